Context: an optimization exercise on an open-source flow, tuned for small area, a short achievable clock period and few clock cycles per item. The choices shown serve that exercise and are no tape-out recipe. Where RTL was checked, it was by simulation tests only, not by an equivalence proof against the original. The runs stand in the order in which they began. Some may have run side by side, so a run need not build on the results above it, and the first need not be the original design. The series may have gaps, and a smaller design here may also do less where the tests do not look. For run 7, only the layout was checked, not whether the RTL still works. Power is estimated from default activity; no workload was simulated.

$ cat flow/config.mk
export PLATFORM = sky130hd
export DESIGN_NAME = alu
export DESIGN_NICKNAME = alu
export VERILOG_FILES = /design/flow/design.v
export SDC_FILE = /design/flow/constraint.sdc
export NUM_CORES = 4
export LEC_CHECK = 0
export CAP_MARGIN = 20
export CORE_MARGIN = 2
export CORE_UTILIZATION = 40
export PLACE_DENSITY = 0.6
export SLEW_MARGIN = 20
$ cat flow/constraint.sdc
create_clock -name core_clock -period 6.5 [get_ports {clk_i}]
set_input_delay 1.3000 -clock core_clock [delete_from_list [all_inputs] [get_ports {clk_i}]]
set_output_delay 1.3000 -clock core_clock [all_outputs]
set_load 0.01 [all_outputs]
$ cat flow/design.v
module add
  #(
    parameter IN_WL = 15,   
    parameter OUT_WL = 16  
    )
  (
    input wire rstb,  
    input wire clk,
    input wire [IN_WL-1:0] a,      
    input wire [IN_WL-1:0] b,      
    output logic [OUT_WL-1:0] r    
  );
  always_ff@(posedge clk) begin: main_ff
    if(rstb == 1'b0)
      r <= '0;
    else begin
      r <= {a[IN_WL-1], a} + {b[IN_WL-1], b};
    end
  end: main_ff
endmodule: add
module sub
  #(
    parameter IN_WL = 15,   
    parameter OUT_WL = 16  
    )
  (
    input wire rstb,  
    input wire clk,
    input wire [IN_WL-1:0] a,      
    input wire [IN_WL-1:0] b,      
    output logic [OUT_WL-1:0] r    
  );
  always_ff@(posedge clk) begin: main_ff
    if(rstb == 1'b0)
      r <= '0;
    else begin
      r <= {a[IN_WL-1], a} - {b[IN_WL-1], b};
    end
  end: main_ff
endmodule: sub
module mult
  #(
    parameter IN_WL = 15,   
    parameter OUT_WL = 16  
    )
  (
    input wire rstb,  
    input wire clk,
    input wire [IN_WL-1:0] a,      
    input wire [IN_WL-1:0] b,      
    output logic [OUT_WL-1:0] r    
  );
  logic [2*IN_WL-1:0] mult_r;
  assign r = mult_r[OUT_WL-1:0];
  always_ff@(posedge clk) begin: main_ff
    if(rstb == 1'b0)
      mult_r <= '0;
    else begin
      mult_r <= a*b;
    end
  end: main_ff
endmodule: mult
module div
  #(
    parameter IN_WL = 15,   
    parameter OUT_WL = 16  
    )
  (
    input wire rstb,  
    input wire clk,
    input wire [IN_WL-1:0] a,      
    input wire [IN_WL-1:0] b,      
    output logic [OUT_WL-1:0] r    
  );
  always_ff@(posedge clk) begin: main_ff
    if(rstb == 1'b0)
      r <= '0;
    else begin
      r <= a >> b;
    end
  end: main_ff
endmodule: div
module add_nsub
  #(
    parameter IN_WL = 15,   
    parameter OUT_WL = 16  
    )
  (
    input wire rstb,  
    input wire clk,
    input wire [IN_WL-1:0] a,      
    input wire [IN_WL-1:0] b,      
    input add_nsub_i,               
    output logic [OUT_WL-1:0] r    
  );
  logic [OUT_WL-1:0] add_r, sub_r;
  add #(.IN_WL(IN_WL), .OUT_WL(OUT_WL)) add_inst(rstb, clk, a, b, add_r);
  sub #(.IN_WL(IN_WL), .OUT_WL(OUT_WL)) sub_inst(rstb, clk, a, b, sub_r);
  always_ff@(posedge clk) begin: main_ff
    if(rstb == 1'b0)
      r <= '0;
    else begin
      if(add_nsub_i == 1'b1)
        r <= add_r;
      else
        r <= sub_r;
    end
  end: main_ff
endmodule: add_nsub
module alu
  #(
    parameter IN_WL = 15,   
    parameter OUT_WL = 16  
    )
  (
    input wire rstb,
    input wire clk_i,
    input wire in_valid,                  
    output wire in_ready,                 
    input wire [1:0] cmd,                 
    input wire [IN_WL-1:0] a,             
    input wire [IN_WL-1:0] b,             
    output logic out_valid,               
    output logic [OUT_WL-1:0] r           
  );
  logic add_or_sub;
  logic [OUT_WL-1:0] add_nsub_r, mult_r, div_r;
  logic [OUT_WL-1:0] mult_q, div_q;
  logic [1:0] cmd_q1, cmd_q2;
  logic valid_q1, valid_q2;
  assign in_ready = 1'b1;
  assign add_or_sub = ~cmd_q1[0];    
  always_ff@(posedge clk_i) begin
    if(!rstb) begin
      cmd_q1 <= '0;
      cmd_q2 <= '0;
      valid_q1 <= 1'b0;
      valid_q2 <= 1'b0;
      out_valid <= 1'b0;
      mult_q <= '0;
      div_q <= '0;
      r <= '0;
    end else begin
      cmd_q1 <= cmd;
      cmd_q2 <= cmd_q1;
      valid_q1 <= in_valid;
      valid_q2 <= valid_q1;
      out_valid <= valid_q2;
      mult_q <= mult_r;
      div_q <= div_r;
      case(cmd_q2)
        2'b00: r <= add_nsub_r;
        2'b01: r <= add_nsub_r;
        2'b10: r <= mult_q;
        2'b11: r <= div_q;
      endcase
    end
  end
  add_nsub #(.IN_WL(IN_WL), .OUT_WL(OUT_WL)) add_nsub_inst(rstb, clk_i, a, b, add_or_sub, add_nsub_r);
  mult
  #(
    IN_WL,
    OUT_WL
  )
  mult_inst
  (
    .rstb(rstb),
    .clk(clk_i),
    .a(a),
    .b(b),
    .r(mult_r)
  );
  div #(.IN_WL(IN_WL), .OUT_WL(OUT_WL)) div_inst(.clk(clk_i), .rstb(rstb), .a(a), .b(b), .r(div_r));
endmodule
$ cat flow/run.sh
#!/bin/bash
# synth_recipe.tcl (not shown) runs the flow's synth.tcl, then flattens the netlist and writes it again
# the make line also repeats each setting of config.mk as NAME=value (left out here)
make -C /OpenROAD-flow-scripts/flow DESIGN_CONFIG=/design/flow/config.mk WORK_HOME=/design/flow/orfs CLKGATE_MAP_FILE= SYNTH_SCRIPT=/design/flow/synth_recipe.tcl finish
==> metrics.yaml, run 1 <==
status: "finished clean"
dr.pass1.iters: 5
cp_max_fo: 6
die_x_um: 157
worstReg2RegStart: "cmd_q2[0]"
worstHoldStart: "div_inst.r[8]"
synth_cells: 1037
netlist_area_um2: 9330
ys.flop_type: "dfxtp_1"
power_w: 0.00408
drcViolationCount: 0
relSlewSlack_pct: 32.9
ioPinCount: 53
critPathLaunchType: "input pin"
ctsResizeCount: 0
period_share_pct: 95.1
arrival_ns: 6.47
slowest_delay_ns: 0.53
hp-class: "flop to flop"
syn_nets: 1229
grt_pass1_wl_um: 38600
synth_area_leader_cell: "dfxtp_1"
clkTransAtPathRegs_ns: 0.05
layout-drive-gt1-share_pct: 11.5
synthArstFlopShare_pct: 0
antenna_found_initial: 1
die-area_um2: 24600
wl_um: 24500
ys_ff_latch: 132
critPathKind: "input pin to flop"
grt_use_total_pct: 20.8
postCtsSetupRepairBufs: 0
reg2regPathDepth: 2
place.gp.congestion: 0.945
ant_nets: 0
timing.critical_path.cells: "clkdlybuf4s50_1, buf_4, and2_1, fa_1, inv_1, fa_1, inv_1, fa_1, inv_1, fa_1, inv_1, fa_1, inv_1, fa_1, inv_1, ha_1, a21oi_1, inv_1, a21oi_1, o21ai_1, buf_4, xnor2_1, nor2_1"
seq_area_um2: 2640
cellLeakagePower_nw: 5.11
whs_endpoint: "div_q[8]"
p_per_area_nw_per_um2: 362
drv_cap: 0
cts_sinks: 132
clk_latency_ns: 0.41
nFillCells: 2202
rsz0062_at_grt: "no"
worstSetupEndpointType: "flop"
r2r_slack_ns: 4.81
slowest_stage: "fa_1"
dp_hpwl_um: 19900
place_inst: 1445
ys.warnings.count: 6
r2r-end: "r[11]"
drv_slew: 0
port_buffers: 51
ctsHoldBuffers: 0
synthTopCellsByCount: "dfxtp_1, inv_1, nor2_1"
final_nets: 1343
htree_levels: 4
n_antenna_cell: 0
yosys.area.top_type_share_pct: 28.3
crit_top_cell: "inv_1"
skew_ns: 0.00740
final.min_clock_period_ns: 6.18
vias: 7143
grt_pass1_vias: 7030
cts_tree: "done"
numCtsBuffers: 17
synth.avg_cell_area_um2: 9.00
synth.most_common_cell: "dfxtp_1"
area_growth_pct: 20.7
via_per_inst: 4.85
fin_cells: 1474
start_util_pct: 41.0
grt_overflow: 0
synthDistinctLibCells: 66
utilization_pct: 49.4
worst_pin_slew_ns: 1.01
grt_start_max_net_pins: 59
yosys-top-cells-area: "dfxtp_1, fa_1, ha_1"
avgRoutedWirePerCell_um: 16.6
crit_required_ns: 6.79
finalSetupViolCount: 0
hold_viol_final: 0
cts_buffer_depth: 2
die_h_um: 157
whs_ns: 0.427
multiInputGateArea_um2: 6020
core_um2: 22800
drt_iter0_drc: 552
clock.fmax_mhz: 162
placementRows: 55
seq_area_frac_synth_pct: 28.3
synth_edf_count: 0
cts.root.buffer_cell: "clkbuf_16"
ir_drop_uv: 320
min_delay_path_depth: 1
cells in the final DEF, fill, tap and decap left out, types with 8 or more instances in the layout:
cell type        count
a211oi_1            17
a21oi_1             38
a31oi_1              8
and2_1              98
buf_4               90
clkbuf_16           17
clkdlybuf4s50_1     49
dfxtp_1            132
fa_1                82
ha_1                75
inv_1              124
mux2i_1             37
nand2_1             92
nor2_1             106
nor3_1              11
o21a_1               9
o21ai_0             21
o22ai_1              8
xnor2_1             38
xor2_1              10
worst max-delay path by stage:
stage	startpoint	endpoint	slack (ns)
final	b[1]	mult_inst.mult_r[13]	0.32
after global routing	b[4]	mult_inst.mult_r[14]	0.1
after CTS	a[6]	mult_inst.mult_r[15]	0.18
after detailed placement	a[6]	mult_inst.mult_r[15]	-0.25
after global placement	a[6]	mult_inst.mult_r[15]	-0.21
after floorplan	b[1]	mult_inst.mult_r[15]	0.03
flip-flops by register name (all words and copies together), names as in the netlist:
signal	cells
div_inst.r	15
r	16
cmd_q2	2
add_nsub_inst.add_inst.r	15
cmd_q1	2
div_q	15
add_nsub_inst.sub_inst.r	16
valid_q1	1
valid_q2	1
mult_inst.mult_r	16
mult_q	16
add_nsub_inst.r	16
out_valid	1
final cells by class:
class                   instances  area share [%]
multi-input cells             731            53.5
flip-flops and latches        132            23.5
repair buffers                142            10.8
clock buffers                  24            4.37
inverters                     127            4.23
well taps                     313            3.48
clock inverters                 5           0.244
per-stage QoR:
step           cell area [um2]  setup TNS [ns]  worst slack, ns
6_report                 11300               0            0.317
3_5_place_dp             10700          -0.453           -0.254
3_3_place_gp             10700          -0.319           -0.207
5_1_grt                  11300               0            0.100
2_1_floorplan             9350               0           0.0347
4_1_cts                  11300               0            0.184
worst max-delay path: cells and delay by family:
| kind | cells | cell delay, ns |
|---|---|---|
| buffers and inverters | 10 | 1.14 |
| XOR/XNOR | 1 | 0.23 |
| AND/OR/NAND/NOR | 2 | 0.24 |
| adder cells (fa/ha/maj) | 7 | 3.22 |
| AO/OA/AOI/OAI | 3 | 0.36 |
power by group:
| group | switching, W | internal (W) | total (W) |
|---|---|---|---|
| clock | 0.000312 | 0.000517 | 0.000829 |
| sequential | 0.0000359 | 0.000913 | 0.000949 |
| combinational | 0.00118 | 0.00112 | 0.00230 |
| total | 0.00153 | 0.00255 | 0.00408 |
metal layers:
| metal | wire length [um] | vias up | global-route usage, % | share of wire, % |
|---|---|---|---|---|
| met1 | 11400 | 3394 | 28.6 | 47 |
| met3 | 1190 | 23 | 3.21 | 4.9 |
| met5 | 0 | - | 0 | 0 |
| met4 | 344 | 0 | 5.24 | 1.4 |
| met2 | 11500 | 192 | 34.2 | 47 |
| li1 | - | 3534 | - | - |
cells by family (layout without fill, tap and decap cells):
| family | after synthesis | in the layout | synth area share [%] |
|---|---|---|---|
| fa+ha+maj | 157 | 157 | 27.6 |
| xor+xnor | 49 | 49 | 4.75 |
| buf+inv | 174 | 298 | 7.17 |
| compound gates | 139 | 139 | 9.80 |
| mux | 38 | 38 | 4.09 |
| simple gates | 347 | 347 | 18.2 |
| flops | 132 | 132 | 28.3 |
| other cells | 1 | 1 | 0.0402 |
Testbench counts, summed over its fixed seeds: cycles 16,016, items 16,000.
==> run 2, diff against run 1 <==
==> flow/design.v (replaced) <==
module add
  #(
    parameter IN_WL = 15,
    parameter OUT_WL = 16
    )
  (
    input wire [IN_WL-1:0] a,
    input wire [IN_WL-1:0] b,
    output logic [OUT_WL-1:0] r
  );
  assign r = {a[IN_WL-1], a} + {b[IN_WL-1], b};
endmodule
module sub
  #(
    parameter IN_WL = 15,
    parameter OUT_WL = 16
    )
  (
    input wire [IN_WL-1:0] a,
    input wire [IN_WL-1:0] b,
    output logic [OUT_WL-1:0] r
  );
  assign r = {a[IN_WL-1], a} - {b[IN_WL-1], b};
endmodule
module mult
  #(
    parameter IN_WL = 15,
    parameter OUT_WL = 16
    )
  (
    input wire [IN_WL-1:0] a,
    input wire [IN_WL-1:0] b,
    output logic [OUT_WL-1:0] r
  );
  logic [2*IN_WL-1:0] p;
  assign p = a * b;
  assign r = p[OUT_WL-1:0];
endmodule
module div
  #(
    parameter IN_WL = 15,
    parameter OUT_WL = 16
    )
  (
    input wire [IN_WL-1:0] a,
    input wire [IN_WL-1:0] b,
    output logic [OUT_WL-1:0] r
  );
  assign r = {1'b0, a} >> b;
endmodule
module add_nsub
  #(
    parameter IN_WL = 15,
    parameter OUT_WL = 16
    )
  (
    input wire [IN_WL-1:0] a,
    input wire [IN_WL-1:0] b,
    input wire add_nsub_i,               
    output logic [OUT_WL-1:0] r
  );
  logic [OUT_WL-1:0] add_r, sub_r;
  add #(.IN_WL(IN_WL), .OUT_WL(OUT_WL)) add_inst(.a(a), .b(b), .r(add_r));
  sub #(.IN_WL(IN_WL), .OUT_WL(OUT_WL)) sub_inst(.a(a), .b(b), .r(sub_r));
  assign r = add_nsub_i ? add_r : sub_r;
endmodule
module alu
  #(
    parameter IN_WL = 15,
    parameter OUT_WL = 16
    )
  (
    input wire rstb,
    input wire clk_i,
    input wire in_valid,
    output wire in_ready,
    input wire [1:0] cmd,                 
    input wire [IN_WL-1:0] a,
    input wire [IN_WL-1:0] b,
    output logic out_valid,
    output logic [OUT_WL-1:0] r
  );
  logic [OUT_WL-1:0] add_nsub_r, mult_r, div_r, res;
  assign in_ready = 1'b1;
  add_nsub #(.IN_WL(IN_WL), .OUT_WL(OUT_WL)) add_nsub_inst(.a(a), .b(b), .add_nsub_i(~cmd[0]), .r(add_nsub_r));
  mult #(.IN_WL(IN_WL), .OUT_WL(OUT_WL)) mult_inst(.a(a), .b(b), .r(mult_r));
  div #(.IN_WL(IN_WL), .OUT_WL(OUT_WL)) div_inst(.a(a), .b(b), .r(div_r));
  always_comb begin
    case(cmd)
      2'b10: res = mult_r;
      2'b11: res = div_r;
      default: res = add_nsub_r;
    endcase
  end
  always_ff@(posedge clk_i) begin
    if(!rstb)
      out_valid <= 1'b0;
    else
      out_valid <= in_valid;
    r <= res;
  end
endmodule
==> metrics.yaml, run 2 <==
status: "finished clean"  # unchanged
place_ws_ns: -0.425  # was -0.254 ns
cts_buffer_depth: 2  # unchanged
core_um2: 15100  # was 22,800 um2
timing.critical_path.cells: "clkdlybuf4s50_1, and2_1, fa_1, inv_1, fa_1, inv_1, fa_1, inv_1, fa_1, fa_1, fa_2, xnor2_2, xnor2_1, xnor2_1, xnor2_1, xnor3_1, xnor2_1, o31ai_1"  # was clkdlybuf4s50_1, buf_4, and2_1, fa_1, inv_1, fa_1, inv_1, fa_1, inv_1, fa_1, inv_1, fa_1, inv_1, fa_1, inv_1, ha_1, a21oi_1, inv_1, a21oi_1, o21ai_1, buf_4, xnor2_1, nor2_1
synth_cells: 763  # was 1,037
synthArstFlopShare_pct: 0  # unchanged
final_cell_mix: "inv_1, buf_4, and2_1"  # was dfxtp_1, inv_1, nor2_1
reg_top3: "r: 16 flops, out_valid: 1 flops"
dr.pass1.iters: 5  # unchanged
grt_pass1_wl_um: 30000  # was 38,600 um
ir_drop_uv: 252  # was 320 uV
layout-drive-gt1-share_pct: 17.2  # was 11.5%
area_growth_pct: 24.1  # was 20.7%
final.min_clock_period_ns: 6.30  # was 6.18 ns
power.share.sequential_pct: 5.5  # was 23.3%
crit_required_ns: 6.63  # was 6.79 ns
ioPinCount: 53  # unchanged
whs_ns: 1.60  # was 0.427 ns
syn_nets: 940  # was 1,229
arrival_ns: 6.43  # was 6.47 ns
numCtsBuffers: 3  # was 17
period_share_pct: 97.0  # was 95.1%
p_per_area_nw_per_um2: 381  # was 362 nW/um2
dr_wl_met2_um: 8490  # was 11,500 um
vias: 5442  # was 7,143
ys.flop_type: "dfxtp_1"  # unchanged
synthDistinctLibCells: 66  # unchanged
cp_max_fo: 4  # was 6
synth_edf_count: 0  # unchanged
p_sw_w: 0.00137  # was 0.00153 W
synth.most_common_cell: "inv_1"  # was dfxtp_1
synth.avg_cell_area_um2: 8.10  # was 9.00 um2
grt_use_total_pct: 23.0  # was 20.8%
avgRoutedWirePerCell_um: 16.9  # was 16.6 um
cts_tree: "done"  # unchanged
stdcell_area_um2: 7670  # was 11,300 um2
met3_wirelength_um: 782  # was 1190 um
final_nets: 1065  # was 1,343
whs_endpoint: "r[2]"  # was div_q[8]
ys_ff_latch: 17  # was 132
worstSetupEndpointType: "flop"  # unchanged
timing.final.ws_setup_ns: 0.197  # was 0.317 ns
slowest_stage: "fa_1"  # unchanged
synth_area_leader_cell: "fa_1"  # was dfxtp_1
drv_slew: 0  # unchanged
drcViolationCount: 0  # unchanged
grt_start_max_net_pins: 20  # was 59
critPathBufInv: 4  # was 10
yosys-top-cells-area: "fa_1, ha_1, and2_1"  # was dfxtp_1, fa_1, ha_1
yosys.area.top_type_share_pct: 26.6  # was 28.3%
seq_area_frac_synth_pct: 5.50  # was 28.3%
sw_frac_of_total_pct: 46.9  # was 37.4%
slowest_delay_ns: 0.54  # was 0.53 ns
synthTopCellsByCount: "inv_1, and2_1, fa_1"  # was dfxtp_1, inv_1, nor2_1
wl_um: 18200  # was 24,500 um
worstHoldStart: "b[2]"  # was div_inst.r[8]
worst_pin_slew_ns: 0.810  # was 1.01 ns
min_delay_path_depth: 5  # was 1
ant_nets: 0  # unchanged
cts.root.buffer_cell: "clkbuf_16"  # unchanged
grt_overflow: 0  # unchanged
htree_levels: 1  # was 4
cpLargestDelayFamily: "adder cells"  # unchanged
dp_hpwl_um: 15500  # was 19,900 um
start_util_pct: 40.8  # was 41.0%
hold_viol_final: 0  # unchanged
largest_reg_flops: 16
cellLeakagePower_nw: 3.71  # was 5.11 nW
die_x_um: 128  # was 157 um
cts_sinks: 17  # was 132
rsz0062_at_grt: "no"  # unchanged
clkPwrFrac_pct: 4.5  # was 20.3%
m1WireLength_um: 8490  # was 11,400 um
critPathLaunchType: "input pin"  # unchanged
routed.top_layer: "met4"  # unchanged
ys.warnings.count: 1  # was 6
place.gp.congestion: 0.915  # was 0.945
top_register: "r"
netlist_area_um2: 6180  # was 9330 um2
nFillCells: 1467  # was 2,202
crit_top_cell: "fa_1"  # was inv_1
die_h_um: 128  # was 157 um
power_frac_comb_pct: 90.1  # was 56.4%
port_buffers: 51  # unchanged
relSlewSlack_pct: 45.8  # was 32.9%
drv_cap: 0  # unchanged
p_int_w: 0.00155  # was 0.00255 W
clock.fmax_mhz: 159  # was 162 MHz
critPathKind: "input pin to flop"  # unchanged
power_w: 0.00292  # was 0.00408 W
placementRows: 45  # was 55
placed_area_um2: 7560  # was 10,700 um2
die-area_um2: 16500  # was 24,600 um2
finalSetupTns_ns: 0  # unchanged
clkTransAtPathRegs_ns: 0.05  # about the same
antenna_found_initial: 0  # was 1
finalSetupViolCount: 0  # unchanged
layout_commonest_cell: "inv_1"  # was dfxtp_1
hp-class: "input pin to flop"  # was flop to flop
grt_pass1_vias: 5847  # was 7,030
n_antenna_cell: 0  # unchanged
drt_iter0_drc: 326  # was 552
via_per_inst: 5.06  # was 4.85
==> run 2: worst max-delay path by stage <==
stage          slack, ns  cells past startpoint  from     to
5_1_grt            0.003                     19  b[8]  r[14]
3_3_place_gp       -0.40                     21  b[1]  r[14]
6_report            0.20                     18  b[8]  r[15]
4_1_cts            -0.03                     22  a[5]  r[14]
2_1_floorplan       0.03                     23  b[1]  r[14]
3_5_place_dp       -0.43                     21  b[1]  r[14]
==> run 2: cell families (layout without fill, tap and decap cells) <==
kind of cell	Yosys count	count (layout)	share of synthesized area, %
multiplexers	13	13	2.55
AND/OR/NAND/NOR	264	264	22.2
XOR/XNOR	55	55	8.01
flip-flops	17	17	5.51
AO/OA/AOI/OAI	113	113	12.4
buffers and inverters	158	282	10.6
other	1	1	0.0607
adder cells (fa/ha/maj)	142	142	38.7
==> run 2: worst min-delay path, stage by stage <==
cell and delay, ns:
clkbuf_2 0.16, nand2_1 0.07, o21ai_0 0.10, a222oi_1 0.09
o21ai_0 0.09
==> run 2: layout make-up <==
cell class	instances	area, um2	share of cell area (%)
Clock buffer	3	75.1	0.979
Clock inverter	1	7.51	0.0979
Inverter	123	462	6.02
Multi-Input combinational cell	588	5230	68.2
Sequential cell	17	340	4.44
Tap cell	188	235	3.07
Timing Repair Buffer	155	1320	17.2
==> run 2: layer usage <==
layer,vias to the layer above,global-route usage [%]
met5,-,0
met4,0,5.56
met3,23,1.17
met2,128,39.4
met1,2589,32.0
li1,2702,-
==> run 2: timing repair <==
action	in CTS	in global routing
gates cloned	0	1
setup buffers	0	2
hold buffers	0	0
resized for setup	18	38
pin swaps	4	12
endpoints found under the setup margin	4	4
==> run 2: per-stage QoR <==
stage / instances / util (%)
after global placement: 1068 / 49.9
after global routing: 1075 / 50.6
final: 1075 / 50.6
after floorplan: 763 / -
after detailed placement: 1068 / 49.9
after CTS: 1072 / 50.5
==> run 2: power by group through the flow <==
stage | clock network, W | logic (W) | registers, W
CTS | 0.000132 | 0.00261 | 0.000161
global placement | 0 | 0.00255 | 0.000162
finish | 0.000131 | 0.00263 | 0.000160
detailed placement | 0 | 0.00254 | 0.000161
global route | 0.000136 | 0.00295 | 0.000163
floorplan | 0 | 0.00160 | 0.000177
Testbench counts for the RTL of run 2, summed over its fixed seeds: cycles 16,000, items 16,000.
==> run 3, diff against run 2 <==
==> flow/design.v (replaced) <==
module alu
  #(
    parameter IN_WL = 15,
    parameter OUT_WL = 16
    )
  (
    input wire rstb,
    input wire clk_i,
    input wire in_valid,                  
    output wire in_ready,                 
    input wire [1:0] cmd,                 
    input wire [IN_WL-1:0] a,             
    input wire [IN_WL-1:0] b,             
    output logic out_valid,               
    output logic [OUT_WL-1:0] r           
  );
  assign in_ready = 1'b1;
  logic mul1;
  logic as2;
  logic sub3;
  logic dv4;
  logic e1_5;
  logic e2_6;
  logic ng_7;
  logic pp8;
  logic pp9;
  logic pp10;
  logic pp11;
  logic pp12;
  logic pp13;
  logic pp14;
  logic pp15;
  logic pp16;
  logic pp17;
  logic pp18;
  logic pp19;
  logic pp20;
  logic pp21;
  logic pp22;
  logic pp23;
  logic e1_24;
  logic e2_25;
  logic ng_26;
  logic pp27;
  logic pp28;
  logic pp29;
  logic pp30;
  logic pp31;
  logic pp32;
  logic pp33;
  logic pp34;
  logic pp35;
  logic pp36;
  logic pp37;
  logic pp38;
  logic pp39;
  logic pp40;
  logic e1_41;
  logic e2_42;
  logic ng_43;
  logic pp44;
  logic pp45;
  logic pp46;
  logic pp47;
  logic pp48;
  logic pp49;
  logic pp50;
  logic pp51;
  logic pp52;
  logic pp53;
  logic pp54;
  logic pp55;
  logic e1_56;
  logic e2_57;
  logic ng_58;
  logic pp59;
  logic pp60;
  logic pp61;
  logic pp62;
  logic pp63;
  logic pp64;
  logic pp65;
  logic pp66;
  logic pp67;
  logic pp68;
  logic e1_69;
  logic e2_70;
  logic ng_71;
  logic pp72;
  logic pp73;
  logic pp74;
  logic pp75;
  logic pp76;
  logic pp77;
  logic pp78;
  logic pp79;
  logic e1_80;
  logic e2_81;
  logic ng_82;
  logic pp83;
  logic pp84;
  logic pp85;
  logic pp86;
  logic pp87;
  logic pp88;
  logic e1_89;
  logic e2_90;
  logic ng_91;
  logic pp92;
  logic pp93;
  logic pp94;
  logic pp95;
  logic e1_96;
  logic e2_97;
  logic pp98;
  logic pp99;
  logic bz100;
  logic sh101;
  logic sh102;
  logic sh103;
  logic sh104;
  logic sh105;
  logic sh106;
  logic sh107;
  logic sh108;
  logic sh109;
  logic sh110;
  logic sh111;
  logic sh112;
  logic sh113;
  logic sh114;
  logic sh115;
  logic sh116;
  logic sh117;
  logic sh118;
  logic sh119;
  logic sh120;
  logic sh121;
  logic sh122;
  logic sh123;
  logic sh124;
  logic sh125;
  logic sh126;
  logic sh127;
  logic sh128;
  logic sh129;
  logic sh130;
  logic sh131;
  logic sh132;
  logic sh133;
  logic sh134;
  logic sh135;
  logic sh136;
  logic sh137;
  logic sh138;
  logic sh139;
  logic sh140;
  logic sh141;
  logic sh142;
  logic sh143;
  logic sh144;
  logic sh145;
  logic sh146;
  logic sh147;
  logic sh148;
  logic sh149;
  logic sh150;
  logic sh151;
  logic sh152;
  logic sh153;
  logic sh154;
  logic sh155;
  logic sh156;
  logic sh157;
  logic sh158;
  logic sh159;
  logic sh160;
  logic y161;
  logic y162;
  logic y163;
  logic y164;
  logic y165;
  logic y166;
  logic y167;
  logic y168;
  logic y169;
  logic y170;
  logic y171;
  logic y172;
  logic y173;
  logic y174;
  logic y175;
  logic y176;
  logic s177;
  logic c178;
  logic s179;
  logic c180;
  logic s181;
  logic c182;
  logic s183;
  logic c184;
  logic s185;
  logic c186;
  logic s187;
  logic c188;
  logic s189;
  logic c190;
  logic s191;
  logic c192;
  logic s193;
  logic c194;
  logic s195;
  logic c196;
  logic s197;
  logic c198;
  logic s199;
  logic c200;
  logic s201;
  logic c202;
  logic s203;
  logic c204;
  logic s205;
  logic c206;
  logic s207;
  logic s208;
  logic s209;
  logic s210;
  logic c211;
  logic s212;
  logic c213;
  logic s214;
  logic c215;
  logic s216;
  logic c217;
  logic s218;
  logic c219;
  logic s220;
  logic c221;
  logic s222;
  logic c223;
  logic s224;
  logic c225;
  logic s226;
  logic c227;
  logic s228;
  logic c229;
  logic s230;
  logic c231;
  logic s232;
  logic c233;
  logic s234;
  logic c235;
  logic s236;
  logic c237;
  logic s238;
  logic c239;
  logic s240;
  logic c241;
  logic s242;
  logic c243;
  logic s244;
  logic c245;
  logic s246;
  logic c247;
  logic s248;
  logic c249;
  logic s250;
  logic s251;
  logic s252;
  logic c253;
  logic s254;
  logic c255;
  logic s256;
  logic c257;
  logic s258;
  logic c259;
  logic s260;
  logic c261;
  logic s262;
  logic c263;
  logic s264;
  logic c265;
  logic s266;
  logic c267;
  logic s268;
  logic c269;
  logic s270;
  logic c271;
  logic s272;
  logic c273;
  logic s274;
  logic c275;
  logic s276;
  logic c277;
  logic s278;
  logic c279;
  logic s280;
  logic s281;
  logic c282;
  logic s283;
  logic c284;
  logic s285;
  logic c286;
  logic s287;
  logic c288;
  logic s289;
  logic c290;
  logic s291;
  logic c292;
  logic s293;
  logic c294;
  logic s295;
  logic c296;
  logic s297;
  logic c298;
  logic s299;
  logic c300;
  logic s301;
  logic c302;
  logic s303;
  logic c304;
  logic s305;
  logic c306;
  logic s307;
  logic c308;
  logic s309;
  logic c310;
  logic s311;
  logic e1_5_q1;
  logic a_0_q1;
  logic ng_7_q1;
  logic a_1_q1;
  logic e2_6_q1;
  logic a_2_q1;
  logic a_3_q1;
  logic a_4_q1;
  logic a_5_q1;
  logic a_6_q1;
  logic a_7_q1;
  logic a_8_q1;
  logic a_9_q1;
  logic a_10_q1;
  logic a_11_q1;
  logic a_12_q1;
  logic a_13_q1;
  logic a_14_q1;
  logic as2_q1;
  logic e1_24_q1;
  logic ng_26_q1;
  logic e2_25_q1;
  logic e1_41_q1;
  logic ng_43_q1;
  logic e2_42_q1;
  logic e1_56_q1;
  logic ng_58_q1;
  logic e2_57_q1;
  logic e1_69_q1;
  logic ng_71_q1;
  logic e2_70_q1;
  logic e1_80_q1;
  logic ng_82_q1;
  logic e2_81_q1;
  logic e1_89_q1;
  logic ng_91_q1;
  logic e2_90_q1;
  logic e1_96_q1;
  logic e2_97_q1;
  logic y169_q1;
  logic y170_q1;
  logic y171_q1;
  logic y172_q1;
  logic y173_q1;
  logic y174_q1;
  logic y175_q1;
  logic y176_q1;
  logic y165_q1;
  logic y166_q1;
  logic y167_q1;
  logic y168_q1;
  logic y163_q1;
  logic y164_q1;
  logic s252_q1;
  logic y161_q1;
  logic c253_q1;
  logic y162_q1;
  logic s224_q2;
  logic c265_q2;
  logic s266_q2;
  logic s228_q2;
  logic c267_q2;
  logic s268_q2;
  logic c269_q2;
  logic s232_q2;
  logic s270_q2;
  logic s236_q2;
  logic c271_q2;
  logic s272_q2;
  logic s240_q2;
  logic c273_q2;
  logic s274_q2;
  logic s244_q2;
  logic c275_q2;
  logic s276_q2;
  logic s248_q2;
  logic c277_q2;
  logic s278_q2;
  logic s251_q2;
  logic c279_q2;
  logic s280_q2;
  logic s281_q2;
  logic c282_q2;
  logic c284_q2;
  logic c286_q2;
  logic c288_q2;
  logic c290_q2;
  logic c292_q2;
  logic c294_q2;
  logic c296_q2;
  logic c298_q2;
  logic pp8_q2;
  logic s283_q2;
  logic s285_q2;
  logic s287_q2;
  logic s289_q2;
  logic s291_q2;
  logic s293_q2;
  logic s295_q2;
  assign mul1 = cmd[1] & ~cmd[0];
  assign as2 = ~cmd[1];
  assign sub3 = ~cmd[1] & cmd[0];
  assign dv4 = cmd[1] & cmd[0];
  assign e1_5 = ((mul1 & (b[0] ^ 1'b0)) | as2);
  assign e2_6 = (mul1 & ((b[1] & ~b[0] & ~1'b0) | (~b[1] & b[0] & 1'b0)));
  assign ng_7 = (mul1 & b[1]);
  assign pp8 = ((e1_5_q1 & a_0_q1) ^ ng_7_q1);
  assign pp9 = (((e1_5_q1 & a_1_q1) | (e2_6_q1 & a_0_q1)) ^ ng_7_q1);
  assign pp10 = (((e1_5_q1 & a_2_q1) | (e2_6_q1 & a_1_q1)) ^ ng_7_q1);
  assign pp11 = (((e1_5_q1 & a_3_q1) | (e2_6_q1 & a_2_q1)) ^ ng_7_q1);
  assign pp12 = (((e1_5_q1 & a_4_q1) | (e2_6_q1 & a_3_q1)) ^ ng_7_q1);
  assign pp13 = (((e1_5_q1 & a_5_q1) | (e2_6_q1 & a_4_q1)) ^ ng_7_q1);
  assign pp14 = (((e1_5_q1 & a_6_q1) | (e2_6_q1 & a_5_q1)) ^ ng_7_q1);
  assign pp15 = (((e1_5_q1 & a_7_q1) | (e2_6_q1 & a_6_q1)) ^ ng_7_q1);
  assign pp16 = (((e1_5_q1 & a_8_q1) | (e2_6_q1 & a_7_q1)) ^ ng_7_q1);
  assign pp17 = (((e1_5_q1 & a_9_q1) | (e2_6_q1 & a_8_q1)) ^ ng_7_q1);
  assign pp18 = (((e1_5_q1 & a_10_q1) | (e2_6_q1 & a_9_q1)) ^ ng_7_q1);
  assign pp19 = (((e1_5_q1 & a_11_q1) | (e2_6_q1 & a_10_q1)) ^ ng_7_q1);
  assign pp20 = (((e1_5_q1 & a_12_q1) | (e2_6_q1 & a_11_q1)) ^ ng_7_q1);
  assign pp21 = (((e1_5_q1 & a_13_q1) | (e2_6_q1 & a_12_q1)) ^ ng_7_q1);
  assign pp22 = (((e1_5_q1 & a_14_q1) | (e2_6_q1 & a_13_q1)) ^ ng_7_q1);
  assign pp23 = (((e2_6_q1 | as2_q1) & a_14_q1) ^ ng_7_q1);
  assign e1_24 = (mul1 & (b[2] ^ b[1]));
  assign e2_25 = (mul1 & ((b[3] & ~b[2] & ~b[1]) | (~b[3] & b[2] & b[1])));
  assign ng_26 = (mul1 & b[3]);
  assign pp27 = ((e1_24_q1 & a_0_q1) ^ ng_26_q1);
  assign pp28 = (((e1_24_q1 & a_1_q1) | (e2_25_q1 & a_0_q1)) ^ ng_26_q1);
  assign pp29 = (((e1_24_q1 & a_2_q1) | (e2_25_q1 & a_1_q1)) ^ ng_26_q1);
  assign pp30 = (((e1_24_q1 & a_3_q1) | (e2_25_q1 & a_2_q1)) ^ ng_26_q1);
  assign pp31 = (((e1_24_q1 & a_4_q1) | (e2_25_q1 & a_3_q1)) ^ ng_26_q1);
  assign pp32 = (((e1_24_q1 & a_5_q1) | (e2_25_q1 & a_4_q1)) ^ ng_26_q1);
  assign pp33 = (((e1_24_q1 & a_6_q1) | (e2_25_q1 & a_5_q1)) ^ ng_26_q1);
  assign pp34 = (((e1_24_q1 & a_7_q1) | (e2_25_q1 & a_6_q1)) ^ ng_26_q1);
  assign pp35 = (((e1_24_q1 & a_8_q1) | (e2_25_q1 & a_7_q1)) ^ ng_26_q1);
  assign pp36 = (((e1_24_q1 & a_9_q1) | (e2_25_q1 & a_8_q1)) ^ ng_26_q1);
  assign pp37 = (((e1_24_q1 & a_10_q1) | (e2_25_q1 & a_9_q1)) ^ ng_26_q1);
  assign pp38 = (((e1_24_q1 & a_11_q1) | (e2_25_q1 & a_10_q1)) ^ ng_26_q1);
  assign pp39 = (((e1_24_q1 & a_12_q1) | (e2_25_q1 & a_11_q1)) ^ ng_26_q1);
  assign pp40 = (((e1_24_q1 & a_13_q1) | (e2_25_q1 & a_12_q1)) ^ ng_26_q1);
  assign e1_41 = (mul1 & (b[4] ^ b[3]));
  assign e2_42 = (mul1 & ((b[5] & ~b[4] & ~b[3]) | (~b[5] & b[4] & b[3])));
  assign ng_43 = (mul1 & b[5]);
  assign pp44 = ((e1_41_q1 & a_0_q1) ^ ng_43_q1);
  assign pp45 = (((e1_41_q1 & a_1_q1) | (e2_42_q1 & a_0_q1)) ^ ng_43_q1);
  assign pp46 = (((e1_41_q1 & a_2_q1) | (e2_42_q1 & a_1_q1)) ^ ng_43_q1);
  assign pp47 = (((e1_41_q1 & a_3_q1) | (e2_42_q1 & a_2_q1)) ^ ng_43_q1);
  assign pp48 = (((e1_41_q1 & a_4_q1) | (e2_42_q1 & a_3_q1)) ^ ng_43_q1);
  assign pp49 = (((e1_41_q1 & a_5_q1) | (e2_42_q1 & a_4_q1)) ^ ng_43_q1);
  assign pp50 = (((e1_41_q1 & a_6_q1) | (e2_42_q1 & a_5_q1)) ^ ng_43_q1);
  assign pp51 = (((e1_41_q1 & a_7_q1) | (e2_42_q1 & a_6_q1)) ^ ng_43_q1);
  assign pp52 = (((e1_41_q1 & a_8_q1) | (e2_42_q1 & a_7_q1)) ^ ng_43_q1);
  assign pp53 = (((e1_41_q1 & a_9_q1) | (e2_42_q1 & a_8_q1)) ^ ng_43_q1);
  assign pp54 = (((e1_41_q1 & a_10_q1) | (e2_42_q1 & a_9_q1)) ^ ng_43_q1);
  assign pp55 = (((e1_41_q1 & a_11_q1) | (e2_42_q1 & a_10_q1)) ^ ng_43_q1);
  assign e1_56 = (mul1 & (b[6] ^ b[5]));
  assign e2_57 = (mul1 & ((b[7] & ~b[6] & ~b[5]) | (~b[7] & b[6] & b[5])));
  assign ng_58 = (mul1 & b[7]);
  assign pp59 = ((e1_56_q1 & a_0_q1) ^ ng_58_q1);
  assign pp60 = (((e1_56_q1 & a_1_q1) | (e2_57_q1 & a_0_q1)) ^ ng_58_q1);
  assign pp61 = (((e1_56_q1 & a_2_q1) | (e2_57_q1 & a_1_q1)) ^ ng_58_q1);
  assign pp62 = (((e1_56_q1 & a_3_q1) | (e2_57_q1 & a_2_q1)) ^ ng_58_q1);
  assign pp63 = (((e1_56_q1 & a_4_q1) | (e2_57_q1 & a_3_q1)) ^ ng_58_q1);
  assign pp64 = (((e1_56_q1 & a_5_q1) | (e2_57_q1 & a_4_q1)) ^ ng_58_q1);
  assign pp65 = (((e1_56_q1 & a_6_q1) | (e2_57_q1 & a_5_q1)) ^ ng_58_q1);
  assign pp66 = (((e1_56_q1 & a_7_q1) | (e2_57_q1 & a_6_q1)) ^ ng_58_q1);
  assign pp67 = (((e1_56_q1 & a_8_q1) | (e2_57_q1 & a_7_q1)) ^ ng_58_q1);
  assign pp68 = (((e1_56_q1 & a_9_q1) | (e2_57_q1 & a_8_q1)) ^ ng_58_q1);
  assign e1_69 = (mul1 & (b[8] ^ b[7]));
  assign e2_70 = (mul1 & ((b[9] & ~b[8] & ~b[7]) | (~b[9] & b[8] & b[7])));
  assign ng_71 = (mul1 & b[9]);
  assign pp72 = ((e1_69_q1 & a_0_q1) ^ ng_71_q1);
  assign pp73 = (((e1_69_q1 & a_1_q1) | (e2_70_q1 & a_0_q1)) ^ ng_71_q1);
  assign pp74 = (((e1_69_q1 & a_2_q1) | (e2_70_q1 & a_1_q1)) ^ ng_71_q1);
  assign pp75 = (((e1_69_q1 & a_3_q1) | (e2_70_q1 & a_2_q1)) ^ ng_71_q1);
  assign pp76 = (((e1_69_q1 & a_4_q1) | (e2_70_q1 & a_3_q1)) ^ ng_71_q1);
  assign pp77 = (((e1_69_q1 & a_5_q1) | (e2_70_q1 & a_4_q1)) ^ ng_71_q1);
  assign pp78 = (((e1_69_q1 & a_6_q1) | (e2_70_q1 & a_5_q1)) ^ ng_71_q1);
  assign pp79 = (((e1_69_q1 & a_7_q1) | (e2_70_q1 & a_6_q1)) ^ ng_71_q1);
  assign e1_80 = (mul1 & (b[10] ^ b[9]));
  assign e2_81 = (mul1 & ((b[11] & ~b[10] & ~b[9]) | (~b[11] & b[10] & b[9])));
  assign ng_82 = (mul1 & b[11]);
  assign pp83 = ((e1_80_q1 & a_0_q1) ^ ng_82_q1);
  assign pp84 = (((e1_80_q1 & a_1_q1) | (e2_81_q1 & a_0_q1)) ^ ng_82_q1);
  assign pp85 = (((e1_80_q1 & a_2_q1) | (e2_81_q1 & a_1_q1)) ^ ng_82_q1);
  assign pp86 = (((e1_80_q1 & a_3_q1) | (e2_81_q1 & a_2_q1)) ^ ng_82_q1);
  assign pp87 = (((e1_80_q1 & a_4_q1) | (e2_81_q1 & a_3_q1)) ^ ng_82_q1);
  assign pp88 = (((e1_80_q1 & a_5_q1) | (e2_81_q1 & a_4_q1)) ^ ng_82_q1);
  assign e1_89 = (mul1 & (b[12] ^ b[11]));
  assign e2_90 = (mul1 & ((b[13] & ~b[12] & ~b[11]) | (~b[13] & b[12] & b[11])));
  assign ng_91 = (mul1 & b[13]);
  assign pp92 = ((e1_89_q1 & a_0_q1) ^ ng_91_q1);
  assign pp93 = (((e1_89_q1 & a_1_q1) | (e2_90_q1 & a_0_q1)) ^ ng_91_q1);
  assign pp94 = (((e1_89_q1 & a_2_q1) | (e2_90_q1 & a_1_q1)) ^ ng_91_q1);
  assign pp95 = (((e1_89_q1 & a_3_q1) | (e2_90_q1 & a_2_q1)) ^ ng_91_q1);
  assign e1_96 = (mul1 & (b[14] ^ b[13]));
  assign e2_97 = (mul1 & ((1'b0 & ~b[14] & ~b[13]) | (~1'b0 & b[14] & b[13])));
  assign pp98 = ((e1_96_q1 & a_0_q1));
  assign pp99 = (((e1_96_q1 & a_1_q1) | (e2_97_q1 & a_0_q1)));
  assign bz100 = ~(b[4] | b[5] | b[6] | b[7] | b[8] | b[9] | b[10] | b[11] | b[12] | b[13] | b[14]);
  assign sh101 = (b[0] ? a[1] : a[0]);
  assign sh102 = (b[0] ? a[2] : a[1]);
  assign sh103 = (b[0] ? a[3] : a[2]);
  assign sh104 = (b[0] ? a[4] : a[3]);
  assign sh105 = (b[0] ? a[5] : a[4]);
  assign sh106 = (b[0] ? a[6] : a[5]);
  assign sh107 = (b[0] ? a[7] : a[6]);
  assign sh108 = (b[0] ? a[8] : a[7]);
  assign sh109 = (b[0] ? a[9] : a[8]);
  assign sh110 = (b[0] ? a[10] : a[9]);
  assign sh111 = (b[0] ? a[11] : a[10]);
  assign sh112 = (b[0] ? a[12] : a[11]);
  assign sh113 = (b[0] ? a[13] : a[12]);
  assign sh114 = (b[0] ? a[14] : a[13]);
  assign sh115 = (~b[0] & a[14]);
  assign sh116 = (b[1] ? sh103 : sh101);
  assign sh117 = (b[1] ? sh104 : sh102);
  assign sh118 = (b[1] ? sh105 : sh103);
  assign sh119 = (b[1] ? sh106 : sh104);
  assign sh120 = (b[1] ? sh107 : sh105);
  assign sh121 = (b[1] ? sh108 : sh106);
  assign sh122 = (b[1] ? sh109 : sh107);
  assign sh123 = (b[1] ? sh110 : sh108);
  assign sh124 = (b[1] ? sh111 : sh109);
  assign sh125 = (b[1] ? sh112 : sh110);
  assign sh126 = (b[1] ? sh113 : sh111);
  assign sh127 = (b[1] ? sh114 : sh112);
  assign sh128 = (b[1] ? sh115 : sh113);
  assign sh129 = (~b[1] & sh114);
  assign sh130 = (~b[1] & sh115);
  assign sh131 = (b[2] ? sh120 : sh116);
  assign sh132 = (b[2] ? sh121 : sh117);
  assign sh133 = (b[2] ? sh122 : sh118);
  assign sh134 = (b[2] ? sh123 : sh119);
  assign sh135 = (b[2] ? sh124 : sh120);
  assign sh136 = (b[2] ? sh125 : sh121);
  assign sh137 = (b[2] ? sh126 : sh122);
  assign sh138 = (b[2] ? sh127 : sh123);
  assign sh139 = (b[2] ? sh128 : sh124);
  assign sh140 = (b[2] ? sh129 : sh125);
  assign sh141 = (b[2] ? sh130 : sh126);
  assign sh142 = (~b[2] & sh127);
  assign sh143 = (~b[2] & sh128);
  assign sh144 = (~b[2] & sh129);
  assign sh145 = (~b[2] & sh130);
  assign sh146 = (b[3] ? sh139 : sh131);
  assign sh147 = (b[3] ? sh140 : sh132);
  assign sh148 = (b[3] ? sh141 : sh133);
  assign sh149 = (b[3] ? sh142 : sh134);
  assign sh150 = (b[3] ? sh143 : sh135);
  assign sh151 = (b[3] ? sh144 : sh136);
  assign sh152 = (b[3] ? sh145 : sh137);
  assign sh153 = (~b[3] & sh138);
  assign sh154 = (~b[3] & sh139);
  assign sh155 = (~b[3] & sh140);
  assign sh156 = (~b[3] & sh141);
  assign sh157 = (~b[3] & sh142);
  assign sh158 = (~b[3] & sh143);
  assign sh159 = (~b[3] & sh144);
  assign sh160 = (~b[3] & sh145);
  assign y161 = ((as2 & (b[0] ^ cmd[0])) | (dv4 & sh146 & bz100));
  assign y162 = ((as2 & (b[1] ^ cmd[0])) | (dv4 & sh147 & bz100));
  assign y163 = ((as2 & (b[2] ^ cmd[0])) | (dv4 & sh148 & bz100));
  assign y164 = ((as2 & (b[3] ^ cmd[0])) | (dv4 & sh149 & bz100));
  assign y165 = ((as2 & (b[4] ^ cmd[0])) | (dv4 & sh150 & bz100));
  assign y166 = ((as2 & (b[5] ^ cmd[0])) | (dv4 & sh151 & bz100));
  assign y167 = ((as2 & (b[6] ^ cmd[0])) | (dv4 & sh152 & bz100));
  assign y168 = ((as2 & (b[7] ^ cmd[0])) | (dv4 & sh153 & bz100));
  assign y169 = ((as2 & (b[8] ^ cmd[0])) | (dv4 & sh154 & bz100));
  assign y170 = ((as2 & (b[9] ^ cmd[0])) | (dv4 & sh155 & bz100));
  assign y171 = ((as2 & (b[10] ^ cmd[0])) | (dv4 & sh156 & bz100));
  assign y172 = ((as2 & (b[11] ^ cmd[0])) | (dv4 & sh157 & bz100));
  assign y173 = ((as2 & (b[12] ^ cmd[0])) | (dv4 & sh158 & bz100));
  assign y174 = ((as2 & (b[13] ^ cmd[0])) | (dv4 & sh159 & bz100));
  assign y175 = ((as2 & (b[14] ^ cmd[0])) | (dv4 & sh160 & bz100));
  assign y176 = (as2 & (b[14] ^ cmd[0]));
  assign s177 = ng_71_q1 ^ y169_q1;
  assign c178 = ng_71_q1 & y169_q1;
  assign s179 = y170_q1 ^ pp17;
  assign c180 = y170_q1 & pp17;
  assign s181 = ng_82_q1 ^ y171_q1 ^ pp83;
  assign c182 = (ng_82_q1 & y171_q1) | (ng_82_q1 & pp83) | (y171_q1 & pp83);
  assign s183 = pp18 ^ pp35;
  assign c184 = pp18 & pp35;
  assign s185 = y172_q1 ^ pp19 ^ pp36;
  assign c186 = (y172_q1 & pp19) | (y172_q1 & pp36) | (pp19 & pp36);
  assign s187 = pp51 ^ pp64;
  assign c188 = pp51 & pp64;
  assign s189 = ng_91_q1 ^ y173_q1 ^ pp92;
  assign c190 = (ng_91_q1 & y173_q1) | (ng_91_q1 & pp92) | (y173_q1 & pp92);
  assign s191 = pp20 ^ pp37 ^ pp52;
  assign c192 = (pp20 & pp37) | (pp20 & pp52) | (pp37 & pp52);
  assign s193 = pp65 ^ pp76;
  assign c194 = pp65 & pp76;
  assign s195 = y174_q1 ^ pp21 ^ pp38;
  assign c196 = (y174_q1 & pp21) | (y174_q1 & pp38) | (pp21 & pp38);
  assign s197 = pp53 ^ pp66 ^ pp77;
  assign c198 = (pp53 & pp66) | (pp53 & pp77) | (pp66 & pp77);
  assign s199 = pp86 ^ pp93;
  assign c200 = pp86 & pp93;
  assign s201 = y175_q1 ^ pp98 ^ pp22;
  assign c202 = (y175_q1 & pp98) | (y175_q1 & pp22) | (pp98 & pp22);
  assign s203 = pp39 ^ pp54 ^ pp67;
  assign c204 = (pp39 & pp54) | (pp39 & pp67) | (pp54 & pp67);
  assign s205 = pp78 ^ pp87 ^ pp94;
  assign c206 = (pp78 & pp87) | (pp78 & pp94) | (pp87 & pp94);
  assign s207 = y176_q1 ^ pp23 ^ pp40;
  assign s208 = pp55 ^ pp68 ^ pp79;
  assign s209 = pp88 ^ pp95 ^ pp99;
  assign s210 = ng_43_q1 ^ y165_q1;
  assign c211 = ng_43_q1 & y165_q1;
  assign s212 = y166_q1 ^ pp13;
  assign c213 = y166_q1 & pp13;
  assign s214 = ng_58_q1 ^ y167_q1 ^ pp59;
  assign c215 = (ng_58_q1 & y167_q1) | (ng_58_q1 & pp59) | (y167_q1 & pp59);
  assign s216 = pp14 ^ pp31;
  assign c217 = pp14 & pp31;
  assign s218 = y168_q1 ^ pp15 ^ pp32;
  assign c219 = (y168_q1 & pp15) | (y168_q1 & pp32) | (pp15 & pp32);
  assign s220 = pp47 ^ pp60;
  assign c221 = pp47 & pp60;
  assign s222 = pp72 ^ pp16 ^ pp33;
  assign c223 = (pp72 & pp16) | (pp72 & pp33) | (pp16 & pp33);
  assign s224 = pp48 ^ pp61 ^ s177;
  assign c225 = (pp48 & pp61) | (pp48 & s177) | (pp61 & s177);
  assign s226 = pp34 ^ pp49 ^ pp62;
  assign c227 = (pp34 & pp49) | (pp34 & pp62) | (pp49 & pp62);
  assign s228 = pp73 ^ c178 ^ s179;
  assign c229 = (pp73 & c178) | (pp73 & s179) | (c178 & s179);
  assign s230 = pp50 ^ pp63 ^ pp74;
  assign c231 = (pp50 & pp63) | (pp50 & pp74) | (pp63 & pp74);
  assign s232 = c180 ^ s183 ^ s181;
  assign c233 = (c180 & s183) | (c180 & s181) | (s183 & s181);
  assign s234 = pp75 ^ pp84 ^ c184;
  assign c235 = (pp75 & pp84) | (pp75 & c184) | (pp84 & c184);
  assign s236 = s187 ^ c182 ^ s185;
  assign c237 = (s187 & c182) | (s187 & s185) | (c182 & s185);
  assign s238 = pp85 ^ c188 ^ s193;
  assign c239 = (pp85 & c188) | (pp85 & s193) | (c188 & s193);
  assign s240 = c186 ^ s189 ^ s191;
  assign c241 = (c186 & s189) | (c186 & s191) | (s189 & s191);
  assign s242 = c194 ^ s199 ^ c190;
  assign c243 = (c194 & s199) | (c194 & c190) | (s199 & c190);
  assign s244 = c192 ^ s195 ^ s197;
  assign c245 = (c192 & s195) | (c192 & s197) | (s195 & s197);
  assign s246 = c200 ^ c196 ^ c198;
  assign c247 = (c200 & c196) | (c200 & c198) | (c196 & c198);
  assign s248 = s201 ^ s203 ^ s205;
  assign c249 = (s201 & s203) | (s201 & s205) | (s203 & s205);
  assign s250 = c202 ^ c204 ^ c206;
  assign s251 = s207 ^ s208 ^ s209;
  assign s252 = sub3 ^ ng_7;
  assign c253 = sub3 & ng_7;
  assign s254 = ng_26_q1 ^ y163_q1;
  assign c255 = ng_26_q1 & y163_q1;
  assign s256 = y164_q1 ^ pp11;
  assign c257 = y164_q1 & pp11;
  assign s258 = pp44 ^ pp12 ^ pp29;
  assign c259 = (pp44 & pp12) | (pp44 & pp29) | (pp12 & pp29);
  assign s260 = pp30 ^ pp45 ^ c211;
  assign c261 = (pp30 & pp45) | (pp30 & c211) | (pp45 & c211);
  assign s262 = pp46 ^ c213 ^ s216;
  assign c263 = (pp46 & c213) | (pp46 & s216) | (c213 & s216);
  assign s264 = c217 ^ s220 ^ c215;
  assign c265 = (c217 & s220) | (c217 & c215) | (s220 & c215);
  assign s266 = c221 ^ c219 ^ s222;
  assign c267 = (c221 & c219) | (c221 & s222) | (c219 & s222);
  assign s268 = c223 ^ s226 ^ c225;
  assign c269 = (c223 & s226) | (c223 & c225) | (s226 & c225);
  assign s270 = c227 ^ s230 ^ c229;
  assign c271 = (c227 & s230) | (c227 & c229) | (s230 & c229);
  assign s272 = c231 ^ s234 ^ c233;
  assign c273 = (c231 & s234) | (c231 & c233) | (s234 & c233);
  assign s274 = c235 ^ s238 ^ c237;
  assign c275 = (c235 & s238) | (c235 & c237) | (s238 & c237);
  assign s276 = c239 ^ s242 ^ c241;
  assign c277 = (c239 & s242) | (c239 & c241) | (s242 & c241);
  assign s278 = c243 ^ c245 ^ s246;
  assign c279 = (c243 & c245) | (c243 & s246) | (c245 & s246);
  assign s280 = c247 ^ c249 ^ s250;
  assign s281 = s252_q1 ^ y161_q1;
  assign c282 = s252_q1 & y161_q1;
  assign s283 = c253_q1 ^ y162_q1 ^ pp9;
  assign c284 = (c253_q1 & y162_q1) | (c253_q1 & pp9) | (y162_q1 & pp9);
  assign s285 = pp27 ^ pp10 ^ s254;
  assign c286 = (pp27 & pp10) | (pp27 & s254) | (pp10 & s254);
  assign s287 = pp28 ^ c255 ^ s256;
  assign c288 = (pp28 & c255) | (pp28 & s256) | (c255 & s256);
  assign s289 = s210 ^ c257 ^ s258;
  assign c290 = (s210 & c257) | (s210 & s258) | (c257 & s258);
  assign s291 = s212 ^ c259 ^ s260;
  assign c292 = (s212 & c259) | (s212 & s260) | (c259 & s260);
  assign s293 = c261 ^ s214 ^ s262;
  assign c294 = (c261 & s214) | (c261 & s262) | (s214 & s262);
  assign s295 = s218 ^ c263 ^ s264;
  assign c296 = (s218 & c263) | (s218 & s264) | (c263 & s264);
  assign s297 = s224_q2 ^ c265_q2 ^ s266_q2;
  assign c298 = (s224 & c265) | (s224 & s266) | (c265 & s266);
  assign s299 = s228_q2 ^ c267_q2 ^ s268_q2;
  assign c300 = (s228_q2 & c267_q2) | (s228_q2 & s268_q2) | (c267_q2 & s268_q2);
  assign s301 = c269_q2 ^ s232_q2 ^ s270_q2;
  assign c302 = (c269_q2 & s232_q2) | (c269_q2 & s270_q2) | (s232_q2 & s270_q2);
  assign s303 = s236_q2 ^ c271_q2 ^ s272_q2;
  assign c304 = (s236_q2 & c271_q2) | (s236_q2 & s272_q2) | (c271_q2 & s272_q2);
  assign s305 = s240_q2 ^ c273_q2 ^ s274_q2;
  assign c306 = (s240_q2 & c273_q2) | (s240_q2 & s274_q2) | (c273_q2 & s274_q2);
  assign s307 = s244_q2 ^ c275_q2 ^ s276_q2;
  assign c308 = (s244_q2 & c275_q2) | (s244_q2 & s276_q2) | (c275_q2 & s276_q2);
  assign s309 = s248_q2 ^ c277_q2 ^ s278_q2;
  assign c310 = (s248_q2 & c277_q2) | (s248_q2 & s278_q2) | (c277_q2 & s278_q2);
  assign s311 = s251_q2 ^ c279_q2 ^ s280_q2;
  always_ff @(posedge clk_i) begin
    e1_5_q1 <= e1_5;
    a_0_q1 <= a[0];
    ng_7_q1 <= ng_7;
    a_1_q1 <= a[1];
    e2_6_q1 <= e2_6;
    a_2_q1 <= a[2];
    a_3_q1 <= a[3];
    a_4_q1 <= a[4];
    a_5_q1 <= a[5];
    a_6_q1 <= a[6];
    a_7_q1 <= a[7];
    a_8_q1 <= a[8];
    a_9_q1 <= a[9];
    a_10_q1 <= a[10];
    a_11_q1 <= a[11];
    a_12_q1 <= a[12];
    a_13_q1 <= a[13];
    a_14_q1 <= a[14];
    as2_q1 <= as2;
    e1_24_q1 <= e1_24;
    ng_26_q1 <= ng_26;
    e2_25_q1 <= e2_25;
    e1_41_q1 <= e1_41;
    ng_43_q1 <= ng_43;
    e2_42_q1 <= e2_42;
    e1_56_q1 <= e1_56;
    ng_58_q1 <= ng_58;
    e2_57_q1 <= e2_57;
    e1_69_q1 <= e1_69;
    ng_71_q1 <= ng_71;
    e2_70_q1 <= e2_70;
    e1_80_q1 <= e1_80;
    ng_82_q1 <= ng_82;
    e2_81_q1 <= e2_81;
    e1_89_q1 <= e1_89;
    ng_91_q1 <= ng_91;
    e2_90_q1 <= e2_90;
    e1_96_q1 <= e1_96;
    e2_97_q1 <= e2_97;
    y169_q1 <= y169;
    y170_q1 <= y170;
    y171_q1 <= y171;
    y172_q1 <= y172;
    y173_q1 <= y173;
    y174_q1 <= y174;
    y175_q1 <= y175;
    y176_q1 <= y176;
    y165_q1 <= y165;
    y166_q1 <= y166;
    y167_q1 <= y167;
    y168_q1 <= y168;
    y163_q1 <= y163;
    y164_q1 <= y164;
    s252_q1 <= s252;
    y161_q1 <= y161;
    c253_q1 <= c253;
    y162_q1 <= y162;
    s224_q2 <= s224;
    c265_q2 <= c265;
    s266_q2 <= s266;
    s228_q2 <= s228;
    c267_q2 <= c267;
    s268_q2 <= s268;
    c269_q2 <= c269;
    s232_q2 <= s232;
    s270_q2 <= s270;
    s236_q2 <= s236;
    c271_q2 <= c271;
    s272_q2 <= s272;
    s240_q2 <= s240;
    c273_q2 <= c273;
    s274_q2 <= s274;
    s244_q2 <= s244;
    c275_q2 <= c275;
    s276_q2 <= s276;
    s248_q2 <= s248;
    c277_q2 <= c277;
    s278_q2 <= s278;
    s251_q2 <= s251;
    c279_q2 <= c279;
    s280_q2 <= s280;
    s281_q2 <= s281;
    c282_q2 <= c282;
    c284_q2 <= c284;
    c286_q2 <= c286;
    c288_q2 <= c288;
    c290_q2 <= c290;
    c292_q2 <= c292;
    c294_q2 <= c294;
    c296_q2 <= c296;
    c298_q2 <= c298;
    pp8_q2 <= pp8;
    s283_q2 <= s283;
    s285_q2 <= s285;
    s287_q2 <= s287;
    s289_q2 <= s289;
    s291_q2 <= s291;
    s293_q2 <= s293;
    s295_q2 <= s295;
  end
  logic [15:0] sum_x, sum_y;
  assign sum_x = {c310, c308, c306, c304, c302, c300, c298_q2, c296_q2, c294_q2, c292_q2, c290_q2, c288_q2, c286_q2, c284_q2, c282_q2, s281_q2};
  assign sum_y = {s311, s309, s307, s305, s303, s301, s299, s297, s295_q2, s293_q2, s291_q2, s289_q2, s287_q2, s285_q2, s283_q2, pp8_q2};
  logic [1:0] vld;
  always_ff @(posedge clk_i) begin
    if (!rstb) begin
      vld <= '0;
      out_valid <= 1'b0;
    end else begin
      vld <= {vld, in_valid};
      out_valid <= vld[1];
    end
    r <= sum_x + sum_y;
  end
endmodule
==> metrics.yaml, run 3 <==
grt_start_max_net_pins: 27  # was 20
r2r_slack_ns: 3.73
core_um2: 17300  # was 15,100 um2
placed_area_um2: 7690  # was 7560 um2
wl_um: 16700  # was 18,200 um
clkTransAtPathRegs_ns: 0.05  # about the same
critPathKind: "input pin to flop"  # unchanged
hp-class: "flop to flop"  # was input pin to flop
ant_nets: 0  # unchanged
crit_required_ns: 6.84  # was 6.63 ns
p_per_area_nw_per_um2: 379  # was 381 nW/um2
worst_pin_slew_ns: 0.947  # was 0.810 ns
stdcell_area_um2: 8290  # was 7670 um2
yosys-top-cells-area: "dfxtp_1, fa_1, xnor2_1"  # was fa_1, ha_1, and2_1
place.gp.congestion: 0.855  # was 0.915
grt_pass1_vias: 5131  # was 5,847
ys.warnings.count: 1  # unchanged
reg2regPathDepth: 6
avgRoutedWirePerCell_um: 17.4  # was 16.9 um
cts_tree: "done"  # unchanged
dr.pass1.iters: 4  # was 5
cts_buffer_depth: 2  # unchanged
die_x_um: 137  # was 128 um
grt_use_met1_pct: 24.9  # was 32.0%
nFillCells: 1630  # was 1,467
worstSetupEndpointType: "flop"  # unchanged
grtUsageMet3_pct: 3.61  # was 1.17%
synthArstFlopShare_pct: 0  # unchanged
synth_area_leader_cell: "dfxtp_1"  # was fa_1
numCtsBuffers: 17  # was 3
final_cell_mix: "dfxtp_1, xnor2_1, a22oi_1"  # was inv_1, buf_4, and2_1
finalSetupViolCount: 0  # unchanged
hold_viol_final: 0  # unchanged
arrival_ns: 3.93  # was 6.43 ns
layout_commonest_cell: "dfxtp_1"  # was inv_1
skew_ns: 0.00960
layout-drive-gt1-share_pct: 8.17  # was 17.2%
relSlewSlack_pct: 36.7  # was 45.8%
synth_edf_count: 0  # unchanged
synth.avg_cell_area_um2: 10.2  # was 8.10 um2
ys.flop_type: "dfxtp_1"  # unchanged
slowest_stage: "clkdlybuf4s50_1"  # was fa_1
syn_nets: 809  # was 940
placementRows: 48  # was 45
antenna_found_initial: 0  # unchanged
port_buffers: 51  # unchanged
timing.critical_path.cells: "clkdlybuf4s50_1, or4b_4, nor4_4, and3b_1, a211oi_1, o22ai_1"  # was clkdlybuf4s50_1, and2_1, fa_1, inv_1, fa_1, inv_1, fa_1, inv_1, fa_1, fa_1, fa_2, xnor2_2, xnor2_1, xnor2_1, xnor2_1, xnor3_1, xnor2_1, o31ai_1
htree_levels: 4  # was 1
cp_max_fo: 20  # was 4
via_per_inst: 5.18  # was 5.06
ir_drop_uv: 235  # was 252 uV
cellLeakagePower_nw: 3.41  # was 3.71 nW
postCtsSetupRepairBufs: 0  # unchanged
dp_hpwl_um: 12800  # was 15,500 um
die-area_um2: 18800  # was 16,500 um2
final_nets: 833  # was 1,065
start_util_pct: 41.0  # was 40.8%
synthDistinctLibCells: 59  # was 66
top_register: "r"  # unchanged
largest_reg_flops: 16  # unchanged
grt_most_used_layer: "met2"  # unchanged
drcViolationCount: 0  # unchanged
grt_overflow: 0  # unchanged
cts.root.buffer_cell: "clkbuf_16"  # unchanged
cts_sinks: 118  # was 17
drt_iter0_drc: 226  # was 326
rsz0062_at_grt: "no"  # unchanged
final.min_clock_period_ns: 3.59  # was 6.30 ns
use_met2_pct: 31.9  # was 39.4%
drv_slew: 0  # unchanged
slowest_delay_ns: 1.08  # was 0.54 ns
ctsHoldBuffers: 0  # unchanged
clock.fmax_mhz: 279  # was 159 MHz
grt_pass1_wl_um: 27300  # was 30,000 um
ctsResizeCount: 0  # was 18
seq_area_frac_synth_pct: 33.3  # was 5.50%
clk_latency_ns: 0.42
die_h_um: 137  # was 128 um
reg_top3: "r: 16 flops, vld: 2 flops"  # was r: 16 flops, out_valid: 1 flops
finalSetupTns_ns: 0  # unchanged
grt_use_total_pct: 19.3  # was 23.0%
vias: 4966  # was 5,442
drv_cap: 0  # unchanged
netlist_area_um2: 7090  # was 6180 um2
status: "finished clean"  # unchanged
critPathLaunchType: "input pin"  # unchanged
min_delay_path_depth: 1  # was 5
ioPinCount: 53  # unchanged
ys_ff_latch: 118  # was 17
area_growth_pct: 16.8  # was 24.1%
period_share_pct: 55.2  # was 97.0%
synthTopCellsByCount: "dfxtp_1, xnor2_1, a22oi_1"  # was inv_1, and2_1, fa_1
n_antenna_cell: 0  # unchanged
synth_cells: 697  # was 763
synth.most_common_cell: "dfxtp_1"  # was inv_1
yosys.area.top_type_share_pct: 33.3  # was 26.6%
[run 3: kinds of logic (layout without fill, tap and decap cells)]
kind of cell    Yosys count  count (layout)  synth area share (%)
fa+ha+maj                78              78                  18.7
compound gates          136             136                  13.4
buf+inv                 101             138                  5.66
mux                      32              32                  5.84
flops                   118             118                  33.3
simple gates            113             113                  8.50
other cells               1               1                0.0529
xor+xnor                118             118                  14.6
[run 3: stage by stage]
stage                     total power (W)  worst slack [ns]  instances  utilization [%]  hold slack (ns)
after floorplan                   0.00187              3.65        697                -            0.406
final                             0.00314              2.91        959             47.9            0.436
after CTS                         0.00317              2.91        959             47.9            0.432
after global routing              0.00338              2.71        959             47.9            0.444
after global placement            0.00219              2.55        927             44.5            0.414
after detailed placement          0.00222              2.47        927             44.5            0.419
[run 3: worst max-delay path: cells and delay by family]
family          cells  cell delay [ns]
buf+inv             1             1.08
simple gates        3             1.19
compound gates      2             0.34
[run 3: path summary, 6_finish.rpt]
kind	startpoint	to
worst max-delay path	cmd[0]	y163_q1
worst min-delay path	vld[1]	out_valid
worst max register to register	ng_7_q1	c298_q2
worst min register to register	vld[1]	out_valid
[run 3: area by class of cell]
type,instances,area (um2),share of cell area [%]
clock inverter,9,125,1.51
tap,225,282,3.40
sequential,118,2360,28.5
clock buffer,23,468,5.65
timing repair buffer,52,518,6.25
inverter,54,203,2.45
multi-input combinational,478,4330,52.2
[run 3: metal layers]
layer  wire (um)  vias to the layer above
met3         621                       21
met5           0                        -
met2        8290                      138
met4         304                        0
met1        7490                     2401
li1            -                     2406
[run 3: power by group]
part / leakage [nW] / internal [W] / switching [W]
Sequential: 0.984 / 0.000892 / 0.0000867
Clock: 0.287 / 0.000619 / 0.000316
Combinational: 2.14 / 0.000592 / 0.000635
Total: 3.41 / 0.00210 / 0.00104
Testbench counts for the RTL of run 3, summed over its fixed seeds: cycles 16,016, items 16,000.
==> run 4, diff against run 3 <==
--- a/flow/config.mk
+++ b/flow/config.mk
@@ -5,8 +5,9 @@
 export SDC_FILE = /design/flow/constraint.sdc
 export NUM_CORES = 4
 export LEC_CHECK = 0
-export CAP_MARGIN = 20
+export CAP_MARGIN = 0
 export CORE_MARGIN = 2
 export CORE_UTILIZATION = 40
 export PLACE_DENSITY = 0.6
-export SLEW_MARGIN = 20
+export SETUP_SLACK_MARGIN = 3.9
+export SLEW_MARGIN = 0
==> metrics.yaml, run 4 <==
status: "finished clean"  # unchanged
avgRoutedWirePerCell_um: 17.6  # was 17.4 um
cts_tree: "done"  # unchanged
ant_nets: 0  # unchanged
grt_start_max_net_pins: 27  # unchanged
worstSetupEndpointType: "output pin"  # was flop
p_per_area_nw_per_um2: 377  # was 379 nW/um2
dr.pass1.iters: 4  # unchanged
place.gp.congestion: 0.871  # was 0.855
hp-class: "flop to flop"  # unchanged
grt_overflow: 0  # unchanged
yosys-top-cells-area: "dfxtp_1, fa_1, xnor2_1"  # unchanged
grt_use_total_pct: 19.9  # was 19.3%
grt_pass1_wl_um: 28100  # was 27,300 um
final.min_clock_period_ns: 2.56  # was 3.59 ns
via_per_inst: 5.16  # was 5.18
ys.warnings.count: 1  # unchanged
critPathBufInv: 1  # unchanged
placementRows: 48  # unchanged
netlist_area_um2: 7090  # unchanged
synth.avg_cell_area_um2: 10.2  # unchanged
ys.flop_type: "dfxtp_1"  # unchanged
fin_cells: 964  # was 959
drv_cap: 0  # unchanged
start_util_pct: 41.0  # unchanged
cts_sinks: 118  # unchanged
n_antenna_cell: 0  # unchanged
worstReg2RegStart: "e1_41_q1"  # was ng_7_q1
worst_pin_slew_ns: 0.575  # was 0.947 ns
yosys.area.top_type_share_pct: 33.3  # unchanged
arrival_ns: 1.26  # was 3.93 ns
layout_commonest_cell: "dfxtp_1"  # unchanged
dp_hpwl_um: 12900  # was 12,800 um
critPathKind: "flop to output pin"  # was input pin to flop
die_h_um: 137  # unchanged
synthDistinctLibCells: 59  # unchanged
seq_area_frac_synth_pct: 33.3  # unchanged
finalSetupViolCount: 0  # unchanged
clk_latency_ns: 0.43  # was 0.42 ns
synth_edf_count: 0  # unchanged
largest_reg_flops: 16  # unchanged
clkTransAtPathRegs_ns: 0.05  # about the same
synth_area_leader_cell: "dfxtp_1"  # unchanged
critPathLaunchType: "flop"  # was input pin
synthArstFlopShare_pct: 0  # unchanged
clock.fmax_mhz: 391  # was 279 MHz
rsz0062_at_grt: "yes"  # was no
relSlewSlack_pct: 61.6  # was 36.7%
ctsHoldBuffers: 0  # unchanged
timing.critical_path.cells: "clkdlybuf4s50_1"  # was clkdlybuf4s50_1, or4b_4, nor4_4, and3b_1, a211oi_1, o22ai_1
drt_iter0_drc: 264  # was 226
port_buffers: 51  # unchanged
cellLeakagePower_nw: 3.63  # was 3.41 nW
drcViolationCount: 0  # unchanged
finalSetupTns_ns: 0  # unchanged
cp_max_fo: 1  # was 20
syn_nets: 809  # unchanged
numCtsBuffers: 17  # unchanged
cpLargestDelayFamily: "buffers and inverters"  # was simple AND/OR/NAND/NOR gates
layout-drive-gt1-share_pct: 13.4  # was 8.17%
period_share_pct: 39.3  # was 55.2%
wl_um: 16900  # was 16,700 um
place_inst: 927  # unchanged
vias: 4979  # was 4,966
drv_slew: 0  # unchanged
antenna_found_initial: 0  # unchanged
skew_ns: 0.0214  # was 0.00960 ns
top_register: "r"  # unchanged
final_cell_mix: "dfxtp_1, xnor2_1, a22oi_1"  # unchanged
ir_drop_uv: 249  # was 235 uV
slowest_delay_ns: 0.53  # was 1.08 ns
slowest_stage: "clkdlybuf4s50_1"  # unchanged
htree_levels: 4  # unchanged
startpoint: "r[2]"  # was cmd[0]
cts_buffer_depth: 2  # unchanged
crit_required_ns: 5.20  # was 6.84 ns
final_nets: 838  # was 833
reg_top3: "r: 16 flops, vld: 2 flops"  # unchanged
synth.most_common_cell: "dfxtp_1"  # unchanged
die_x_um: 137  # unchanged
area_growth_pct: 19.4  # was 16.8%
synth_cells: 697  # unchanged
ioPinCount: 53  # unchanged
core_um2: 17300  # unchanged
hold_viol_final: 0  # unchanged
synthTopCellsByCount: "dfxtp_1, xnor2_1, a22oi_1"  # unchanged
die-area_um2: 18800  # unchanged
cts.root.buffer_cell: "clkbuf_16"  # unchanged
grt_pass1_vias: 5287  # was 5,131
ys_ff_latch: 118  # unchanged
worstHoldStart: "vld[1]"  # unchanged
==> run 4: final timing paths <==
check | endpoint | slack [ns] | cells after the start
worst max-delay path | r[2] | 3.94 | 1
worst min-delay path | out_valid | 0.42 | 1
worst max register to register | s278_q2 | 4.03 | 6
worst min register to register | out_valid | 0.42 | 1
==> run 4: cell type report <==
type | count | area (um2)
inverters | 54 | 203
well taps | 225 | 282
fillers | 1618 | 8820
multi-input cells | 478 | 4370
clock buffers | 20 | 467
clock inverters | 12 | 175
flip-flops and latches | 118 | 2380
repair buffers | 57 | 593
==> run 4: report_power, final <==
part / leakage, nW / total, W / switching, W / internal, W
logic: 2.34 / 0.00122 / 0.000632 / 0.000588
clock network: 0.308 / 0.000997 / 0.000328 / 0.000670
registers: 0.987 / 0.000979 / 0.0000863 / 0.000893
total: 3.63 / 0.00320 / 0.00105 / 0.00215
==> run 4: cells by family (layout without fill, tap and decap cells) <==
group / after synthesis / in the layout / share of synthesized area [%]
xor+xnor: 118 / 118 / 14.6
fa+ha+maj: 78 / 78 / 18.7
flops: 118 / 118 / 33.3
other cells: 1 / 1 / 0.0529
buf+inv: 101 / 143 / 5.66
mux: 32 / 32 / 5.84
compound gates: 136 / 136 / 13.4
simple gates: 113 / 113 / 8.50
==> run 4: repair_timing <==
item | CTS | global route
buffers inserted | 4 | 0
gates cloned | 0 | 1
resized for setup | 53 | 29
pin swaps | 5 | 1
setup endpoints to repair | 46 | 25
==> run 4: metal layers <==
metal,share of wire (%),up-vias,track usage [%]
met2,50,113,33.1
li1,-,2420,-
met4,2.1,0,8.25
met1,44,2421,24.8
met3,3.9,25,4.60
met5,0,-,0
==> run 4: metrics by stage <==
step,hold slack (ns),cell area (um2),power (W),utilization [%],worst slack [ns]
finish,0.424,8470,0.00320,49.0,3.94
global route,0.436,8470,0.00345,49.0,3.84
CTS,0.429,8390,0.00322,48.5,3.89
detailed placement,0.416,7700,0.00221,44.5,2.33
global placement,0.410,7700,0.00219,44.5,2.44
floorplan,0.406,7120,0.00187,-,3.73
==> run 5, diff against run 4 <==
--- a/flow/design.v
+++ b/flow/design.v
@@ -383,12 +383,6 @@
   logic y161_q1;
   logic c253_q1;
   logic y162_q1;
-  logic s224_q2;
-  logic c265_q2;
-  logic s266_q2;
-  logic s228_q2;
-  logic c267_q2;
-  logic s268_q2;
   logic c269_q2;
   logic s232_q2;
   logic s270_q2;
@@ -417,6 +411,8 @@
   logic c294_q2;
   logic c296_q2;
   logic c298_q2;
+  logic c300_q2;
+  logic c302_q2;
   logic pp8_q2;
   logic s283_q2;
   logic s285_q2;
@@ -425,6 +421,8 @@
   logic s291_q2;
   logic s293_q2;
   logic s295_q2;
+  logic s297_q2;
+  logic s299_q2;
   assign mul1 = cmd[1] & ~cmd[0];
   assign as2 = ~cmd[1];
   assign sub3 = ~cmd[1] & cmd[0];
@@ -721,12 +719,12 @@
   assign c294 = (c261 & s214) | (c261 & s262) | (s214 & s262);
   assign s295 = s218 ^ c263 ^ s264;
   assign c296 = (s218 & c263) | (s218 & s264) | (c263 & s264);
-  assign s297 = s224_q2 ^ c265_q2 ^ s266_q2;
+  assign s297 = s224 ^ c265 ^ s266;
   assign c298 = (s224 & c265) | (s224 & s266) | (c265 & s266);
-  assign s299 = s228_q2 ^ c267_q2 ^ s268_q2;
-  assign c300 = (s228_q2 & c267_q2) | (s228_q2 & s268_q2) | (c267_q2 & s268_q2);
+  assign s299 = s228 ^ c267 ^ s268;
+  assign c300 = (s228 & c267) | (s228 & s268) | (c267 & s268);
   assign s301 = c269_q2 ^ s232_q2 ^ s270_q2;
-  assign c302 = (c269_q2 & s232_q2) | (c269_q2 & s270_q2) | (s232_q2 & s270_q2);
+  assign c302 = (c269 & s232) | (c269 & s270) | (s232 & s270);
   assign s303 = s236_q2 ^ c271_q2 ^ s272_q2;
   assign c304 = (s236_q2 & c271_q2) | (s236_q2 & s272_q2) | (c271_q2 & s272_q2);
   assign s305 = s240_q2 ^ c273_q2 ^ s274_q2;
@@ -794,12 +792,6 @@
     y161_q1 <= y161;
     c253_q1 <= c253;
     y162_q1 <= y162;
-    s224_q2 <= s224;
-    c265_q2 <= c265;
-    s266_q2 <= s266;
-    s228_q2 <= s228;
-    c267_q2 <= c267;
-    s268_q2 <= s268;
     c269_q2 <= c269;
     s232_q2 <= s232;
     s270_q2 <= s270;
@@ -828,6 +820,8 @@
     c294_q2 <= c294;
     c296_q2 <= c296;
     c298_q2 <= c298;
+    c300_q2 <= c300;
+    c302_q2 <= c302;
     pp8_q2 <= pp8;
     s283_q2 <= s283;
     s285_q2 <= s285;
@@ -836,10 +830,12 @@
     s291_q2 <= s291;
     s293_q2 <= s293;
     s295_q2 <= s295;
+    s297_q2 <= s297;
+    s299_q2 <= s299;
   end
   logic [15:0] sum_x, sum_y;
-  assign sum_x = {c310, c308, c306, c304, c302, c300, c298_q2, c296_q2, c294_q2, c292_q2, c290_q2, c288_q2, c286_q2, c284_q2, c282_q2, s281_q2};
-  assign sum_y = {s311, s309, s307, s305, s303, s301, s299, s297, s295_q2, s293_q2, s291_q2, s289_q2, s287_q2, s285_q2, s283_q2, pp8_q2};
+  assign sum_x = {c310, c308, c306, c304, c302_q2, c300_q2, c298_q2, c296_q2, c294_q2, c292_q2, c290_q2, c288_q2, c286_q2, c284_q2, c282_q2, s281_q2};
+  assign sum_y = {s311, s309, s307, s305, s303, s301, s299_q2, s297_q2, s295_q2, s293_q2, s291_q2, s289_q2, s287_q2, s285_q2, s283_q2, pp8_q2};
   logic [1:0] vld;
   always_ff @(posedge clk_i) begin
     if (!rstb) begin
--- a/flow/config.mk
+++ b/flow/config.mk
@@ -8,6 +8,7 @@
 export CAP_MARGIN = 0
 export CORE_MARGIN = 2
 export CORE_UTILIZATION = 40
+export CTS_BUF_LIST = sky130_fd_sc_hd__clkbuf_4
 export PLACE_DENSITY = 0.6
-export SETUP_SLACK_MARGIN = 3.9
+export SETUP_SLACK_MARGIN = 4.3
 export SLEW_MARGIN = 0
==> metrics.yaml, run 5 <==
worstSetupEndpointType: "flop"  # was output pin
arrival_ns: 2.76  # was 1.26 ns
clk_latency_ns: 0.53  # was 0.43 ns
p_per_area_nw_per_um2: 337  # was 377 nW/um2
wl_um: 16100  # was 16,900 um
ir_drop_uv: 228  # was 249 uV
clkTransAtPathRegs_ns: 0.09  # was 0.05 ns
synth_fa_ha_area_share_pct: 19.0  # was 18.7%
drt_iter0_drc: 228  # was 264
ioPinCount: 53  # unchanged
relSlewSlack_pct: 66.4  # was 61.6%
cpLargestDelayFamily: "adder cells"  # was buffers and inverters
r2r_slack_ns: 4.15  # was 4.03 ns
cts.root.buffer_cell: "clkbuf_4"  # was clkbuf_16
place.gp.congestion: 0.959  # was 0.871
synthArstFlopShare_pct: 0  # unchanged
critPathBufInv: 4  # was 1
utilization_pct: 48.2  # was 49.0%
placed_area_um2: 7680  # was 7700 um2
multiInputGateArea_um2: 4570  # was 4370 um2
via_per_inst: 5.19  # was 5.16
hold_viol_final: 0  # unchanged
timing.critical_path.cells: "buf_6, buf_4, a22oi_1, xnor2_1, ha_1, inv_1, fa_2, inv_1, fa_1"  # was clkdlybuf4s50_1
cts_tree: "done"  # unchanged
die_x_um: 136  # was 137 um
numCtsBuffers: 17  # unchanged
synthXorXnorAreaFrac_pct: 15.1  # was 14.6%
whs_ns: 0.450  # was 0.424 ns
crit_top_cell: "inv_1"
status: "finished clean"  # unchanged
layout-drive-gt1-share_pct: 30.3  # was 13.4%
start_util_pct: 40.6  # was 41.0%
stdcell_area_um2: 8270  # was 8470 um2
avgRoutedWirePerCell_um: 16.8  # was 17.6 um
seq_area_um2: 2410  # was 2380 um2
finalSetupTns_ns: 0  # unchanged
min_delay_path_depth: 1  # unchanged
placementRows: 48  # unchanged
syn_nets: 785  # was 809
dr.pass1.iters: 6  # was 4
drv_slew: 0  # unchanged
r2r-end: "s293_q2"  # was s278_q2
grt_start_max_net_pins: 24  # was 27
synth_top_family_by_area: "adder cells"  # unchanged
synth_mux_area_share_pct: 6.12  # was 5.84%
grt_pass1_wl_um: 25500  # was 28,100 um
area_growth_pct: 18.6  # was 19.4%
ys.warnings.count: 1  # unchanged
period_share_pct: 36.1  # was 39.3%
synth.most_common_cell: "dfxtp_1"  # unchanged
die-area_um2: 18500  # was 18,800 um2
ys.flop_type: "dfxtp_1"  # unchanged
vias: 4966  # was 4,979
yosys.area.top_type_share_pct: 33.3  # about the same
reg2regPathDepth: 9  # was 6
synth_cells: 673  # was 697
antenna_found_initial: 1  # was 0
worstReg2RegStart: "e1_5_q1"  # was e1_41_q1
skew_ns: 0.0128  # was 0.0214 ns
cts_buffer_depth: 2  # unchanged
final_nets: 829  # was 838
ant_nets: 0  # unchanged
synthTopCellsByCount: "dfxtp_1, xnor2_1, a22oi_1"  # unchanged
seq_area_frac_synth_pct: 33.3  # about the same
final.min_clock_period_ns: 2.35  # was 2.56 ns
crit_required_ns: 6.91  # was 5.20 ns
nFillCells: 1607  # was 1,618
synth.avg_cell_area_um2: 10.4  # was 10.2 um2
core_um2: 17200  # was 17,300 um2
drcViolationCount: 0  # unchanged
drv_cap: 0  # unchanged
hp-class: "flop to flop"  # unchanged
whs_endpoint: "out_valid"  # unchanged
top_register: "r"  # unchanged
reg_top3: "r: 16 flops, vld: 2 flops"  # unchanged
critPathLaunchType: "flop"  # unchanged
dp_hpwl_um: 12000  # was 12,900 um
cp_max_fo: 6  # was 1
htree_levels: 4  # unchanged
rsz0062_at_grt: "yes"  # unchanged
synth_area_leader_cell: "dfxtp_1"  # unchanged
synth_edf_count: 0  # unchanged
synth-compound-area-share_pct: 13.7  # was 13.4%
grt_pass1_vias: 4936  # was 5,287
worstHoldStart: "vld[1]"  # unchanged
yosys-top-cells-area: "dfxtp_1, fa_1, xnor2_1"  # unchanged
final_cell_mix: "dfxtp_1, xnor2_1, inv_1"  # was dfxtp_1, xnor2_1, a22oi_1
die_h_um: 136  # was 137 um
largest_reg_flops: 16  # unchanged
ys_ff_latch: 116  # was 118
netlist_area_um2: 6980  # was 7090 um2
finalSetupViolCount: 0  # unchanged
startpoint: "e1_5_q1"  # was r[2]
critPathKind: "flop to flop"  # was flop to output pin
cellLeakagePower_nw: 3.36  # was 3.63 nW
grt_overflow: 0  # unchanged
worst_pin_slew_ns: 0.505  # was 0.575 ns
layout_commonest_cell: "dfxtp_1"  # unchanged
cts_sinks: 116  # was 118
grt_use_total_pct: 17.9  # was 19.9%
slowest_delay_ns: 0.51  # was 0.53 ns
port_buffers: 51  # unchanged
synth-simple-area-share_pct: 6.53  # was 8.50%
synthDistinctLibCells: 59  # unchanged
clock.fmax_mhz: 426  # was 391 MHz
slowest_stage: "fa_2"  # was clkdlybuf4s50_1
run 5: cell count changes after synthesis, moves of 5 or more:
| cell | delta |
|---|---|
| xnor2_1 | +5 |
| nor3_1 | -6 |
| mux4_2 | +7 |
| nor2_1 | +8 |
| clkbuf_1 | -9 |
| mux2_2 | -14 |
| o21ai_0 | -6 |
| nand2_1 | -8 |
| a21oi_1 | +9 |
run 5: repair_timing:
action                                  CTS  global route
buffers inserted                         10            11
gates resized for setup                 197            95
pin swaps                                 5            28
hold buffers                              0             0
endpoints found under the setup margin   88            50
run 5: logic make-up (layout without fill, tap and decap cells):
family,count (synthesis),in the layout
compound gates,139,139
other cells,1,2
simple gates,91,91
mux,26,26
flops,116,116
buf+inv,102,159
fa+ha+maj,78,78
xor+xnor,120,120
run 5: worst max path at each step:
stage              end  depth (start not counted)  slack (ns)
5_1_grt        s297_q2                          5        4.08
3_5_place_dp   y162_q1                          5        2.67
4_1_cts        s297_q2                          5        4.16
6_report       s293_q2                          9        4.15
3_3_place_gp   y162_q1                          5        2.71
2_1_floorplan  y162_q1                          5        3.87
run 5: metal layers:
layer | up-vias | global-route usage, % | share of wire [%]
li1 | 2377 | - | -
met1 | 2376 | 23.6 | 44
met2 | 184 | 28.8 | 47
met3 | 29 | 3.36 | 5.7
met4 | 0 | 7.75 | 2.7
met5 | - | 0 | 0
run 5: worst reg2reg max path, stage by stage, from the launching register on:
cell and delay [ns]:
dfxtp_4 0.39, buf_6 0.13, buf_4 0.12, a22oi_1 0.19
xnor2_1 0.10, ha_1 0.29, inv_1 0.05, fa_2 0.51
inv_1 0.04, fa_1 0.42
run 5: cell type report:
class | instances | share of cell area [%]
Antenna cell | 1 | 0.0302
Clock buffer | 20 | 1.81
Clock inverter | 12 | 1.66
Inverter | 55 | 2.50
Multi-Input combinational cell | 455 | 55.2
Sequential cell | 116 | 29.2
Tap cell | 225 | 3.40
Timing Repair Buffer | 72 | 6.20
run 5: power by group:
part           switching, W  internal, W
Sequential        0.0000894     0.000878
Combinational      0.000669     0.000621
Clock              0.000257     0.000273
Total               0.00102      0.00177
run 5: per-stage QoR:
stage / total power, W / std cells / worst slack [ns]
floorplan: 0.00184 / 673 / 3.87
global placement: 0.00212 / 902 / 2.71
detailed placement: 0.00215 / 902 / 2.67
CTS: 0.00268 / 944 / 4.16
global route: 0.00300 / 956 / 4.08
finish: 0.00279 / 956 / 4.15
Testbench counts for the RTL of run 5, summed over its fixed seeds: cycles 16,016, items 16,000.
==> run 6, diff against run 5 <==
--- a/flow/config.mk
+++ b/flow/config.mk
@@ -10,5 +10,5 @@
 export CORE_UTILIZATION = 40
 export CTS_BUF_LIST = sky130_fd_sc_hd__clkbuf_4
 export PLACE_DENSITY = 0.6
-export SETUP_SLACK_MARGIN = 4.3
+export SETUP_SLACK_MARGIN = 4.4
 export SLEW_MARGIN = 0
==> metrics.yaml, run 6 <==
timing.final.ws_setup_ns: 4.18  # was 4.15 ns
reg2regPathDepth: 5  # was 9
rsz0062_at_grt: "yes"  # unchanged
synthArstFlopShare_pct: 0  # unchanged
vias: 5104  # was 4,966
grt_use_total_pct: 19.0  # was 17.9%
cellLeakagePower_nw: 3.51  # was 3.36 nW
cp_max_fo: 10  # was 6
hold_viol_final: 0  # unchanged
synth_fa_ha_area_share_pct: 19.0  # unchanged
synthDistinctLibCells: 59  # unchanged
numCtsBuffers: 17  # unchanged
seq_area_frac_synth_pct: 33.3  # unchanged
synth_cells: 673  # unchanged
final_cell_mix: "dfxtp_1, xnor2_1, inv_1"  # unchanged
area_growth_pct: 23.3  # was 18.6%
start_util_pct: 40.6  # unchanged
r2r-end: "s297_q2"  # was s293_q2
synth.most_common_cell: "dfxtp_1"  # unchanged
arrival_ns: 2.80  # was 2.76 ns
clk_latency_ns: 0.53  # about the same
dp_hpwl_um: 12000  # about the same
die_x_um: 136  # unchanged
skew_ns: 0.0126  # was 0.0128 ns
via_per_inst: 5.23  # was 5.19
netlist_area_um2: 6980  # unchanged
finalSetupTns_ns: 0  # unchanged
critPathLaunchType: "flop"  # unchanged
clock.fmax_mhz: 431  # was 426 MHz
yosys-top-cells-area: "dfxtp_1, fa_1, xnor2_1"  # unchanged
p_per_area_nw_per_um2: 330  # was 337 nW/um2
ys_ff_latch: 116  # unchanged
synth-simple-area-share_pct: 6.53  # unchanged
antenna_found_initial: 1  # unchanged
crit_required_ns: 6.98  # was 6.91 ns
placementRows: 48  # unchanged
whs_ns: 0.442  # was 0.450 ns
min_delay_path_depth: 1  # unchanged
drt_iter0_drc: 223  # was 228
place_inst: 902  # unchanged
synthXorXnorAreaFrac_pct: 15.1  # unchanged
place.gp.congestion: 0.931  # was 0.959
cts_sinks: 116  # unchanged
drcViolationCount: 0  # unchanged
die_h_um: 136  # unchanged
finalSetupViolCount: 0  # unchanged
synth-compound-area-share_pct: 13.7  # unchanged
drv_cap: 0  # unchanged
synth_mux_area_share_pct: 6.12  # unchanged
drv_slew: 0  # unchanged
cts_tree: "done"  # unchanged
syn_nets: 785  # unchanged
worstHoldStart: "vld[1]"  # unchanged
synth_edf_count: 0  # unchanged
grt_pass1_wl_um: 26800  # was 25,500 um
layout-drive-gt1-share_pct: 34.2  # was 30.3%
r2r_slack_ns: 4.18  # was 4.15 ns
final.min_clock_period_ns: 2.32  # was 2.35 ns
grt_pass1_vias: 5184  # was 4,936
core_um2: 17200  # unchanged
worst_pin_slew_ns: 0.551  # was 0.505 ns
worstSetupEndpointType: "flop"  # unchanged
fin_cells: 975  # was 956
die-area_um2: 18500  # unchanged
port_buffers: 51  # unchanged
cts_buffer_depth: 2  # unchanged
synth.avg_cell_area_um2: 10.4  # unchanged
ys.warnings.count: 1  # unchanged
grt_start_max_net_pins: 24  # unchanged
ioPinCount: 53  # unchanged
reg_top3: "r: 16 flops, vld: 2 flops"  # unchanged
ir_drop_uv: 214  # was 228 uV
htree_levels: 4  # unchanged
layout_commonest_cell: "dfxtp_1"  # unchanged
largest_reg_flops: 16  # unchanged
worstReg2RegStart: "a_6_q1"  # was e1_5_q1
synthTopCellsByCount: "dfxtp_1, xnor2_1, a22oi_1"  # unchanged
clkTransAtPathRegs_ns: 0.10  # was 0.09 ns
grt_overflow: 0  # unchanged
relSlewSlack_pct: 63.2  # was 66.4%
top_register: "r"  # unchanged
synth_area_leader_cell: "dfxtp_1"  # unchanged
avgRoutedWirePerCell_um: 17.2  # was 16.8 um
period_share_pct: 35.7  # was 36.1%
whs_endpoint: "out_valid"  # unchanged
synth_top_family_by_area: "adder cells"  # unchanged
place_ws_ns: 2.66  # was 2.67 ns
ys.flop_type: "dfxtp_1"  # unchanged
dr.pass1.iters: 4  # was 6
wl_um: 16700  # was 16,100 um
critPathKind: "flop to flop"  # unchanged
yosys.area.top_type_share_pct: 33.3  # unchanged
cts.root.buffer_cell: "clkbuf_4"  # unchanged
status: "finished clean"  # unchanged
hp-class: "flop to flop"  # unchanged
final_nets: 848  # was 829
ant_nets: 0  # unchanged
[run 6: power by group]
part	switching (W)	total (W)	internal (W)
Clock	0.000259	0.000538	0.000279
Combinational	0.000694	0.00134	0.000649
Sequential	0.0000863	0.000962	0.000876
Total	0.00104	0.00284	0.00180
[run 6: logic make-up (layout without fill, tap and decap cells)]
kind of cell               after synthesis  after routing
AOI/OAI and AO/OA                      139            139
xor gates and xnor gates               120            120
DFF                                    116            116
buffers and inverters                  102            178
and+or+nand+nor                         91             91
adders and majority gates               78             78
muxes                                   26             26
other                                    1              2
[run 6: metrics by stage]
step | instance area (um2) | util [%] | power (W)
finish | 8600 | 50.1 | 0.00284
global route | 8600 | 50.1 | 0.00306
CTS | 8310 | 48.4 | 0.00273
detailed placement | 7740 | 45.1 | 0.00215
global placement | 7740 | 45.1 | 0.00212
floorplan | 7430 | - | 0.00184
[run 6: worst max path at each step]
stage	cells after the start	from	end
after global routing	6	a_7_q1	s278_q2
after global placement	5	b[0]	y162_q1
after CTS	5	e2_6_q1	s297_q2
final	5	a_6_q1	s297_q2
after floorplan	5	b[0]	y162_q1
after detailed placement	5	b[0]	y162_q1
[run 6: layout make-up]
| cell class | count | area, um2 |
|---|---|---|
| fill | 1559 | 8570 |
| antenna | 1 | 2.50 |
| clock buffer | 21 | 158 |
| sequential | 116 | 2410 |
| clock inverter | 11 | 135 |
| inverter | 55 | 209 |
| multi-input combinational | 455 | 4670 |
| tap | 225 | 282 |
| timing repair buffer | 91 | 737 |
[run 6: what timing repair did]
item,4_1_cts,5_1_grt
gates cloned,0,1
endpoints found under the setup margin,94,54
setup buffers,25,14
pin swaps,25,28
hold buffers,0,0
gates resized for setup,255,67
[run 6: layer usage]
| layer | GRT usage [%] | wire length (um) |
|---|---|---|
| met1 | 24.1 | 7480 |
| met2 | 31.1 | 8060 |
| met3 | 3.54 | 656 |
| met4 | 9.32 | 548 |
| met5 | 0 | 0 |
[run 6: worst max-delay path, cell delays in order, from the launching register on]
cell	delay [ns]
dfxtp_4	0.40
a22oi_2	0.24
xnor2_2	0.11
fa_2	0.58
fa_1	0.43
fa_2	0.52
==> run 7, diff against run 6 <==
--- a/flow/design.v
+++ b/flow/design.v
@@ -383,9 +383,6 @@
   logic y161_q1;
   logic c253_q1;
   logic y162_q1;
-  logic c269_q2;
-  logic s232_q2;
-  logic s270_q2;
   logic s236_q2;
   logic c271_q2;
   logic s272_q2;
@@ -423,6 +420,7 @@
   logic s295_q2;
   logic s297_q2;
   logic s299_q2;
+  logic s301_q2;
   assign mul1 = cmd[1] & ~cmd[0];
   assign as2 = ~cmd[1];
   assign sub3 = ~cmd[1] & cmd[0];
@@ -723,7 +721,7 @@
   assign c298 = (s224 & c265) | (s224 & s266) | (c265 & s266);
   assign s299 = s228 ^ c267 ^ s268;
   assign c300 = (s228 & c267) | (s228 & s268) | (c267 & s268);
-  assign s301 = c269_q2 ^ s232_q2 ^ s270_q2;
+  assign s301 = c269 ^ s232 ^ s270;
   assign c302 = (c269 & s232) | (c269 & s270) | (s232 & s270);
   assign s303 = s236_q2 ^ c271_q2 ^ s272_q2;
   assign c304 = (s236_q2 & c271_q2) | (s236_q2 & s272_q2) | (c271_q2 & s272_q2);
@@ -792,9 +790,6 @@
     y161_q1 <= y161;
     c253_q1 <= c253;
     y162_q1 <= y162;
-    c269_q2 <= c269;
-    s232_q2 <= s232;
-    s270_q2 <= s270;
     s236_q2 <= s236;
     c271_q2 <= c271;
     s272_q2 <= s272;
@@ -832,10 +827,11 @@
     s295_q2 <= s295;
     s297_q2 <= s297;
     s299_q2 <= s299;
+    s301_q2 <= s301;
   end
   logic [15:0] sum_x, sum_y;
   assign sum_x = {c310, c308, c306, c304, c302_q2, c300_q2, c298_q2, c296_q2, c294_q2, c292_q2, c290_q2, c288_q2, c286_q2, c284_q2, c282_q2, s281_q2};
-  assign sum_y = {s311, s309, s307, s305, s303, s301, s299_q2, s297_q2, s295_q2, s293_q2, s291_q2, s289_q2, s287_q2, s285_q2, s283_q2, pp8_q2};
+  assign sum_y = {s311, s309, s307, s305, s303, s301_q2, s299_q2, s297_q2, s295_q2, s293_q2, s291_q2, s289_q2, s287_q2, s285_q2, s283_q2, pp8_q2};
   logic [1:0] vld;
   always_ff @(posedge clk_i) begin
     if (!rstb) begin
--- a/flow/config.mk
+++ b/flow/config.mk
@@ -10,5 +10,5 @@
 export CORE_UTILIZATION = 40
 export CTS_BUF_LIST = sky130_fd_sc_hd__clkbuf_4
 export PLACE_DENSITY = 0.6
-export SETUP_SLACK_MARGIN = 4.4
+export SETUP_SLACK_MARGIN = 4.3
 export SLEW_MARGIN = 0
==> metrics.yaml, run 7 <==
status: "finished clean"  # unchanged
netlist_area_um2: 6840  # was 6980 um2
avgRoutedWirePerCell_um: 18.0  # was 17.2 um
place.gp.congestion: 0.861  # was 0.931
synthTopCellsByCount: "dfxtp_1, xnor2_1, a22oi_1"  # unchanged
period_share_pct: 36.4  # was 35.7%
ir_drop_uv: 192  # was 214 uV
reg_top3: "r: 16 flops, vld: 2 flops"  # unchanged
die_h_um: 135  # was 136 um
drv_slew: 0  # unchanged
p_per_area_nw_per_um2: 312  # was 330 nW/um2
start_util_pct: 41.1  # was 40.6%
synth_edf_count: 0  # unchanged
die_x_um: 135  # was 136 um
cellLeakagePower_nw: 3.48  # was 3.51 nW
yosys.area.top_type_share_pct: 33.4  # was 33.3%
synth.most_common_cell: "dfxtp_1"  # unchanged
clkTransAtPathRegs_ns: 0.11  # was 0.10 ns
cts_buffer_depth: 2  # unchanged
grt_overflow: 0  # unchanged
critPathKind: "flop to flop"  # unchanged
syn_nets: 766  # was 785
worstSetupEndpointType: "flop"  # unchanged
placementRows: 47  # was 48
cp_max_fo: 5  # was 10
final_cell_mix: "dfxtp_1, xnor2_1, inv_1"  # unchanged
synth.avg_cell_area_um2: 10.5  # was 10.4 um2
clock.fmax_mhz: 422  # was 431 MHz
finalSetupViolCount: 0  # unchanged
layout_commonest_cell: "dfxtp_1"  # unchanged
grt_use_total_pct: 20.2  # was 19.0%
synth_area_leader_cell: "dfxtp_1"  # unchanged
wl_um: 17200  # was 16,700 um
hold_viol_final: 0  # unchanged
drt_iter0_drc: 170  # was 223
worst_pin_slew_ns: 0.562  # was 0.551 ns
antenna_found_initial: 0  # was 1
ant_nets: 0  # unchanged
htree_levels: 4  # unchanged
multiInputGateArea_um2: 4620  # was 4670 um2
synthDistinctLibCells: 53  # was 59
cts_sinks: 114  # was 116
seq_area_frac_synth_pct: 33.4  # was 33.3%
relSlewSlack_pct: 62.5  # was 63.2%
largest_reg_flops: 16  # unchanged
final.min_clock_period_ns: 2.37  # was 2.32 ns
die-area_um2: 18200  # was 18,500 um2
stdcell_area_um2: 8650  # was 8600 um2
ys_ff_latch: 114  # was 116
critPathLaunchType: "flop"  # unchanged
ys.flop_type: "dfxtp_1"  # unchanged
cts_tree: "done"  # unchanged
grt_start_max_net_pins: 24  # unchanged
synth_cells: 653  # was 673
rsz0062_at_grt: "yes"  # unchanged
ioPinCount: 53  # unchanged
nFillCells: 1489  # was 1,559
grt_pass1_wl_um: 28000  # was 26,800 um
dr.pass1.iters: 4  # unchanged
skew_ns: 0.0186  # was 0.0126 ns
core_um2: 16600  # was 17,200 um2
cts.root.buffer_cell: "clkbuf_4"  # unchanged
synthArstFlopShare_pct: 0  # unchanged
drv_cap: 0  # unchanged
final_nets: 840  # was 848
area_growth_pct: 26.4  # was 23.3%
ctsHoldBuffers: 0  # unchanged
yosys-top-cells-area: "dfxtp_1, fa_1, xnor2_1"  # unchanged
grt_pass1_vias: 5271  # was 5,184
clk_latency_ns: 0.52  # was 0.53 ns
numCtsBuffers: 17  # unchanged
n_antenna_cell: 0  # was 1
ys.warnings.count: 1  # unchanged
place_ws_ns: 2.67  # was 2.66 ns
vias: 5045  # was 5,104
placed_area_um2: 7560  # was 7740 um2
arrival_ns: 2.76  # was 2.80 ns
hp-class: "flop to flop"  # unchanged
port_buffers: 51  # unchanged
layout-drive-gt1-share_pct: 34.2  # about the same
via_per_inst: 5.26  # was 5.23
top_register: "r"  # unchanged
timing.final.ws_setup_ns: 4.13  # was 4.18 ns
finalSetupTns_ns: 0  # unchanged
crit_required_ns: 6.90  # was 6.98 ns
drcViolationCount: 0  # unchanged
seq_area_um2: 2380  # was 2410 um2
dp_hpwl_um: 12400  # was 12,000 um
run 7: cell types whose count changed after synthesis, moves of 3 or more:
| cell | previous run | this run |
|---|---|---|
| nand3b_1 | 0 | 3 |
| o21ai_1 | 8 | 3 |
| mux4_2 | 13 | 10 |
| inv_1 | 53 | 45 |
| a211oi_1 | 2 | 6 |
| a22oi_1 | 67 | 64 |
| mux2_2 | 1 | 5 |
| o211ai_1 | 0 | 4 |
| nor2_1 | 37 | 30 |
| a21oi_1 | 27 | 23 |
| o21ai_0 | 3 | 12 |
| nor2b_1 | 1 | 4 |
run 7: worst paths after layout:
| path | startpoint | to | slack [ns] | depth (start not counted) |
|---|---|---|---|---|
| hold reg to reg | pp8_q2 | r[0] | 0.45 | 1 |
| hold / removal | pp8_q2 | r[0] | 0.45 | 1 |
| setup reg to reg | e1_41_q1 | s278_q2 | 4.13 | 7 |
| setup / recovery | e1_41_q1 | s278_q2 | 4.13 | 7 |
run 7: stage by stage:
step | hold WS, ns | total power, W | utilization, % | cells
final | 0.450 | 0.00269 | 52.0 | 959
after global routing | 0.473 | 0.00291 | 52.0 | 959
after CTS | 0.454 | 0.00267 | 50.6 | 953
after detailed placement | 0.430 | 0.00203 | 45.4 | 879
after global placement | 0.419 | 0.00199 | 45.4 | 879
after floorplan | 0.406 | 0.00172 | - | 653
run 7: kinds of logic after synthesis:
kind of cell | synth area share (%)
AOI/OAI and AO/OA | 14.0
xor gates and xnor gates | 15.2
adders and majority gates | 19.5
buffers and inverters | 5.58
DFF | 33.4
muxes | 5.29
other | 0.0548
and+or+nand+nor | 6.97
run 7: metal layers:
metal	wire length, um	share of wire, %	up-vias	track usage, %
met2	8180	47	161	32.5
met3	901	5.2	44	5.37
met1	7590	44	2469	25.6
met5	0	0	-	0
li1	-	-	2371	-
met4	546	3.2	0	9.18
run 7: cell type report:
| class | instances | share of cell area [%] |
|---|---|---|
| flip-flops and latches | 114 | 27.5 |
| inverters | 45 | 1.95 |
| clock inverters | 11 | 2.43 |
| repair buffers | 100 | 9.77 |
| multi-input cells | 449 | 53.4 |
| clock buffers | 20 | 1.74 |
| well taps | 220 | 3.18 |
run 7: what timing repair did:
item	in CTS	in global routing
setup endpoints to repair	86	48
gates resized for setup	219	56
setup buffers	43	6
pin swaps	45	24
run 7: power by group:
part / switching, W / leakage, nW / internal (W)
combinational: 0.000581 / 2.33 / 0.000519
sequential: 0.0000785 / 0.963 / 0.000862
clock: 0.000262 / 0.190 / 0.000392
total: 0.000922 / 3.48 / 0.00177
run 7: critical path, cell delays in order (launching register included):
cell and delay [ns]:
dfxtp_4 0.39, buf_4 0.15, a22oi_2 0.16, xor2_1 0.22, fa_2 0.49, fa_2 0.36
inv_2 0.06, fa_2 0.41
==> run 8, diff against run 7 <==
--- a/flow/design.v
+++ b/flow/design.v
@@ -383,6 +383,9 @@
   logic y161_q1;
   logic c253_q1;
   logic y162_q1;
+  logic c269_q2;
+  logic s232_q2;
+  logic s270_q2;
   logic s236_q2;
   logic c271_q2;
   logic s272_q2;
@@ -420,7 +423,6 @@
   logic s295_q2;
   logic s297_q2;
   logic s299_q2;
-  logic s301_q2;
   assign mul1 = cmd[1] & ~cmd[0];
   assign as2 = ~cmd[1];
   assign sub3 = ~cmd[1] & cmd[0];
@@ -721,7 +723,7 @@
   assign c298 = (s224 & c265) | (s224 & s266) | (c265 & s266);
   assign s299 = s228 ^ c267 ^ s268;
   assign c300 = (s228 & c267) | (s228 & s268) | (c267 & s268);
-  assign s301 = c269 ^ s232 ^ s270;
+  assign s301 = c269_q2 ^ s232_q2 ^ s270_q2;
   assign c302 = (c269 & s232) | (c269 & s270) | (s232 & s270);
   assign s303 = s236_q2 ^ c271_q2 ^ s272_q2;
   assign c304 = (s236_q2 & c271_q2) | (s236_q2 & s272_q2) | (c271_q2 & s272_q2);
@@ -790,6 +792,9 @@
     y161_q1 <= y161;
     c253_q1 <= c253;
     y162_q1 <= y162;
+    c269_q2 <= c269;
+    s232_q2 <= s232;
+    s270_q2 <= s270;
     s236_q2 <= s236;
     c271_q2 <= c271;
     s272_q2 <= s272;
@@ -827,11 +832,10 @@
     s295_q2 <= s295;
     s297_q2 <= s297;
     s299_q2 <= s299;
-    s301_q2 <= s301;
   end
   logic [15:0] sum_x, sum_y;
   assign sum_x = {c310, c308, c306, c304, c302_q2, c300_q2, c298_q2, c296_q2, c294_q2, c292_q2, c290_q2, c288_q2, c286_q2, c284_q2, c282_q2, s281_q2};
-  assign sum_y = {s311, s309, s307, s305, s303, s301_q2, s299_q2, s297_q2, s295_q2, s293_q2, s291_q2, s289_q2, s287_q2, s285_q2, s283_q2, pp8_q2};
+  assign sum_y = {s311, s309, s307, s305, s303, s301, s299_q2, s297_q2, s295_q2, s293_q2, s291_q2, s289_q2, s287_q2, s285_q2, s283_q2, pp8_q2};
   logic [1:0] vld;
   always_ff @(posedge clk_i) begin
     if (!rstb) begin
--- a/flow/config.mk
+++ b/flow/config.mk
@@ -10,5 +10,6 @@
 export CORE_UTILIZATION = 40
 export CTS_BUF_LIST = sky130_fd_sc_hd__clkbuf_4
 export PLACE_DENSITY = 0.6
-export SETUP_SLACK_MARGIN = 4.3
+export SETUP_SLACK_MARGIN = 4.2
 export SLEW_MARGIN = 0
+export TNS_END_PERCENT = 0
==> metrics.yaml, run 8 <==
layout-drive-gt1-share_pct: 18.6  # was 34.2%
grt_pass1_wl_um: 25300  # was 28,000 um
slowest_stage: "or4_4"  # was fa_2
avgRoutedWirePerCell_um: 16.3  # was 18.0 um
ir_drop_uv: 173  # was 192 uV
power_w: 0.00261  # was 0.00269 W
grt_overflow: 0  # unchanged
slowest_delay_ns: 0.53  # was 0.49 ns
placementRows: 48  # was 47
layout_commonest_cell: "dfxtp_1"  # unchanged
die_x_um: 136  # was 135 um
clk_latency_ns: 0.53  # was 0.52 ns
cts_tree: "done"  # unchanged
die-area_um2: 18500  # was 18,200 um2
rsz0062_at_grt: "yes"  # unchanged
period_share_pct: 36.7  # was 36.4%
yosys.area.top_type_share_pct: 33.3  # was 33.4%
ys.flop_type: "dfxtp_1"  # unchanged
drcViolationCount: 0  # unchanged
dp_hpwl_um: 11600  # was 12,400 um
reg_top3: "r: 16 flops, vld: 2 flops"  # unchanged
synth_area_leader_cell: "dfxtp_1"  # unchanged
cp_max_fo: 7  # was 5
synthArstFlopShare_pct: 0  # unchanged
seq_area_frac_synth_pct: 33.3  # was 33.4%
finalSetupTns_ns: 0  # unchanged
antenna_found_initial: 1  # was 0
relSlewSlack_pct: 60.1  # was 62.5%
synth.most_common_cell: "dfxtp_1"  # unchanged
wl_um: 15400  # was 17,200 um
timing.critical_path.cells: "dlygate4sd2_1, nor2_4, nand3_2, or4_4, or3_1, o21ai_2"  # was buf_4, a22oi_2, xor2_1, fa_2, fa_2, inv_2, fa_2
cts.root.buffer_cell: "clkbuf_4"  # unchanged
place.gp.congestion: 0.976  # was 0.861
dr.pass1.iters: 6  # was 4
start_util_pct: 40.6  # was 41.1%
status: "finished clean"  # unchanged
synthTopCellsByCount: "dfxtp_1, xnor2_1, a22oi_1"  # unchanged
critPathBufInv: 1  # was 2
skew_ns: 0.0127  # was 0.0186 ns
synth_edf_count: 0  # unchanged
drv_cap: 0  # unchanged
drv_slew: 0  # unchanged
synthDistinctLibCells: 59  # was 53
htree_levels: 4  # unchanged
ioPinCount: 53  # unchanged
worst_pin_slew_ns: 0.598  # was 0.562 ns
drt_iter0_drc: 167  # was 170
ys.warnings.count: 1  # unchanged
die_h_um: 136  # was 135 um
hold_viol_final: 0  # unchanged
ys_ff_latch: 116  # was 114
port_buffers: 51  # unchanged
area_growth_pct: 14.4  # was 26.4%
yosys-top-cells-area: "dfxtp_1, fa_1, xnor2_1"  # unchanged
multiInputGateArea_um2: 4330  # was 4620 um2
grt_use_total_pct: 17.8  # was 20.2%
clock.fmax_mhz: 419  # was 422 MHz
vias: 4920  # was 5,045
netlist_area_um2: 6980  # was 6840 um2
hp-class: "flop to flop"  # unchanged
syn_nets: 785  # was 766
largest_reg_flops: 16  # unchanged
seq_area_um2: 2400  # was 2380 um2
final_cell_mix: "dfxtp_1, xnor2_1, a22oi_1"  # was dfxtp_1, xnor2_1, inv_1
top_register: "r"  # unchanged
core_um2: 17200  # was 16,600 um2
final_nets: 818  # was 840
final.min_clock_period_ns: 2.38  # was 2.37 ns
cpLargestDelayFamily: "simple AND/OR/NAND/NOR gates"  # was adder cells
grt_pass1_vias: 5015  # was 5,271
cellLeakagePower_nw: 3.27  # was 3.48 nW
via_per_inst: 5.21  # was 5.26
synth_cells: 673  # was 653
nFillCells: 1630  # was 1,489
arrival_ns: 2.85  # was 2.76 ns
critPathKind: "input pin to flop"  # was flop to flop
worstSetupEndpointType: "flop"  # unchanged
synth.avg_cell_area_um2: 10.4  # was 10.5 um2
finalSetupViolCount: 0  # unchanged
cts_sinks: 116  # was 114
p_per_area_nw_per_um2: 327  # was 312 nW/um2
cts_buffer_depth: 2  # unchanged
critPathLaunchType: "input pin"  # was flop
crit_required_ns: 6.97  # was 6.90 ns
clkTransAtPathRegs_ns: 0.10  # was 0.11 ns
grt_start_max_net_pins: 24  # unchanged
numCtsBuffers: 17  # unchanged
ant_nets: 0  # unchanged
## run 8: changes by cell type after synthesis, sizes merged, moves of 3 or more
cell,delta
mux4,+3
nor2,+9
a22oi,+3
nor2b,-3
inv,+9
buf,+3
a21oi,+4
o21ai,-3
nand3b,-3
o211ai,-4
a211oi,-4
## run 8: final timing paths
path | slack (ns) | cells past startpoint | to | startpoint
max | 4.12 | 6 | y173_q1 | b[11]
min | 0.43 | 1 | out_valid | vld[1]
max reg2reg | 4.18 | 5 | s297_q2 | e1_5_q1
min reg2reg | 0.43 | 1 | out_valid | vld[1]
## run 8: area by class of cell
type / count / share of cell area, %
clock inverters: 15 / 1.99
inverters: 55 / 2.59
well taps: 225 / 3.53
flip-flops and latches: 116 / 30.1
clock buffers: 17 / 1.60
diodes: 1 / 0.0314
multi-input cells: 455 / 54.2
repair buffers: 61 / 5.99
## run 8: cell families after synthesis
family	share of synthesized area, %
other cells	0.0538
compound gates	13.7
fa+ha+maj	19.0
xor+xnor	15.1
simple gates	6.53
mux	6.12
flops	33.3
buf+inv	6.26
## run 8: worst reg2reg max path: stages (launching register included)
cell and delay (ns):
dfxtp_4 0.44, a22oi_1 0.12, xnor2_1 0.26, fa_1 0.48, fa_1 0.51, fa_1 0.40
## run 8: metal layers
layer	vias up	GRT usage [%]	wire length [um]
met5	-	0	0
met1	2371	22.8	6810
li1	2350	-	-
met3	31	3.80	966
met2	168	28.4	7270
met4	0	8.68	377
## run 8: power by group
group	internal [W]	total [W]	switching, W
registers	0.000876	0.000956	0.0000808
clock network	0.000229	0.000509	0.000279
logic	0.000535	0.00114	0.000610
## run 8: timing repair
| item | CTS | global route |
|---|---|---|
| hold buffers | 0 | 0 |
| setup endpoints to repair | 82 | 48 |
| gates cloned | 0 | 0 |
| buffers inserted | 7 | 3 |
| gates resized for setup | 167 | 20 |
| pin swaps | 3 | 4 |
## run 8: through the flow
stage / instance area [um2] / utilization (%) / std cells / hold WS [ns] / worst slack (ns)
final: 7980 / 46.5 / 945 / 0.433 / 4.12
after global routing: 7980 / 46.5 / 945 / 0.471 / 4.09
after CTS: 7870 / 45.8 / 941 / 0.437 / 4.17
after detailed placement: 7540 / 43.9 / 902 / 0.414 / 2.66
after global placement: 7540 / 43.9 / 902 / 0.418 / 2.74
after floorplan: 6990 / - / 673 / 0.406 / 3.87
Testbench counts for the RTL of run 8, summed over its fixed seeds: cycles 16,016, items 16,000.
==> run 9, diff against run 8 <==
--- a/flow/config.mk
+++ b/flow/config.mk
@@ -10,6 +10,6 @@
 export CORE_UTILIZATION = 40
 export CTS_BUF_LIST = sky130_fd_sc_hd__clkbuf_4
 export PLACE_DENSITY = 0.6
-export SETUP_SLACK_MARGIN = 4.2
+export SETUP_SLACK_MARGIN = 4.3
 export SLEW_MARGIN = 0
 export TNS_END_PERCENT = 0
==> metrics.yaml, run 9 <==
status: "finished clean"  # unchanged
htree_levels: 4  # unchanged
antenna_found_initial: 1  # unchanged
crit_required_ns: 6.97  # about the same
cp_max_fo: 7  # unchanged
die_h_um: 136  # unchanged
arrival_ns: 2.84  # was 2.85 ns
cts.root.buffer_cell: "clkbuf_4"  # unchanged
synthTopCellsByCount: "dfxtp_1, xnor2_1, a22oi_1"  # unchanged
multiInputGateArea_um2: 4350  # was 4330 um2
critPathLaunchType: "input pin"  # unchanged
p_per_area_nw_per_um2: 325  # was 327 nW/um2
netlist_area_um2: 6980  # unchanged
nFillCells: 1627  # was 1,630
grtUsageMet3_pct: 3.80  # unchanged
synth_area_leader_cell: "dfxtp_1"  # unchanged
final_cell_mix: "dfxtp_1, xnor2_1, inv_1, a22oi_1, fa_1"  # was dfxtp_1, xnor2_1, a22oi_1
grt_use_total_pct: 17.8  # unchanged
yosys-top-cells-area: "dfxtp_1, fa_1, xnor2_1"  # unchanged
worst_pin_slew_ns: 0.562  # was 0.598 ns
clkTransAtPathRegs_ns: 0.11  # was 0.10 ns
use_met2_pct: 28.4  # unchanged
port_buffers: 51  # unchanged
reg_top3: "r: 16 flops, vld: 2 flops"  # unchanged
rsz0062_at_grt: "yes"  # unchanged
die_x_um: 136  # unchanged
avgRoutedWirePerCell_um: 16.6  # was 16.3 um
ctsHoldBuffers: 0  # unchanged
area_growth_pct: 15.3  # was 14.4%
largest_reg_flops: 16  # unchanged
grt_overflow: 0  # unchanged
worstSetupEndpointType: "flop"  # unchanged
grt_most_used_layer: "met2"  # unchanged
grt_pass1_vias: 5015  # unchanged
fin_cells: 950  # was 945
grt_start_max_net_pins: 24  # unchanged
clk_latency_ns: 0.54  # was 0.53 ns
ioPinCount: 53  # unchanged
synth_edf_count: 0  # unchanged
ir_drop_uv: 174  # was 173 uV
syn_nets: 785  # unchanged
synthDistinctLibCells: 59  # unchanged
slowest_delay_ns: 0.54  # was 0.53 ns
start_util_pct: 40.6  # unchanged
core_um2: 17200  # unchanged
drv_cap: 0  # unchanged
cts_tree: "done"  # unchanged
period_share_pct: 36.3  # was 36.7%
ys.flop_type: "dfxtp_1"  # unchanged
die-area_um2: 18500  # unchanged
finalSetupViolCount: 0  # unchanged
hp-class: "flop to flop"  # unchanged
ant_nets: 0  # unchanged
drt_iter0_drc: 217  # was 167
top_register: "r"  # unchanged
numCtsBuffers: 17  # unchanged
via_per_inst: 5.24  # was 5.21
dp_hpwl_um: 11600  # unchanged
seq_area_frac_synth_pct: 33.3  # unchanged
synthArstFlopShare_pct: 0  # unchanged
final.min_clock_period_ns: 2.36  # was 2.38 ns
layout_commonest_cell: "dfxtp_1"  # unchanged
slowest_stage: "or4_4"  # unchanged
grt_pass1_wl_um: 25300  # unchanged
dr.pass1.iters: 5  # was 6
r2r_slack_ns: 4.18  # about the same
drcViolationCount: 0  # unchanged
cts_sinks: 116  # unchanged
synth.avg_cell_area_um2: 10.4  # unchanged
placementRows: 48  # unchanged
cts_buffer_depth: 2  # unchanged
layout-drive-gt1-share_pct: 20.2  # was 18.6%
finalSetupTns_ns: 0  # unchanged
drv_slew: 0  # unchanged
skew_ns: 0.0134  # was 0.0127 ns
yosys.area.top_type_share_pct: 33.3  # unchanged
cellLeakagePower_nw: 3.30  # was 3.27 nW
place_inst: 902  # unchanged
synth_cells: 673  # unchanged
ys.warnings.count: 1  # unchanged
critPathKind: "input pin to flop"  # unchanged
grt_use_met1_pct: 22.8  # unchanged
final_nets: 823  # was 818
ys_ff_latch: 116  # unchanged
hold_viol_final: 0  # unchanged
vias: 4976  # was 4,920
place.gp.congestion: 0.976  # unchanged
clock.fmax_mhz: 423  # was 419 MHz
wl_um: 15800  # was 15,400 um
timing.critical_path.cells: "dlygate4sd2_1, nor2_4, nand3_2, or4_4, or3_1, o21ai_2"  # unchanged
seq_area_um2: 2410  # was 2400 um2
synth.most_common_cell: "dfxtp_1"  # unchanged
relSlewSlack_pct: 62.5  # was 60.1%
==> run 9: cell count changes in the layout (fill, tap and decap cells not counted), sizes merged <==
cell,delta
buf,+3
clkbuf,+4
clkdlybuf4s15,-1
dlygate4sd2,-1
==> run 9: path summary, 6_finish.rpt <==
path	to	from	cells after the start
worst max-delay path	y173_q1	b[7]	6
worst min-delay path	out_valid	vld[1]	1
worst max register to register	s297_q2	e1_5_q1	5
worst min register to register	out_valid	vld[1]	1
==> run 9: cell type report <==
type | instances | share of cell area (%)
Clock buffer | 17 | 1.59
Timing Repair Buffer | 66 | 6.33
Clock inverter | 15 | 1.98
Inverter | 55 | 2.57
Tap cell | 225 | 3.50
Sequential cell | 116 | 29.9
Multi-Input combinational cell | 455 | 54.1
Antenna cell | 1 | 0.0311
==> run 9: where the power goes <==
group | internal [W] | switching [W] | leakage [nW] | total (W)
Combinational | 0.000537 | 0.000613 | 2.18 | 0.00115
Sequential | 0.000875 | 0.0000807 | 0.979 | 0.000956
Clock | 0.000229 | 0.000281 | 0.137 | 0.000510
Total | 0.00164 | 0.000974 | 3.30 | 0.00262
==> run 9: kinds of logic (layout without fill, tap and decap cells) <==
| family | count (synthesis) | after routing | share of synthesized area [%] |
|---|---|---|---|
| DFF | 116 | 116 | 33.3 |
| xor gates and xnor gates | 120 | 120 | 15.1 |
| and+or+nand+nor | 91 | 91 | 6.53 |
| adders and majority gates | 78 | 78 | 19.0 |
| muxes | 26 | 26 | 6.12 |
| buffers and inverters | 102 | 153 | 6.26 |
| other | 1 | 2 | 0.0538 |
| AOI/OAI and AO/OA | 139 | 139 | 13.7 |
==> run 9: critical path, delay by kind of cell <==
kind / cells / cell delay, ns
simple gates: 4 / 1.14
buf+inv: 1 / 0.35
compound gates: 1 / 0.06
==> run 9: timing repair <==
item	CTS	global route
endpoints found under the setup margin	89	54
gates resized for setup	167	31
setup buffers	7	8
pin swaps	3	6
==> run 9: metrics by stage <==
step	cell area, um2	hold slack [ns]	setup slack (ns)	power [W]	utilization [%]
3_3_place_gp	7540	0.418	2.74	0.00210	43.9
4_1_cts	7870	0.437	4.17	0.00260	45.8
5_1_grt	8050	0.471	4.11	0.00283	46.8
2_1_floorplan	6990	0.406	3.87	0.00181	-
6_report	8050	0.433	4.14	0.00262	46.8
3_5_place_dp	7540	0.414	2.66	0.00213	43.9
==> run 9: routing by layer <==
| metal | share of wire, % | wire length [um] |
|---|---|---|
| met5 | 0 | 0 |
| met4 | 2.8 | 435 |
| met3 | 5.3 | 840 |
| met2 | 47 | 7420 |
| met1 | 45 | 7060 |
==> run 10, diff against run 9 <==
==> flow/flow/run.sh (new file) <==
#!/bin/bash
# The standard layout (standard.sh: standard synthesis, floorplan, place, CTS, route),
# with one change: timing repair only resizes gates, removes buffers and swaps pins
# (SETUP_MOVE_SEQUENCE), so it does not add buffers or clone gates.
# make's full output goes to flow_make.log here; each ORFS step keeps its own log under orfs/logs.
set -euo pipefail
bash standard.sh SETUP_MOVE_SEQUENCE=unbuffer,sizeup,swap finish > flow_make.log 2>&1
==> flow/standard.sh (new file) <==
#!/bin/bash
# synth_recipe.tcl (not shown) runs the flow's synth.tcl, then flattens the netlist and writes it again
# the make line also repeats each setting of config.mk as NAME=value (left out here)
make -C /OpenROAD-flow-scripts/flow DESIGN_CONFIG=/design/flow/config.mk WORK_HOME=/design/flow/orfs CLKGATE_MAP_FILE= SYNTH_SCRIPT=/design/flow/synth_recipe.tcl "${@:-finish}"
removed: flow/run.sh
==> metrics.yaml, run 10 <==
avgRoutedWirePerCell_um: 16.2  # was 16.6 um
yosys-top-cells-area: "dfxtp_1, fa_1, xnor2_1"  # unchanged
cts_sinks: 116  # unchanged
rsz0062_at_grt: "yes"  # unchanged
grt_pass1_vias: 4950  # was 5,015
drcViolationCount: 0  # unchanged
die_h_um: 136  # unchanged
top_register: "r"  # unchanged
grt_use_total_pct: 17.5  # was 17.8%
synth.most_common_cell: "dfxtp_1"  # unchanged
placementRows: 48  # unchanged
final_nets: 808  # was 823
status: "finished clean"  # unchanged
timing.final.ws_setup_ns: 4.12  # was 4.14 ns
synth_area_leader_cell: "dfxtp_1"  # unchanged
die_x_um: 136  # unchanged
synth_cells: 673  # unchanged
drv_slew: 0  # unchanged
syn_nets: 785  # unchanged
place.gp.congestion: 0.976  # unchanged
vias: 4829  # was 4,976
cp_max_fo: 7  # unchanged
startpoint: "b[11]"  # was b[7]
cpLargestDelayFamily: "simple AND/OR/NAND/NOR gates"  # unchanged
crit_cells: 6  # unchanged
grtUsageMet3_pct: 3.80  # unchanged
start_util_pct: 40.6  # unchanged
synthDistinctLibCells: 59  # unchanged
grt_most_used_layer: "met2"  # unchanged
r2r-end: "s297_q2"  # unchanged
worstSetupEndpointType: "flop"  # unchanged
htree_levels: 4  # unchanged
port_buffers: 51  # unchanged
ir_drop_uv: 173  # was 174 uV
ctsHoldBuffers: 0  # unchanged
cp-endpoint: "y173_q1"  # unchanged
grt_pass1_wl_um: 24900  # was 25,300 um
drv_cap: 0  # unchanged
period_share_pct: 36.6  # was 36.3%
core_um2: 17200  # unchanged
hp-class: "flop to flop"  # unchanged
wl_um: 15200  # was 15,800 um
worst_pin_slew_ns: 0.589  # was 0.562 ns
grt_start_max_net_pins: 24  # unchanged
cts_tree: "done"  # unchanged
dr.pass1.iters: 5  # unchanged
netlist_area_um2: 6980  # unchanged
critPathBufInv: 1  # unchanged
area_growth_pct: 13.8  # was 15.3%
grt_use_met1_pct: 22.7  # was 22.8%
layout_commonest_cell: "dfxtp_1"  # unchanged
grt_overflow: 0  # unchanged
n_antenna_cell: 0  # was 1
relSlewSlack_pct: 60.8  # was 62.5%
synth_edf_count: 0  # unchanged
nFillCells: 1635  # was 1,627
clk_latency_ns: 0.53  # was 0.54 ns
antenna_found_initial: 0  # was 1
slowest_stage: "or4_4"  # unchanged
skew_ns: 0.0120  # was 0.0134 ns
arrival_ns: 2.85  # was 2.84 ns
largest_reg_flops: 16  # unchanged
ant_nets: 0  # unchanged
finalSetupViolCount: 0  # unchanged
die-area_um2: 18500  # unchanged
layout-drive-gt1-share_pct: 18.9  # was 20.2%
hold_viol_final: 0  # unchanged
cellLeakagePower_nw: 3.23  # was 3.30 nW
p_per_area_nw_per_um2: 329  # was 325 nW/um2
clkTransAtPathRegs_ns: 0.11  # about the same
synth.avg_cell_area_um2: 10.4  # unchanged
worstReg2RegStart: "e1_5_q1"  # unchanged
clock.fmax_mhz: 421  # was 423 MHz
dp_hpwl_um: 11600  # unchanged
critPathKind: "input pin to flop"  # unchanged
crit_required_ns: 6.97  # about the same
numCtsBuffers: 17  # unchanged
finalSetupTns_ns: 0  # unchanged
ys_ff_latch: 116  # unchanged
reg_top3: "r: 16 flops, vld: 2 flops"  # unchanged
final.min_clock_period_ns: 2.38  # was 2.36 ns
cts.root.buffer_cell: "clkbuf_4"  # unchanged
timing.critical_path.cells: "dlygate4sd2_1, nor2_4, nand3_2, or4_4, or3_1, o21ai_2"  # unchanged
via_per_inst: 5.17  # was 5.24
use_met2_pct: 27.7  # was 28.4%
postCtsSetupRepairBufs: 0  # was 7
ys.warnings.count: 1  # unchanged
cts_buffer_depth: 2  # unchanged
synthTopCellsByCount: "dfxtp_1, xnor2_1, a22oi_1"  # unchanged
r2r_slack_ns: 4.16  # was 4.18 ns
slowest_delay_ns: 0.53  # was 0.54 ns
place_ws_ns: 2.66  # unchanged
yosys.area.top_type_share_pct: 33.3  # unchanged
critPathLaunchType: "input pin"  # unchanged
drt_iter0_drc: 184  # was 217
ioPinCount: 53  # unchanged
seq_area_frac_synth_pct: 33.3  # unchanged
reg2regPathDepth: 5  # unchanged
synthArstFlopShare_pct: 0  # unchanged
ys.flop_type: "dfxtp_1"  # unchanged
final_cell_mix: "dfxtp_1, xnor2_1, a22oi_1"  # was dfxtp_1, xnor2_1, inv_1, a22oi_1, fa_1
power_w: 0.00261  # was 0.00262 W
==> run 10: cell types whose count changed in the layout (fill, tap and decap cells not counted), moves of 2 or more <==
cell | previous run | this run
buf_4 | 14 | 1
fa_1 | 46 | 43
fa_2 | 1 | 4
xnor2_1 | 84 | 81
xnor2_2 | 3 | 6
clkbuf_2 | 2 | 0
dfxtp_2 | 7 | 9
dfxtp_4 | 20 | 18
dlygate4sd2_1 | 22 | 24
==> run 10: final cells by class <==
cell class	instances	area [um2]	area share [%]
Inverter	55	206	2.60
Multi-Input combinational cell	455	4370	55.1
Sequential cell	116	2400	30.3
Clock buffer	17	128	1.61
Timing Repair Buffer	51	389	4.90
Tap cell	225	282	3.55
Clock inverter	15	159	2.00
==> run 10: cells by family after synthesis <==
| group | share of synthesized area, % |
|---|---|
| compound gates | 13.7 |
| xor+xnor | 15.1 |
| flops | 33.3 |
| buf+inv | 6.26 |
| simple gates | 6.53 |
| fa+ha+maj | 19.0 |
| mux | 6.12 |
| other cells | 0.0538 |
==> run 10: repair_timing <==
action,4_1_cts,5_1_grt
resized for setup,168,30
hold endpoints to repair,0,0
pin swaps,3,15
setup endpoints to repair,89,52
==> run 10: routing by layer <==
metal,part of all wire (%),up-vias
li1,-,2329
met5,0,-
met3,5.3,28
met2,47,153
met1,45,2319
met4,2.4,0
==> run 10: through the flow <==
stage	area [um2]	cells	util [%]	hold WS, ns
3_5_place_dp	7540	902	43.9	0.414
3_3_place_gp	7540	902	43.9	0.418
5_1_grt	7940	934	46.2	0.471
6_report	7940	934	46.2	0.433
2_1_floorplan	6990	673	-	0.406
4_1_cts	7820	934	45.5	0.437
==> run 10: worst min path at each step <==
| stage | startpoint | endpoint | cells after the start |
|---|---|---|---|
| 6_report | vld[1] | out_valid | 1 |
| 4_1_cts | vld[1] | out_valid | 1 |
| 5_1_grt | pp8_q2 | r[0] | 1 |
| 3_5_place_dp | vld[1] | out_valid | 1 |
| 2_1_floorplan | vld[1] | out_valid | 1 |
| 3_3_place_gp | vld[1] | out_valid | 1 |
==> run 10: power by group <==
group / switching, W / total [W] / internal, W
registers: 0.0000833 / 0.000959 / 0.000876
clock network: 0.000280 / 0.000510 / 0.000229
logic: 0.000606 / 0.00114 / 0.000532
total: 0.000970 / 0.00261 / 0.00164
==> run 10: worst register-to-register path, stage by stage, from the launching register on <==
cell and delay, ns:
dfxtp_4 0.48, a22oi_2 0.12, xnor2_1 0.25, fa_1 0.48, fa_1 0.51, fa_1 0.40
==> run 11, diff against run 10 <==
==> flow/run.sh (new file) <==
#!/bin/bash
# synth_recipe.tcl (not shown) runs the flow's synth.tcl, then flattens the netlist and writes it again
# the make line also repeats each setting of config.mk as NAME=value (left out here)
make -C /OpenROAD-flow-scripts/flow DESIGN_CONFIG=/design/flow/config.mk WORK_HOME=/design/flow/orfs CLKGATE_MAP_FILE= SYNTH_SCRIPT=/design/flow/synth_recipe.tcl finish
--- a/flow/config.mk
+++ b/flow/config.mk
@@ -7,9 +7,9 @@
 export LEC_CHECK = 0
 export CAP_MARGIN = 0
 export CORE_MARGIN = 2
-export CORE_UTILIZATION = 40
+export CORE_UTILIZATION = 50
 export CTS_BUF_LIST = sky130_fd_sc_hd__clkbuf_4
-export PLACE_DENSITY = 0.6
+export PLACE_DENSITY = 0.65
 export SETUP_SLACK_MARGIN = 4.3
 export SLEW_MARGIN = 0
 export TNS_END_PERCENT = 0
removed: flow/flow/run.sh
removed: flow/standard.sh
==> metrics.yaml, run 11 <==
status: "finished clean"  # unchanged
synth.most_common_cell: "dfxtp_1"  # unchanged
cts_tree: "done"  # unchanged
worst_pin_slew_ns: 0.546  # was 0.589 ns
synthTopCellsByCount: "dfxtp_1, xnor2_1, a22oi_1"  # unchanged
area_growth_pct: 14.2  # was 13.8%
ctsHoldBuffers: 0  # unchanged
period_share_pct: 36.1  # was 36.6%
netlist_area_um2: 6980  # unchanged
slowest_delay_ns: 0.50  # was 0.53 ns
whs_ns: 0.437  # was 0.433 ns
drv_cap: 0  # unchanged
slowest_stage: "or4_4"  # unchanged
cts.root.buffer_cell: "clkbuf_4"  # unchanged
dr.pass1.iters: 5  # unchanged
clock.fmax_mhz: 426  # was 421 MHz
ir_drop_uv: 167  # was 173 uV
relSlewSlack_pct: 63.6  # was 60.8%
reg_top3: "r: 16 flops, vld: 2 flops"  # unchanged
grt_overflow: 0  # unchanged
critPathKind: "input pin to flop"  # unchanged
synth.avg_cell_area_um2: 10.4  # unchanged
crit_required_ns: 6.97  # about the same
clk_latency_ns: 0.54  # was 0.53 ns
timing.critical_path.cells: "dlygate4sd2_1, nor2_2, nand4b_1, or4_4, or3_1, o21ai_2"  # was dlygate4sd2_1, nor2_4, nand3_2, or4_4, or3_1, o21ai_2
cts_buffer_depth: 2  # unchanged
cpLargestDelayFamily: "simple AND/OR/NAND/NOR gates"  # unchanged
synth_cells: 673  # unchanged
cts_sinks: 116  # unchanged
power_w: 0.00266  # was 0.00261 W
wl_um: 15700  # was 15,200 um
ioPinCount: 53  # unchanged
numCtsBuffers: 17  # unchanged
place.gp.congestion: 0.919  # was 0.976
p_per_area_nw_per_um2: 334  # was 329 nW/um2
layout-drive-gt1-share_pct: 18.8  # was 18.9%
cellLeakagePower_nw: 3.30  # was 3.23 nW
die_h_um: 122  # was 136 um
avgRoutedWirePerCell_um: 17.3  # was 16.2 um
critPathLaunchType: "input pin"  # unchanged
hold_viol_final: 0  # unchanged
final.min_clock_period_ns: 2.35  # was 2.38 ns
worstHoldStart: "vld[1]"  # unchanged
drcViolationCount: 0  # unchanged
worstReg2RegStart: "e2_6_q1"  # was e1_5_q1
final_cell_mix: "dfxtp_1, xnor2_1, a22oi_1"  # unchanged
layout_commonest_cell: "dfxtp_1"  # unchanged
dp_hpwl_um: 11600  # about the same
clkTransAtPathRegs_ns: 0.10  # was 0.11 ns
grt_pass1_vias: 5030  # was 4,950
startpoint: "b[9]"  # was b[11]
grt_use_total_pct: 22.4  # was 17.5%
synthDistinctLibCells: 59  # unchanged
critPathBufInv: 1  # unchanged
yosys-top-cells-area: "dfxtp_1, fa_1, xnor2_1"  # unchanged
ys.warnings.count: 1  # unchanged
skew_ns: 0.0220  # was 0.0120 ns
arrival_ns: 2.82  # was 2.85 ns
top_register: "r"  # unchanged
rsz0062_at_grt: "yes"  # unchanged
finalSetupTns_ns: 0  # unchanged
drt_iter0_drc: 308  # was 184
ys.flop_type: "dfxtp_1"  # unchanged
finalSetupViolCount: 0  # unchanged
start_util_pct: 50.6  # was 40.6%
die_x_um: 122  # was 136 um
drv_slew: 0  # unchanged
die-area_um2: 14900  # was 18,500 um2
syn_nets: 785  # unchanged
grt_pass1_wl_um: 25400  # was 24,900 um
hp-class: "flop to flop"  # unchanged
final_nets: 822  # was 808
port_buffers: 51  # unchanged
synth_area_leader_cell: "dfxtp_1"  # unchanged
ys_ff_latch: 116  # unchanged
vias: 4951  # was 4,829
grt_start_max_net_pins: 24  # unchanged
synthArstFlopShare_pct: 0  # unchanged
worstSetupEndpointType: "flop"  # unchanged
yosys.area.top_type_share_pct: 33.3  # unchanged
ant_nets: 0  # unchanged
synth_edf_count: 0  # unchanged
placementRows: 43  # was 48
via_per_inst: 5.48  # was 5.17
core_um2: 13800  # was 17,200 um2
largest_reg_flops: 16  # unchanged
htree_levels: 4  # unchanged
cp_max_fo: 7  # unchanged
seq_area_frac_synth_pct: 33.3  # unchanged
antenna_found_initial: 1  # was 0
[run 11: cell counts after synthesis]
Identical to the previous run, type by type.
[run 11: worst reg2reg max path, cell delays in order (launching register included)]
cell and delay (ns):
dfxtp_4 0.39, a22oi_1 0.22, xnor2_1 0.14, fa_1 0.52
inv_1 0.07, fa_1 0.46, xnor2_2 0.17, xnor2_2 0.16
xnor2_1 0.13
[run 11: worst paths after layout]
check / slack (ns) / end / depth (start not counted)
max: 4.15 / y173_q1 / 6
min: 0.44 / out_valid / 1
max reg2reg: 4.16 / s280_q2 / 8
min reg2reg: 0.44 / out_valid / 1
[run 11: per-stage QoR]
| stage | cell area, um2 | instances | setup slack [ns] | utilization (%) |
|---|---|---|---|---|
| 6_report | 7960 | 904 | 4.15 | 57.8 |
| 2_1_floorplan | 6990 | 673 | 3.87 | - |
| 3_3_place_gp | 7480 | 857 | 2.70 | 54.3 |
| 5_1_grt | 7960 | 904 | 4.08 | 57.8 |
| 3_5_place_dp | 7480 | 857 | 2.68 | 54.3 |
| 4_1_cts | 7920 | 903 | 4.18 | 57.5 |
[run 11: final cells by class]
class,instances,area [um2]
well taps,180,225
diodes,1,2.50
inverters,55,206
clock inverters,13,164
flip-flops and latches,116,2410
fillers,1252,5810
multi-input cells,455,4320
repair buffers,65,498
clock buffers,19,143
[run 11: kinds of logic after synthesis]
| logic type | Yosys count | synth area share [%] |
|---|---|---|
| XOR/XNOR | 120 | 15.1 |
| multiplexers | 26 | 6.12 |
| adder cells (fa/ha/maj) | 78 | 19.0 |
| AO/OA/AOI/OAI | 139 | 13.7 |
| buffers and inverters | 102 | 6.26 |
| AND/OR/NAND/NOR | 91 | 6.53 |
| flip-flops | 116 | 33.3 |
| other | 1 | 0.0538 |
[run 11: metal layers]
| layer | part of all wire, % | wire length, um | track usage [%] | up-vias |
|---|---|---|---|---|
| li1 | - | - | - | 2352 |
| met1 | 43 | 6740 | 27.8 | 2394 |
| met2 | 49 | 7650 | 37.6 | 171 |
| met3 | 5.3 | 836 | 4.82 | 34 |
| met4 | 2.9 | 451 | 9.77 | 0 |
| met5 | 0 | 0 | 0 | - |
[run 11: what timing repair did]
action / in CTS / in global routing
gates resized for setup: 183 / 12
pin swaps: 6 / 3
endpoints found under the setup margin: 87 / 53
cloned: 0 / 0
buffers inserted: 14 / 0
[run 11: power breakdown]
part | total [W] | internal (W) | leakage [nW] | switching (W)
sequential | 0.000959 | 0.000876 | 0.980 | 0.0000832
combinational | 0.00114 | 0.000534 | 2.16 | 0.000603
clock | 0.000562 | 0.000306 | 0.160 | 0.000256

## afterwards: timing with drivers on the ports
The flow's constraints put no driver on any port. The routed layouts listed below were extracted and timed again, unchanged, in two steps. Step 1 assumes that a clkbuf_16 drives the clock port and a buf_2 every other input. Step 2 times the ports against the registers' clock, not the clock port: input delays grow and output delays shrink by t, the midpoint of the rising clock arrivals with the driver on. Slacks: no drivers / after step 1 / after step 2; pairs: no drivers / after step 1.
run	t, ns	slack for setup (ns)	worst setup path at the end	worst slew at a driven data input, ns
run 1	0.448	0.317 / 0.334 / -0.113	input to register	0.05
run 2	0.285	0.197 / 0.197 / -0.088	input to register	0.04
run 3	0.458	2.912 / 2.931 / 2.473	input to register	0.03
run 4	0.458	3.944 / 3.901 / 3.515	input to register	0.04
run 5	0.559	4.153 / 4.153 / 3.684	input to register	0.08
run 6	0.556	4.182 / 4.182 / 3.717	input to register	0.15
run 7	0.550	4.133 / 4.133 / 3.729	input to register	0.04
run 8	0.565	4.116 / 4.136 / 3.572	input to register	0.03
run 9	0.569	4.138 / 4.161 / 3.593	input to register	0.03
run 10	0.561	4.122 / 4.138 / 3.577	input to register	0.03
run 11	0.565	4.154 / 4.164 / 3.608	input to register	0.05
Met with ideal ports but missed after step 2: setup timing in run 1 and run 2. The setup slack of run 11, which loses most, moves by +0.010 ns with the drivers and by -0.546 ns with both steps.
